Context: an optimization exercise on an open-source flow, tuned for small area. The choices shown serve that exercise and are no tape-out recipe. Where RTL was checked, it was by simulation tests only, not by an equivalence proof against the original. Runs are listed by start time; runs that overlapped did not see each other's results, and the first one shown may already differ from the original design. Not every run is shown, and edits may drop behaviour that the tests do not exercise. No functional check of the RTL was part of runs 2, 3 and 6 to 8. Power figures rest on the tool's default switching activity, not on a simulated workload.

## design/flow/design.v

```verilog
`timescale 1ns/1ps
module FIFO_sync(clk,reset,wr_en,rd_en,din,dout,full,empty);
  input clk,reset;
  input wr_en,rd_en;
  input [7:0]din;
  output [7:0]dout;
  output full,empty;
  reg [7:0]mem[0:15]; 
  wire clk,reset;
  wire wr_en,rd_en;
  wire [7:0]din;
  reg [7:0]dout;
  wire full,empty;
  reg [4:0]addr;
  integer i;
  assign full = (addr ==5'b10000) ? 1'b1 : 1'b0;
  assign empty = (addr ==5'b00000) ? 1'b1 : 1'b0;
  always@(posedge clk)
    begin
      if(reset)
        begin
        	addr = 4'b0000;
      		for(i=0;i<=15;i=i+1) 
        		mem[i] = 8'b0;
        end
      else if(wr_en | rd_en) 
        begin
          if(wr_en && (!full))
            begin
            	mem[addr]=din;
            	addr = addr + 1;
            end
          else
            if(rd_en && (!empty))
              begin
                dout =mem[0];
                mem[0] = mem[1];
                mem[1] = mem[2];
                mem[2] = mem[3];
                mem[3] = mem[4];
                mem[4] = mem[5];
                mem[5] = mem[6];
                mem[6] = mem[7];
                mem[7] = mem[8];
                mem[8] = mem[9];
                mem[9] = mem[10];
                mem[10] = mem[11];
                mem[11] = mem[12];
                mem[12] = mem[13];
                mem[13] = mem[14];
                mem[14] = mem[15];
                mem[15] = 8'b0;
                   addr = addr - 1;         
              end
        end
    end
endmodule
```

## design/flow/config.mk

```make
export PLATFORM = sky130hd
export DESIGN_NAME = FIFO_sync
export DESIGN_NICKNAME = FIFO_sync
export VERILOG_FILES = /design/flow/design.v
export SDC_FILE = /design/flow/constraint.sdc
export NUM_CORES = 4
export LEC_CHECK = 0
export CAP_MARGIN = 20
export CORE_MARGIN = 2
export CORE_UTILIZATION = 40
export SLEW_MARGIN = 20
```

## design/flow/constraint.sdc

```tcl
create_clock -name core_clock -period 5.0 [get_ports {clk}]
set_input_delay 1.0000 -clock core_clock [delete_from_list [all_inputs] [get_ports {clk}]]
set_output_delay 1.0000 -clock core_clock [all_outputs]
set_load 0.01 [all_outputs]
```

## design/flow/run.sh

```bash
#!/bin/bash
# synth_recipe.tcl (not shown) runs the flow's synth.tcl, then flattens the netlist and writes it again
# the make line also repeats each setting of config.mk as NAME=value (left out here)
make -C /OpenROAD-flow-scripts/flow DESIGN_CONFIG=/design/flow/config.mk WORK_HOME=/design/flow/orfs CLKGATE_MAP_FILE= SYNTH_SCRIPT=/design/flow/synth_recipe.tcl finish
```

==> flow_summary.json, run 1 <==
{
  "post-cts-setup-buffer-count": 0,
  "wire_per_inst_um": 18.8,
  "fmax_ghz": 0.284,
  "layout-drive-gt1-share_pct": 14.7,
  "clkSinkCount": 141,
  "n_antenna_cell": 0,
  "tns_ns": 0,
  "path_class": "register to output pin",
  "r2r_slack_ns": 1.69,
  "p_per_area_nw_per_um2": 619,
  "ys_seq_area_share_pct": 44.0,
  "first_iter_violations": 409,
  "finalHoldViolations": 0,
  "r2r_cells": 9,
  "r2r_end": "addr[4]",
  "grt_max_degree": 90,
  "worst_setup_path_end_kind": "output pin",
  "hold_end": "dout[1]",
  "min_from": "mem[0][1]",
  "ir_drop_v": 0.000325,
  "crit_fanout": 20,
  "clk_latency_ns": 0.42,
  "dpl_worst_slack_ns": 1.24,
  "grt.overflow.total": 0,
  "layout_commonest_cell": "dfxtp_1",
  "viasPerCell": 6.15,
  "die_h_um": 132,
  "slew_headroom_pct": 28.1,
  "placed_area_um2": 6920,
  "numCtsBuffers": 17,
  "max_stage_delay_ns": 0.82,
  "dp_hpwl_um": 11100,
  "outcome": "finished clean",
  "syn_inst": 711,
  "crit_chain": "or4_1, nor2_1, clkdlybuf4s50_1",
  "layout_common_cells": "dfxtp_1, a21oi_1, nor2_1",
  "reg2reg_from": "addr[0]",
  "power_leakage_nw": 2.64,
  "grt_setup_unrepaired": "false",
  "ctsResizeCount": 0,
  "cp_slowest_cell": "or4_1",
  "synth_flop_cell": "dfxtp_1",
  "wirelength_um": 17400,
  "cp_top_family": "simple AND/OR/NAND/NOR gates",
  "first_global_vias": 5490,
  "avgSynthCellArea_um2": 9.27,
  "syn_area_um2": 6590,
  "area_delta_synth_final_pct": 14.8,
  "ant_nets": 0,
  "slew_violations": 0,
  "final_nets": 709,
  "dieArea_um2": 17500,
  "clk_pin_slew_ns": 0.06,
  "first_pass_iters": 5,
  "synth_edf_count": 8,
  "drc": 0,
  "setup.worst_path.start_class": "register",
  "portBuffers": 21,
  "io_pins": 22,
  "rows": 46,
  "syn-num-nets": 727,
  "grt_pass1_wl_um": 28700,
  "required_ns": 4.00,
  "tightestPinTransition_ns": 1.08,
  "synthArstFlopShare_pct": 0,
  "start_util_pct": 41.2,
  "total_power_mw": 4.68,
  "cts_tree": "built",
  "clk_path_buf_depth": 2,
  "setup_viol": 0,
  "antenna_found_initial": 0,
  "maxCapViolations": 0,
  "grt_usage_pct": 20.2,
  "place.gp.congestion": 0.811,
  "htreeDepth": 4,
  "die_w_um": 132,
  "ys_seq_elements": 141,
  "cts-root-buf": "clkbuf_16",
  "hold_buffers": 0,
  "final_area_um2": 7560,
  "synthDistinctLibCells": 49,
  "coreArea_um2": 16000,
  "worstSetupPathDepth": 3,
  "fin_crit_sh_pct": 70.4,
  "setup_ws_ns": 1.48,
  "via_count": 5667,
  "critPathArrivalTime_ns": 2.52,
  "yosys_warnings": 2,
  "whs_path_depth": 0,
  "clock_skew_ns": 0.00663,
  "path_buf_inv": 1,
  "period_minus_slack_ns": 3.52,
  "hold_class": "register to register"
}
==> layout make-up <==
class                   count  area (um2)
inverters                  28         106
clock buffers              23         489
flip-flops and latches    141        2900
well taps                 216         270
fillers                  1549        8440
repair buffers             37         340
multi-input cells         468        3300
clock inverters             9         158
==> where the power goes <==
part           leakage, nW  switching [mW]  internal (mW)  total, mW
clock network        0.309           0.468          0.892       1.36
logic                 1.16           0.918          0.609       1.53
registers             1.17           0.288           1.51       1.80
==> flip-flops by register name, summed over array words and instances, names as in the netlist <==
signal / flops
mem: 128
dout: 8
addr: 5
==> cells by family (layout without fill, tap and decap cells) <==
logic type,Yosys count,in the layout,synth area share (%)
AOI/OAI and AO/OA,322,322,38.1
DFF,141,141,44.0
and+or+nand+nor,140,140,10.2
buffers and inverters,102,97,6.51
adders and majority gates,4,4,0.873
xor gates and xnor gates,2,2,0.266
==> Yosys cell counts (all sizes together) (2+ instances only) <==
master | count | share of area [%]
o22ai | 2 | 0.38
a21boi | 3 | 0.34
or2 | 3 | 0.28
buf | 29 | 2.3
a21oi | 126 | 9.6
o221a | 10 | 1.7
a21o | 5 | 0.57
o221ai | 2 | 0.27
a211oi | 44 | 5.0
o41a | 2 | 0.34
or3 | 2 | 0.19
xor2 | 2 | 0.27
nand2 | 6 | 0.34
edfxtp | 8 | 3.6
o31a | 2 | 0.27
o31ai | 18 | 2.1
clkbuf | 45 | 2.6
nor3 | 25 | 2.0
or4bb | 2 | 0.34
nand3 | 2 | 0.15
a221oi | 64 | 11
o311ai | 16 | 2.1
nor2 | 73 | 4.2
and2 | 4 | 0.38
a2111oi | 8 | 1.1
o21ai | 8 | 1.5
dfxtp | 133 | 40
ha | 3 | 0.57
nand2b | 19 | 1.8
a41o | 8 | 1.2
inv | 28 | 1.6
==> stage by stage <==
step	instances	hold slack, ns	utilization [%]
6_report	922	0.436	47.3
5_1_grt	922	0.454	47.3
4_1_cts	922	0.436	47.3
3_5_place_dp	890	0.422	43.2
3_3_place_gp	890	0.431	43.2
2_1_floorplan	711	0.409	-
==> how the worst max path moves through the flow <==
stage,end,start
floorplan,addr[4],wr_en
global placement,addr[3],wr_en
detailed placement,addr[4],wr_en
CTS,full,addr[0]
global route,empty,addr[0]
finish,full,addr[0]
==> per-layer routing <==
metal / GRT usage [%] / part of all wire [%] / wire (um) / vias up
li1: - / - / - / 2709
met1: 27.4 / 47 / 8100 / 2782
met2: 32.8 / 48 / 8370 / 156
met3: 3.38 / 3.6 / 619 / 20
met4: 6.75 / 1.5 / 266 / 0
met5: 0 / 0 / 0 / -
==> run 2: changes to the inputs <==
==> design/flow/design.v (replaced) <==
`timescale 1ns/1ps
module FIFO_sync(clk,reset,wr_en,rd_en,din,dout,full,empty);
  input clk,reset;
  input wr_en,rd_en;
  input [7:0]din;
  output [7:0]dout;
  output full,empty;
  reg [7:0] dout;
  reg [4:0] count;
  reg [7:0] mem [0:15];    
  integer i;
  assign full  = count[4];
  assign empty = (count == 5'd0);
  wire wr = wr_en & ~full;
  wire rd = ~wr & rd_en & ~empty;
  wire [15:0] sel;
  fifo_dec dec (.rd(rd), .idx(count[3:0]), .sel(sel));
  wire [7:0] rdata;
  genvar b;
  generate
    for (b = 0; b < 8; b = b + 1) begin : g_bit
      fifo_rmux m (.sel(sel), .hold(~rd),
                   .d({mem[15][b], mem[14][b], mem[13][b], mem[12][b],
                       mem[11][b], mem[10][b], mem[9][b],  mem[8][b],
                       mem[7][b],  mem[6][b],  mem[5][b],  mem[4][b],
                       mem[3][b],  mem[2][b],  mem[1][b],  mem[0][b]}),
                   .q(dout[b]), .y(rdata[b]));
    end
  endgenerate
  always @(posedge clk)
    dout <= rdata;
  always @(posedge clk)
    if (wr) begin
      mem[1] <= din;
      for (i = 2; i <= 15; i = i + 1)
        mem[i] <= mem[i-1];
      mem[0] <= mem[15];
    end
  always @(posedge clk)
    if (reset)
      count <= 5'd0;
    else if (wr)
      count <= count + 5'd1;
    else if (rd)
      count <= count - 5'd1;
endmodule
module fifo_dec(rd, idx, sel);
  input rd;
  input [3:0] idx;
  output [15:0] sel;
  genvar k;
  generate
    for (k = 0; k < 16; k = k + 1) begin : g_sel
      assign sel[k] = rd & (idx == k);
    end
  endgenerate
endmodule
module fifo_rmux(sel, hold, d, q, y);
  input [15:0] sel;
  input hold;
  input [15:0] d;
  input q;
  output y;
  assign y = (|(sel & d)) | (hold & q);
endmodule
--- a/design/flow/config.mk
+++ b/design/flow/config.mk
@@ -9,3 +9,6 @@
 export CORE_MARGIN = 2
 export CORE_UTILIZATION = 40
+export CTS_BUF_LIST = sky130_fd_sc_hd__clkbuf_4
 export SLEW_MARGIN = 20
+export SYNTH_HIERARCHICAL = 1
+export SYNTH_MINIMUM_KEEP_SIZE = 0
==> flow_summary.json, run 2 <==
{
  "cp_slowest_cell": "nor2_1",
  "dpl_worst_slack_ns": 0.965,
  "ctsResizeCount": 0,
  "synthArstFlopShare_pct": 0,
  "layout_common_cells": "edfxtp_1, a22oi_1, clkbuf_4",
  "via_count": 2899,
  "syn-num-nets": 304,
  "slew_violations": 0,
  "cp_top_family": "simple AND/OR/NAND/NOR gates",
  "clock_skew_ns": 0.0167,
  "synth_adder_area_share_pct": 1.11,
  "largest_register_ffs": 128,
  "fin_crit_sh_pct": 69.7,
  "max_stage_delay_ns": 0.66,
  "synth_area_leaders": "edfxtp_1, dfxtp_1, a22oi_1, a221oi_2, a222oi_1",
  "area_delta_synth_final_pct": 14.1,
  "dp_hpwl_um": 6440,
  "yosys-top-cells-count": "edfxtp_1, a22oi_1, nand2_1, nor2_1, dfxtp_1",
  "synth.top_cell.area_share_pct": 74.2,
  "worst_setup_path_end_kind": "register",
  "ys_seq_area_share_pct": 79.3,
  "antenna_found_initial": 1,
  "syn_inst": 288,
  "power_leakage_nw": 1.96,
  "synthDistinctLibCells": 31,
  "avgSynthCellArea_um2": 18.0,
  "ir_drop_v": 0.000314,
  "synth_compound_area_share_pct": 12.8,
  "synth_flop_cell": "edfxtp_1",
  "p_per_area_nw_per_um2": 510,
  "layout_commonest_cell": "edfxtp_1",
  "grt_max_degree": 90,
  "die_h_um": 118,
  "critPathArrivalTime_ns": 3.94,
  "outcome": "finished clean",
  "synth_top_cell_by_area": "edfxtp_1",
  "slew_headroom_pct": 31.1,
  "clk_pin_slew_ns": 0.11,
  "required_ns": 5.46,
  "crit_fanout": 9,
  "fmax_ghz": 0.287,
  "grt.overflow.total": 0,
  "ant_nets": 0,
  "synth_top_family_by_area": "compound AO/OA/AOI/OAI gates",
  "period_minus_slack_ns": 3.49,
  "synth_edf_count": 128,
  "cts-root-buf": "clkbuf_4",
  "layout-drive-gt1-share_pct": 15.1,
  "tightestPinTransition_ns": 1.03,
  "synth.area.mux_share_pct": 0,
  "drc": 0,
  "total_power_mw": 3.01,
  "wirelength_um": 10700,
  "setup_ws_ns": 1.51,
  "post-cts-setup-buffer-count": 0,
  "dpl.cell_count": 490,
  "path_buf_inv": 2,
  "clk_latency_ns": 0.52,
  "tns_ns": 0,
  "clk_path_buf_depth": 2,
  "portBuffers": 21,
  "viasPerCell": 5.54,
  "first_global_vias": 2869,
  "grt_pass1_wl_um": 16500,
  "finalHoldViolations": 0,
  "synth_xor_area_share_pct": 0.338,
  "first_iter_violations": 357,
  "clkSinkCount": 141,
  "setup.worst_path.start_class": "input port",
  "grt_setup_unrepaired": "false",
  "io_pins": 22,
  "synthSimpleGateAreaFrac_pct": 6.28,
  "fillers": 1116,
  "path_class": "input port to register",
  "start_util_pct": 41.0,
  "place.gp.congestion": 0.813,
  "htreeDepth": 4,
  "ys_seq_elements": 141,
  "maxCapViolations": 0,
  "grt_usage_pct": 16.3,
  "dieArea_um2": 13900,
  "wire_per_inst_um": 20.4,
  "yosys_warnings": 8,
  "hold_class": "register to register",
  "rows": 41,
  "hold_buffers": 0,
  "coreArea_um2": 12600,
  "instances_no_fill": 523,
  "cts_tree": "built",
  "synth_most_common_cell": "edfxtp_1",
  "hold_slack_ns": 0.445,
  "setup_viol": 0,
  "syn_area_um2": 5180,
  "final_nets": 353,
  "first_pass_iters": 5,
  "die_w_um": 118,
  "numCtsBuffers": 17,
  "crit_chain": "clkdlybuf4s50_1, nand2b_1, nand2_1, inv_1, or3b_4, nor2_1, a22o_1, a221oi_2, and3_1, nand3_1"
}
==> run 2: per-stage QoR <==
step	area, um2	utilization (%)
CTS	5910	46.8
detailed placement	5690	45.1
global placement	5690	45.1
global route	5910	46.8
finish	5910	46.8
floorplan	5180	-
==> run 2: cells by family (layout without fill, tap and decap cells) <==
group / count (synthesis) / count (layout)
simple gates: 62 / 62
buf+inv: 3 / 65
compound gates: 76 / 76
fa+ha+maj: 4 / 4
xor+xnor: 2 / 2
other cells: 0 / 1
flops: 141 / 141
==> run 2: power breakdown <==
part	internal, mW	total [mW]	switching [mW]
clock network	0.215	0.588	0.373
registers	1.67	1.86	0.194
logic	0.255	0.564	0.309
total	2.14	3.01	0.876
==> run 2: path summary, 6_finish.rpt <==
| path | from | to | slack (ns) | cells after the start |
|---|---|---|---|---|
| worst max-delay path | wr_en | dout[0] | 1.51 | 10 |
| worst min-delay path | mem[12][0] | mem[13][0] | 0.44 | 0 |
| worst max register to register | count[0] | dout[0] | 1.81 | 10 |
| worst min register to register | mem[12][0] | mem[13][0] | 0.44 | 0 |
==> run 2: area by class of cell <==
cell class | count | area, um2 | area share, %
multi-input cells | 144 | 1070 | 18.1
diodes | 1 | 2.50 | 0.0423
repair buffers | 30 | 290 | 4.91
well taps | 172 | 215 | 3.64
flip-flops and latches | 141 | 4100 | 69.4
clock inverters | 10 | 51.3 | 0.868
inverters | 3 | 13.8 | 0.233
clock buffers | 22 | 165 | 2.79
==> run 2: layer usage <==
metal / GRT usage (%) / wire, um
met5: 0 / 0
met4: 6.70 / 280
met3: 5.09 / 858
met2: 23.8 / 4870
met1: 22.7 / 4680
==> run 2: modules after synthesis, one instance, submodules excluded <==
module | cells inside | cell area, um2 | flip-flops and latches | copies in the design
FIFO_sync | 177 | 4360 | 141 | 1
fifo_dec | 23 | 118 | 0 | 1
fifo_rmux | 11 | 87.6 | 0 | 8
==> run 3: changes to the inputs <==
--- a/design/flow/config.mk
+++ b/design/flow/config.mk
@@ -9,5 +9,5 @@
 export CORE_MARGIN = 2
 export CORE_UTILIZATION = 40
-export CTS_BUF_LIST = sky130_fd_sc_hd__clkbuf_4
+export CTS_BUF_LIST = sky130_fd_sc_hd__clkbuf_2 sky130_fd_sc_hd__clkbuf_4 sky130_fd_sc_hd__clkbuf_8
 export SLEW_MARGIN = 20
 export SYNTH_HIERARCHICAL = 1
==> flow_summary.json, run 3 <==
{
  "grt.overflow.total": 0,
  "period_minus_slack_ns": 3.57,
  "r2r_end": "dout[5]",
  "htreeDepth": 4,
  "first_global_vias": 2901,
  "instances_no_fill": 522,
  "syn_area_um2": 5180,
  "cp_slowest_cell": "nor2_1",
  "ir_drop_v": 0.000253,
  "yosys_warnings": 8,
  "required_ns": 5.37,
  "setup_viol": 0,
  "synth_flop_cell": "edfxtp_1",
  "hold_end": "mem[13][0]",
  "tns_ns": 0,
  "drc": 0,
  "io_pins": 22,
  "dpl.cell_count": 490,
  "syn-num-nets": 304,
  "largest_register_ffs": 128,
  "dp_hpwl_um": 6440,
  "via_count": 2905,
  "fin_crit_sh_pct": 71.5,
  "grt_usage_pct": 16.3,
  "cp_top_family": "simple AND/OR/NAND/NOR gates",
  "whs_path_depth": 0,
  "hold_class": "register to register",
  "hold_slack_ns": 0.444,
  "fillers": 1109,
  "layout_commonest_cell": "edfxtp_1",
  "clock_skew_ns": 0.00958,
  "setup.worst_path.start_class": "input port",
  "hold_buffers": 0,
  "ys_seq_area_share_pct": 79.3,
  "synth_edf_count": 128,
  "place.gp.congestion": 0.813,
  "grt_pass1_wl_um": 16500,
  "area_delta_synth_final_pct": 16.1,
  "coreArea_um2": 12600,
  "yosys-top-cells-count": "edfxtp_1, a22oi_1, nand2_1, nor2_1, dfxtp_1",
  "wirelength_um": 10700,
  "clk_latency_ns": 0.43,
  "path_buf_inv": 2,
  "crit_fanout": 9,
  "ctsResizeCount": 0,
  "avgSynthCellArea_um2": 18.0,
  "dieArea_um2": 13900,
  "clkSinkCount": 141,
  "synth.top_cell.area_share_pct": 74.2,
  "synth_area_leaders": "edfxtp_1, dfxtp_1, a22oi_1, a221oi_2, a222oi_1",
  "multi_input_area_um2": 1070,
  "layout_common_cells": "edfxtp_1, a22oi_1, clkdlybuf4s50_1",
  "synthDistinctLibCells": 31,
  "grt_setup_unrepaired": "false",
  "crit_chain": "clkdlybuf4s50_1, nand2b_1, nand2_1, inv_1, or3b_4, nor2_1, a22o_1, a221oi_2, and3_1, nand3_1",
  "max_stage_delay_ns": 0.68,
  "numCtsBuffers": 17,
  "first_iter_violations": 328,
  "slew_headroom_pct": 32.9,
  "antenna_found_initial": 0,
  "path_class": "input port to register",
  "final_nets": 353,
  "synthArstFlopShare_pct": 0,
  "outcome": "finished clean",
  "min_from": "mem[12][0]",
  "first_pass_iters": 5,
  "p_per_area_nw_per_um2": 529,
  "reg2reg_from": "count[0]",
  "r2r_slack_ns": 1.81,
  "wire_per_inst_um": 20.5,
  "cts-root-buf": "clkbuf_8",
  "layout-drive-gt1-share_pct": 15.1,
  "n_antenna_cell": 0,
  "r2r_cells": 10,
  "critPathArrivalTime_ns": 3.94,
  "synth_most_common_cell": "edfxtp_1",
  "portBuffers": 21,
  "grt_max_degree": 90,
  "die_h_um": 118,
  "power_leakage_nw": 2.00,
  "clk_pin_slew_ns": 0.07,
  "syn_inst": 288,
  "viasPerCell": 5.57,
  "finalHoldViolations": 0,
  "rows": 41,
  "ys_seq_elements": 141,
  "slew_violations": 0,
  "synth_top_cell_by_area": "edfxtp_1",
  "fmax_ghz": 0.280,
  "ant_nets": 0,
  "clk_path_buf_depth": 2,
  "cts_tree": "built",
  "post-cts-setup-buffer-count": 0,
  "start_util_pct": 41.0,
  "regArea_um2": 4100,
  "tightestPinTransition_ns": 1.00,
  "die_w_um": 118,
  "maxCapViolations": 0,
  "worst_setup_path_end_kind": "register"
}
## run 3: cell count changes in the layout (fill, tap and decap cells not counted), sizes merged
cell   delta
diode     -1
## run 3: worst max-delay path by stage
stage	start	to	slack, ns	cells after the start
floorplan	wr_en	count[0]	0.71	4
global placement	wr_en	dout[2]	1.07	10
detailed placement	wr_en	dout[0]	0.96	10
CTS	wr_en	dout[0]	1.43	10
global route	wr_en	dout[6]	1.25	10
finish	wr_en	dout[5]	1.43	10
## run 3: where the power goes
| part | total (mW) | internal (mW) | leakage [nW] | switching [mW] |
|---|---|---|---|---|
| logic | 0.563 | 0.255 | 0.484 | 0.308 |
| clock network | 0.752 | 0.359 | 0.170 | 0.393 |
| registers | 1.86 | 1.67 | 1.35 | 0.193 |
## run 3: final cells by class
class,instances,share of cell area [%]
timing repair buffer,30,4.83
sequential,141,68.2
clock buffer,22,4.52
multi-input combinational,144,17.7
inverter,3,0.229
clock inverter,10,0.853
tap,172,3.58
## run 3: per-layer routing
metal  part of all wire (%)  vias to the layer above  global-route usage, %
met3                    7.0                       23                   4.55
met5                      0                        -                      0
met4                    2.3                        0                   8.28
li1                       -                     1318                      -
met2                     46                      118                   23.8
met1                     44                     1446                   22.4
## run 3: through the flow
stage	total power, mW	util, %	cell area (um2)	worst slack [ns]
2_1_floorplan	2.20	-	5180	0.713
3_3_place_gp	2.44	45.1	5690	1.07
3_5_place_dp	2.45	45.1	5690	0.965
4_1_cts	3.21	47.7	6010	1.43
5_1_grt	3.35	47.7	6010	1.25
6_report	3.18	47.7	6010	1.43
## run 3: cell families (layout without fill, tap and decap cells)
family,after synthesis,in the layout,synth area share (%)
AO/OA/AOI/OAI,76,76,12.8
XOR/XNOR,2,2,0.338
buffers and inverters,3,65,0.217
adder cells (fa/ha/maj),4,4,1.11
AND/OR/NAND/NOR,62,62,6.28
flip-flops,141,141,79.3
## run 3: worst register-to-register path, delay by kind of cell (launching register included)
family | cells | cell delay (ns)
buffers and inverters | 1 | 0.22
DFF | 1 | 0.60
AOI/OAI and AO/OA | 3 | 0.49
and+or+nand+nor | 6 | 1.83
## run 3: per-module statistics from Yosys (local to each module, per instance)
module / copies in the design / cells inside
FIFO_sync: 1 / 177
fifo_dec: 1 / 23
fifo_rmux: 8 / 11
==> run 4: changes to the inputs <==
--- a/design/flow/design.v
+++ b/design/flow/design.v
@@ -62,4 +62,21 @@
   input q;
   output y;
-  assign y = (|(sel & d)) | (hold & q);
+  wire [5:0] n;
+  fifo_aoi222 g0 (.a0(sel[0]),  .b0(d[0]),  .a1(sel[1]),  .b1(d[1]),  .a2(sel[2]),  .b2(d[2]),  .y(n[0]));
+  fifo_aoi222 g1 (.a0(sel[3]),  .b0(d[3]),  .a1(sel[4]),  .b1(d[4]),  .a2(sel[5]),  .b2(d[5]),  .y(n[1]));
+  fifo_aoi222 g2 (.a0(sel[6]),  .b0(d[6]),  .a1(sel[7]),  .b1(d[7]),  .a2(sel[8]),  .b2(d[8]),  .y(n[2]));
+  fifo_aoi222 g3 (.a0(sel[9]),  .b0(d[9]),  .a1(sel[10]), .b1(d[10]), .a2(sel[11]), .b2(d[11]), .y(n[3]));
+  fifo_aoi222 g4 (.a0(sel[12]), .b0(d[12]), .a1(sel[13]), .b1(d[13]), .a2(sel[14]), .b2(d[14]), .y(n[4]));
+  fifo_aoi22  g5 (.a0(sel[15]), .b0(d[15]), .a1(hold),    .b1(q),     .y(n[5]));
+  assign y = ~&n;
 endmodule
+module fifo_aoi222(a0, b0, a1, b1, a2, b2, y);
+  input a0, b0, a1, b1, a2, b2;
+  output y;
+  assign y = ~((a0 & b0) | (a1 & b1) | (a2 & b2));
+endmodule
+module fifo_aoi22(a0, b0, a1, b1, y);
+  input a0, b0, a1, b1;
+  output y;
+  assign y = ~((a0 & b0) | (a1 & b1));
+endmodule
==> design/flow/flow/run.sh (new file) <==
#!/bin/bash
# Standard layout, with small port buffers and a clock tree without dummy loads.
set -euo pipefail
bash standard.sh \
  BUFFER_PORTS_ARGS="-buffer_cell sky130_fd_sc_hd__buf_1" \
  CTS_ARGS="-sink_clustering_enable -repair_clock_nets -dont_use_dummy_load -buf_list {sky130_fd_sc_hd__clkbuf_2 sky130_fd_sc_hd__clkbuf_4 sky130_fd_sc_hd__clkbuf_8} -sink_clustering_size 30" \
  finish > make.log 2>&1
==> design/flow/standard.sh (new file) <==
#!/bin/bash
# synth_recipe.tcl (not shown) runs the flow's synth.tcl, then flattens the netlist and writes it again
# the make line also repeats each setting of config.mk as NAME=value (left out here)
make -C /OpenROAD-flow-scripts/flow DESIGN_CONFIG=/design/flow/config.mk WORK_HOME=/design/flow/orfs CLKGATE_MAP_FILE= SYNTH_SCRIPT=/design/flow/synth_recipe.tcl "${@:-finish}"
--- a/design/flow/config.mk
+++ b/design/flow/config.mk
@@ -9,5 +9,4 @@
 export CORE_MARGIN = 2
 export CORE_UTILIZATION = 40
-export CTS_BUF_LIST = sky130_fd_sc_hd__clkbuf_2 sky130_fd_sc_hd__clkbuf_4 sky130_fd_sc_hd__clkbuf_8
 export SLEW_MARGIN = 20
 export SYNTH_HIERARCHICAL = 1
removed: design/flow/run.sh
==> flow_summary.json, run 4 <==
{
  "outcome": "finished clean",
  "htreeDepth": 4,
  "dp_hpwl_um": 6320,
  "grt_usage_pct": 16.1,
  "fin_crit_sh_pct": 63.2,
  "drc": 0,
  "first_pass_iters": 6,
  "place.gp.congestion": 0.768,
  "path_buf_inv": 2,
  "synthDistinctLibCells": 28,
  "clock_skew_ns": 0.0230,
  "synth_area_leaders": "edfxtp_1, a222oi_1, dfxtp_1, a22oi_2, and4_1",
  "wire_per_inst_um": 21.7,
  "synth_xor_area_share_pct": 0.344,
  "cts_tree": "built",
  "critPathArrivalTime_ns": 3.52,
  "top_layer_used": "met4",
  "dpl.cell_count": 461,
  "layout_commonest_cell": "edfxtp_1",
  "avgSynthCellArea_um2": 19.3,
  "synth_adder_area_share_pct": 1.13,
  "wl_met1_um": 4420,
  "post-cts-setup-buffer-count": 0,
  "layout_common_cells": "edfxtp_1, a222oi_1, buf_1",
  "r2r_end": "dout[3]",
  "reg2reg_from": "count[0]",
  "wirelength_um": 10400,
  "finalHoldViolations": 0,
  "die_w_um": 117,
  "synth.area.mux_share_pct": 0,
  "synth_top_family_by_area": "compound AO/OA/AOI/OAI gates",
  "largest_register_ffs": 128,
  "crit_fanout": 9,
  "via_count": 2826,
  "hold_end": "mem[15][5]",
  "yosys-top-cells-count": "edfxtp_1, a222oi_1, nor2_1, dfxtp_1, nand3_1",
  "total_power_mw": 3.02,
  "first_global_vias": 2684,
  "slew_headroom_pct": 31.4,
  "dieArea_um2": 13600,
  "period_minus_slack_ns": 3.16,
  "syn_inst": 264,
  "maxCapViolations": 0,
  "clk_pin_slew_ns": 0.08,
  "tns_ns": 0,
  "antenna_found_initial": 0,
  "area_delta_synth_final_pct": 11.3,
  "met2_length_um": 4890,
  "synth_most_common_cell": "edfxtp_1",
  "grt_setup_unrepaired": "false",
  "hold_slack_ns": 0.439,
  "whs_path_depth": 0,
  "final_nets": 324,
  "ctsResizeCount": 0,
  "die_h_um": 117,
  "io_pins": 22,
  "synth_edf_count": 128,
  "worstSetupPathDepth": 9,
  "ys_seq_elements": 141,
  "synth.top_cell.area_share_pct": 75.6,
  "clk_path_buf_depth": 2,
  "power_leakage_nw": 1.79,
  "ir_drop_v": 0.000189,
  "hold_class": "register to register",
  "n_antenna_cell": 0,
  "tightestPinTransition_ns": 1.03,
  "rows": 41,
  "start_util_pct": 40.6,
  "max_stage_delay_ns": 0.81,
  "grt_max_degree": 71,
  "yosys_warnings": 8,
  "numCtsBuffers": 17,
  "met3WireLength_um": 893,
  "crit_chain": "buf_1, nand2b_1, nand2_1, inv_1, nand3_1, nor2_1, a22oi_2, and4_1, nand3_1",
  "clk_latency_ns": 0.42,
  "hold_buffers": 0,
  "r2r_slack_ns": 1.86,
  "cts-root-buf": "clkbuf_8",
  "instances_no_fill": 478,
  "syn_area_um2": 5090,
  "cp_top_family": "simple AND/OR/NAND/NOR gates",
  "fmax_ghz": 0.317,
  "viasPerCell": 5.91,
  "first_iter_violations": 396,
  "synth_flop_cell": "edfxtp_1",
  "required_ns": 5.36,
  "grt_pass1_wl_um": 15600,
  "layout-drive-gt1-share_pct": 11.4,
  "coreArea_um2": 12500,
  "p_per_area_nw_per_um2": 534,
  "synthArstFlopShare_pct": 0,
  "setup.worst_path.start_class": "input port",
  "ant_nets": 0,
  "clkSinkCount": 141,
  "syn-num-nets": 280,
  "synth_top_cell_by_area": "edfxtp_1",
  "portBuffers": 21,
  "cpMostUsedCell": "nand3_1",
  "synth_compound_area_share_pct": 11.4,
  "min_from": "mem[14][5]",
  "ys_seq_area_share_pct": 80.7,
  "cp_slowest_cell": "nor2_1",
  "synthSimpleGateAreaFrac_pct": 6.20,
  "setup_viol": 0,
  "slew_violations": 0,
  "worst_setup_path_end_kind": "register",
  "r2r_cells": 9,
  "grt.overflow.total": 0,
  "path_class": "input port to register"
}
[run 4: changes by cell type after synthesis, sizes merged]
| cell | previous run | this run |
|---|---|---|
| a222oi | 8 | 40 |
| a22oi | 32 | 8 |
| a221oi | 16 | 0 |
| a22o | 8 | 0 |
| and3 | 8 | 0 |
| and4 | 0 | 8 |
| nand2 | 14 | 6 |
[run 4: area by class of cell]
cell class / count / area, um2
clock buffers: 17 / 234
well taps: 172 / 215
inverters: 3 / 13.8
repair buffers: 25 / 121
flip-flops and latches: 141 / 4100
fillers: 1119 / 6860
multi-input cells: 120 / 972
[run 4: worst max-delay path by stage]
stage | startpoint | to | slack (ns)
finish | wr_en | dout[5] | 1.84
floorplan | wr_en | count[0] | 0.71
CTS | count[0] | dout[3] | 1.88
global placement | wr_en | dout[7] | 1.51
global route | count[0] | dout[3] | 1.68
detailed placement | wr_en | dout[6] | 1.48
[run 4: per-module statistics from Yosys, one instance, submodules excluded]
| module | flops+latches | area (um2) | copies in the design |
|---|---|---|---|
| FIFO_sync | 141 | 4360 | 1 |
| fifo_aoi22 | 0 | 12.5 | 8 |
| fifo_aoi222 | 0 | 10.0 | 40 |
| fifo_dec | 0 | 118 | 1 |
| fifo_rmux | 0 | 13.8 | 8 |
[run 4: power by group]
part / switching, mW / internal (mW) / total [mW]
registers: 0.203 / 1.67 / 1.88
clock network: 0.350 / 0.299 / 0.649
logic: 0.305 / 0.192 / 0.497
[run 4: per-layer routing]
metal,up-vias,track usage (%)
met5,-,0
met4,0,7.29
met3,18,4.94
met2,141,23.3
met1,1425,22.6
li1,1242,-
[run 4: through the flow]
| stage | setup slack [ns] | util, % | instance area [um2] |
|---|---|---|---|
| floorplan | 0.713 | - | 5090 |
| detailed placement | 1.48 | 43.4 | 5430 |
| CTS | 1.88 | 45.2 | 5660 |
| finish | 1.84 | 45.2 | 5660 |
| global route | 1.68 | 45.2 | 5660 |
| global placement | 1.51 | 43.4 | 5430 |
[run 4: logic make-up after synthesis]
kind of cell / after synthesis
buf+inv: 3
fa+ha+maj: 4
xor+xnor: 2
simple gates: 54
flops: 141
compound gates: 60
[run 4: worst register-to-register path: cells and delay by family, from the launching register on]
kind | cells | cell delay, ns
AND/OR/NAND/NOR | 6 | 1.62
flip-flops | 1 | 0.45
AO/OA/AOI/OAI | 2 | 0.74
buffers and inverters | 1 | 0.18
==> run 5: changes to the inputs <==
==> design/flow/flow/run.sh (replaced) <==
#!/bin/bash
# Standard layout, with small port buffers and a clock tree without dummy loads.
set -euo pipefail
bash standard.sh \
  BUFFER_PORTS_ARGS="-buffer_cell sky130_fd_sc_hd__buf_1" \
  CTS_ARGS="-sink_clustering_enable -repair_clock_nets -dont_use_dummy_load -buf_list sky130_fd_sc_hd__clkbuf_4" \
  finish > make.log 2>&1
==> flow_summary.json, run 5 <==
{
  "outcome": "finished clean",
  "antenna_found_initial": 0,
  "multi_input_area_um2": 972,
  "ctsResizeCount": 0,
  "setup_ws_ns": 1.87,
  "maxCapViolations": 0,
  "die_w_um": 117,
  "final_nets": 324,
  "wire_per_inst_um": 21.6,
  "layout_common_cells": "edfxtp_1, a222oi_1, buf_1",
  "io_pins": 22,
  "clk_pin_slew_ns": 0.11,
  "dp_hpwl_um": 6320,
  "p_per_area_nw_per_um2": 513,
  "via_count": 2799,
  "tightestPinTransition_ns": 1.01,
  "portBuffers": 21,
  "avgSynthCellArea_um2": 19.3,
  "ir_drop_v": 0.000232,
  "setup.worst_path.start_class": "register",
  "synth_edf_count": 128,
  "clkSinkCount": 141,
  "clk_latency_ns": 0.51,
  "cts_tree": "built",
  "power_leakage_nw": 1.75,
  "dpl_worst_slack_ns": 1.48,
  "die_h_um": 117,
  "rows": 41,
  "first_iter_violations": 411,
  "syn_area_um2": 5090,
  "yosys_warnings": 8,
  "crit_fanout": 12,
  "coreArea_um2": 12500,
  "largest_register_ffs": 128,
  "ys_seq_elements": 141,
  "clock_skew_ns": 0.0298,
  "layout-drive-gt1-share_pct": 11.4,
  "first_pass_iters": 6,
  "start_util_pct": 40.6,
  "cts-root-buf": "clkbuf_4",
  "place.gp.congestion": 0.768,
  "post-cts-setup-buffer-count": 0,
  "fmax_ghz": 0.319,
  "grt.overflow.total": 0,
  "synth_top_cell_by_area": "edfxtp_1",
  "slew_violations": 0,
  "ys_seq_area_share_pct": 80.7,
  "synthArstFlopShare_pct": 0,
  "numCtsBuffers": 17,
  "syn_inst": 264,
  "grt_setup_unrepaired": "false",
  "setup_viol": 0,
  "area_delta_synth_final_pct": 9.22,
  "hold_buffers": 0,
  "dieArea_um2": 13600,
  "worst_setup_path_end_kind": "register",
  "synth.top_cell.area_share_pct": 75.6,
  "finalHoldViolations": 0,
  "wirelength_um": 10400,
  "hold_class": "register to register",
  "drc": 0,
  "period_minus_slack_ns": 3.13,
  "viasPerCell": 5.84,
  "clk_path_buf_depth": 2,
  "synth_area_leaders": "edfxtp_1, a222oi_1, dfxtp_1, a22oi_2, and4_1",
  "regArea_um2": 4100,
  "yosys-top-cells-count": "edfxtp_1, a222oi_1, nor2_1, dfxtp_1, nand3_1",
  "ant_nets": 0,
  "fillers": 1145,
  "layout_commonest_cell": "edfxtp_1",
  "slew_headroom_pct": 32.3,
  "synth_most_common_cell": "edfxtp_1",
  "path_class": "register to register",
  "tns_ns": 0,
  "first_global_vias": 2655,
  "required_ns": 5.39,
  "synthDistinctLibCells": 28,
  "critPathArrivalTime_ns": 3.52,
  "grt_pass1_wl_um": 15400,
  "syn-num-nets": 280,
  "synth_flop_cell": "edfxtp_1",
  "grt_max_degree": 71,
  "grt_usage_pct": 15.9,
  "fin_crit_sh_pct": 62.7,
  "htreeDepth": 4
}
run 5: cell counts after synthesis:
Identical to the previous run, type by type.
run 5: per-stage QoR:
stage / utilization [%] / cell area (um2) / hold WS [ns] / power (mW) / cells
global route: 44.4 / 5550 / 0.458 / 3.00 / 478
global placement: 43.4 / 5430 / 0.428 / 2.37 / 461
detailed placement: 43.4 / 5430 / 0.433 / 2.39 / 461
CTS: 44.4 / 5550 / 0.439 / 2.87 / 478
finish: 44.4 / 5560 / 0.441 / 2.85 / 479
floorplan: - / 5090 / 0.425 / 2.19 / 264
run 5: modules after synthesis, one instance, submodules excluded:
| module | cells inside | flops+latches |
|---|---|---|
| FIFO_sync | 177 | 141 |
| fifo_aoi22 | 1 | 0 |
| fifo_aoi222 | 1 | 0 |
| fifo_dec | 23 | 0 |
| fifo_rmux | 2 | 0 |
run 5: area by class of cell:
cell class | count | share of cell area (%)
Multi-Input combinational cell | 120 | 17.5
Sequential cell | 141 | 73.9
Antenna cell | 1 | 0.0450
Tap cell | 172 | 3.87
Inverter | 3 | 0.248
Clock buffer | 17 | 2.30
Timing Repair Buffer | 25 | 2.18
run 5: power breakdown:
part,internal [mW],total [mW],switching (mW)
clock network,0.155,0.481,0.325
logic,0.192,0.495,0.304
registers,1.67,1.87,0.204
total,2.02,2.85,0.833
run 5: final timing paths:
check,from,endpoint,slack (ns),cells after the start
worst min register to register,mem[14][5],mem[15][5],0.44,0
worst max-delay path,count[0],dout[6],1.87,10
worst min-delay path,mem[14][5],mem[15][5],0.44,0
worst max register to register,count[0],dout[6],1.87,10
run 5: kinds of logic after synthesis:
| group | Yosys count | synth area share (%) |
|---|---|---|
| xor+xnor | 2 | 0.344 |
| fa+ha+maj | 4 | 1.13 |
| buf+inv | 3 | 0.221 |
| simple gates | 54 | 6.20 |
| compound gates | 60 | 11.4 |
| flops | 141 | 80.7 |
run 5: critical path: stages (launching register included):
cell	delay (ns)
dfxtp_1	0.46
or3_4	0.43
o31a_4	0.32
nand2_1	0.44
inv_1	0.17
nand3b_1	0.20
nor3_1	0.12
buf_4	0.22
a222oi_1	0.31
and4_1	0.27
nand3_1	0.08
run 5: routing by layer:
layer | up-vias | part of all wire, % | GRT usage, %
li1 | 1246 | - | -
met1 | 1415 | 43 | 22.5
met2 | 126 | 47 | 23.0
met3 | 12 | 8.5 | 5.10
met4 | 0 | 1.2 | 6.51
met5 | - | 0 | 0
==> run 6: changes to the inputs <==
==> design/flow/design.v (replaced) <==
`timescale 1ns/1ps
module FIFO_sync(clk,reset,wr_en,rd_en,din,dout,full,empty);
  input clk,reset;
  input wr_en,rd_en;
  input [7:0]din;
  output [7:0]dout;
  output full,empty;
  reg [7:0] dout;
  reg [4:0] count;
  reg [7:0] mem [0:15];    
  integer i;
  wire wr, rd, rd_n;
  wire [4:0] count_nxt;
  wire [15:0] sel;
  assign full = count[4];
  fifo_ctl ctl (.reset(reset), .wr_en(wr_en), .rd_en(rd_en), .c(count),
                .wr(wr), .rd(rd), .rd_n(rd_n), .empty(empty), .cn(count_nxt));
  fifo_dec dec (.rd(rd), .c(count[3:0]), .sel(sel));
  wire [7:0] rdata;
  genvar b;
  generate
    for (b = 0; b < 8; b = b + 1) begin : g_bit
      fifo_rmux m (.sel(sel), .hold(rd_n),
                   .d({mem[15][b], mem[14][b], mem[13][b], mem[12][b],
                       mem[11][b], mem[10][b], mem[9][b],  mem[8][b],
                       mem[7][b],  mem[6][b],  mem[5][b],  mem[4][b],
                       mem[3][b],  mem[2][b],  mem[1][b],  mem[0][b]}),
                   .q(dout[b]), .y(rdata[b]));
    end
  endgenerate
  always @(posedge clk)
    dout <= rdata;
  always @(posedge clk)
    count <= count_nxt;
  always @(posedge clk)
    if (wr) begin
      mem[1] <= din;
      for (i = 2; i <= 15; i = i + 1)
        mem[i] <= mem[i-1];
      mem[0] <= mem[15];
    end
endmodule
module fifo_ctl(reset, wr_en, rd_en, c, wr, rd, rd_n, empty, cn);
  input reset, wr_en, rd_en;
  input [4:0] c;
  output wr, rd, rd_n, empty;
  output [4:0] cn;
  wire z4, nwz, nt0, nt1, nt2, nt3, a2, z2, a3, z3, x4;
  wire [3:0] s;
  fifo_nor4  u_z4  (.a(c[0]), .b(c[1]), .c(c[2]), .d(c[3]), .y(z4));
  fifo_nor2b u_emp (.a(c[4]), .bn(z4), .y(empty));
  fifo_nor2b u_wr  (.a(c[4]), .bn(wr_en), .y(wr));
  fifo_nor2  u_nwz (.a(wr_en), .b(z4), .y(nwz));
  fifo_o21ai u_rdn (.a1(c[4]), .a2(nwz), .b1(rd_en), .y(rd_n));
  fifo_inv   u_rd  (.a(rd_n), .y(rd));
  fifo_nor2  u_t0  (.a(wr), .b(rd), .y(nt0));
  fifo_mux2i u_t1  (.s(c[0]), .a0(rd), .a1(wr), .y(nt1));
  fifo_and2  u_a2  (.a(c[0]), .b(c[1]), .y(a2));
  fifo_nor2  u_z2  (.a(c[0]), .b(c[1]), .y(z2));
  fifo_a22oi u_t2  (.a1(wr), .a2(a2), .b1(rd), .b2(z2), .y(nt2));
  fifo_and3  u_a3  (.a(c[0]), .b(c[1]), .c(c[2]), .y(a3));
  fifo_nor3  u_z3  (.a(c[0]), .b(c[1]), .c(c[2]), .y(z3));
  fifo_a22oi u_t3  (.a1(wr), .a2(a3), .b1(rd), .b2(z3), .y(nt3));
  fifo_xor2  u_s0  (.a(c[0]), .b(nt0), .y(s[0]));
  fifo_xor2  u_s1  (.a(c[1]), .b(nt1), .y(s[1]));
  fifo_xor2  u_s2  (.a(c[2]), .b(nt2), .y(s[2]));
  fifo_xor2  u_s3  (.a(c[3]), .b(nt3), .y(s[3]));
  fifo_nor2  u_n0  (.a(reset), .b(s[0]), .y(cn[0]));
  fifo_nor2  u_n1  (.a(reset), .b(s[1]), .y(cn[1]));
  fifo_nor2  u_n2  (.a(reset), .b(s[2]), .y(cn[2]));
  fifo_nor2  u_n3  (.a(reset), .b(s[3]), .y(cn[3]));
  fifo_a32oi u_x4  (.a1(wr), .a2(c[3]), .a3(a3), .b1(c[4]), .b2(rd_n), .y(x4));
  fifo_nor2  u_n4  (.a(reset), .b(x4), .y(cn[4]));
endmodule
module fifo_dec(rd, c, sel);
  input rd;
  input [3:0] c;
  output [15:0] sel;
  wire [3:0] nlo, nhi;
  wire z2, a2;
  fifo_nor2   u_z2 (.a(c[0]), .b(c[1]), .y(z2));
  fifo_and2   u_a2 (.a(c[0]), .b(c[1]), .y(a2));
  fifo_nand2  u_l0 (.a(rd), .b(z2), .y(nlo[0]));
  fifo_nand3b u_l1 (.an(c[1]), .b(c[0]), .c(rd), .y(nlo[1]));
  fifo_nand3b u_l2 (.an(c[0]), .b(c[1]), .c(rd), .y(nlo[2]));
  fifo_nand2  u_l3 (.a(rd), .b(a2), .y(nlo[3]));
  fifo_or2    u_h0 (.a(c[2]), .b(c[3]), .y(nhi[0]));
  fifo_nand2b u_h1 (.an(c[3]), .b(c[2]), .y(nhi[1]));
  fifo_nand2b u_h2 (.an(c[2]), .b(c[3]), .y(nhi[2]));
  fifo_nand2  u_h3 (.a(c[2]), .b(c[3]), .y(nhi[3]));
  genvar j, k;
  generate
    for (j = 0; j < 4; j = j + 1) begin : g_hi
      for (k = 0; k < 4; k = k + 1) begin : g_lo
        fifo_nor2 u_s (.a(nhi[j]), .b(nlo[k]), .y(sel[4*j+k]));
      end
    end
  endgenerate
endmodule
module fifo_rmux(sel, hold, d, q, y);
  input [15:0] sel;
  input hold;
  input [15:0] d;
  input q;
  output y;
  wire [5:0] n;
  wire m;
  fifo_a222oi g0 (.a1(sel[0]),  .a2(d[0]),  .b1(sel[1]),  .b2(d[1]),  .c1(sel[2]),  .c2(d[2]),  .y(n[0]));
  fifo_a222oi g1 (.a1(sel[3]),  .a2(d[3]),  .b1(sel[4]),  .b2(d[4]),  .c1(sel[5]),  .c2(d[5]),  .y(n[1]));
  fifo_a222oi g2 (.a1(sel[6]),  .a2(d[6]),  .b1(sel[7]),  .b2(d[7]),  .c1(sel[8]),  .c2(d[8]),  .y(n[2]));
  fifo_a222oi g3 (.a1(sel[9]),  .a2(d[9]),  .b1(sel[10]), .b2(d[10]), .c1(sel[11]), .c2(d[11]), .y(n[3]));
  fifo_a222oi g4 (.a1(sel[12]), .a2(d[12]), .b1(sel[13]), .b2(d[13]), .c1(sel[14]), .c2(d[14]), .y(n[4]));
  fifo_a22oi  g5 (.a1(sel[15]), .a2(d[15]), .b1(hold),    .b2(q),     .y(n[5]));
  fifo_and4   g6 (.a(n[0]), .b(n[1]), .c(n[2]), .d(n[3]), .y(m));
  fifo_nand3  g7 (.a(m), .b(n[4]), .c(n[5]), .y(y));
endmodule
module fifo_inv(a, y);          input a; output y; assign y = ~a; endmodule
module fifo_and2(a, b, y);      input a, b; output y; assign y = a & b; endmodule
module fifo_and3(a, b, c, y);   input a, b, c; output y; assign y = a & b & c; endmodule
module fifo_and4(a, b, c, d, y); input a, b, c, d; output y; assign y = a & b & c & d; endmodule
module fifo_or2(a, b, y);       input a, b; output y; assign y = a | b; endmodule
module fifo_nand2(a, b, y);     input a, b; output y; assign y = ~(a & b); endmodule
module fifo_nand2b(an, b, y);   input an, b; output y; assign y = ~(~an & b); endmodule
module fifo_nand3(a, b, c, y);  input a, b, c; output y; assign y = ~(a & b & c); endmodule
module fifo_nand3b(an, b, c, y); input an, b, c; output y; assign y = ~(~an & b & c); endmodule
module fifo_nor2(a, b, y);      input a, b; output y; assign y = ~(a | b); endmodule
module fifo_nor2b(a, bn, y);    input a, bn; output y; assign y = ~(a | ~bn); endmodule
module fifo_nor3(a, b, c, y);   input a, b, c; output y; assign y = ~(a | b | c); endmodule
module fifo_nor4(a, b, c, d, y); input a, b, c, d; output y; assign y = ~(a | b | c | d); endmodule
module fifo_xor2(a, b, y);      input a, b; output y; assign y = a ^ b; endmodule
module fifo_mux2i(s, a0, a1, y); input s, a0, a1; output y; assign y = ~(s ? a1 : a0); endmodule
module fifo_o21ai(a1, a2, b1, y); input a1, a2, b1; output y; assign y = ~((a1 | a2) & b1); endmodule
module fifo_a22oi(a1, a2, b1, b2, y); input a1, a2, b1, b2; output y; assign y = ~((a1 & a2) | (b1 & b2)); endmodule
module fifo_a32oi(a1, a2, a3, b1, b2, y); input a1, a2, a3, b1, b2; output y; assign y = ~((a1 & a2 & a3) | (b1 & b2)); endmodule
module fifo_a222oi(a1, a2, b1, b2, c1, c2, y); input a1, a2, b1, b2, c1, c2; output y; assign y = ~((a1 & a2) | (b1 & b2) | (c1 & c2)); endmodule
==> design/flow/flow/run.sh (replaced) <==
#!/bin/bash
# Standard layout with three changes that only affect cell sizes:
#  - port buffers are buf_1 cells;
#  - after floorplan every combinational cell is set to its smallest size
#    (repair_design later upsizes where slew or load needs it);
#  - the clock tree uses clkbuf_4 and no dummy loads.
set -euo pipefail
here=$(pwd)
bash standard.sh \
  BUFFER_PORTS_ARGS="-buffer_cell sky130_fd_sc_hd__buf_1" \
  POST_FLOORPLAN_TCL="$here/flow/downsize.tcl" \
  CTS_ARGS="-sink_clustering_enable -repair_clock_nets -dont_use_dummy_load -buf_list sky130_fd_sc_hd__clkbuf_4" \
  finish > make.log 2>&1
==> design/flow/flow/downsize.tcl (new file) <==
# Resize every combinational cell to the smallest drive of its own
# function; repair_design then upsizes only where slew or load demand it.
proc fifo_downsize {} {
  set n 0
  foreach inst [get_cells *] {
    set master [get_property $inst ref_name]
    if {![regexp {^(sky130_fd_sc_hd__[a-z0-9]+)_([0-9]+)$} $master -> base drive]} { continue }
    if {[regexp {^sky130_fd_sc_hd__(df|edf|sdf|tap|fill|decap|conb|clk|dly|buf|inv)} $base]} { continue }
    set best ""
    set best_area 1e9
    foreach cand [get_lib_cells */${base}_*] {
      set cn [get_property $cand name]
      if {[lsearch -exact $::env(DONT_USE_CELLS) $cn] >= 0} { continue }
      set a [get_property $cand area]
      if {$a < $best_area} { set best_area $a; set best $cand }
    }
    set cur [get_property [get_lib_cells */$master] area]
    if {$best ne "" && $best_area < $cur} {
      if {[replace_cell $inst $best]} { incr n }
    }
  }
  puts "fifo_downsize: resized $n cells"
}
fifo_downsize
==> flow_summary.json, run 6 <==
{
  "synth_flop_cell": "edfxtp_1",
  "hold_slack_ns": 0.413,
  "synthDistinctLibCells": 21,
  "dieArea_um2": 13400,
  "cp_top_family": "simple AND/OR/NAND/NOR gates",
  "slew_headroom_pct": 26.7,
  "ys_seq_elements": 141,
  "clk_path_buf_depth": 2,
  "p_per_area_nw_per_um2": 392,
  "crit_fanout": 11,
  "coreArea_um2": 12100,
  "largest_register_ffs": 128,
  "wirelength_um": 10200,
  "fmax_ghz": 0.346,
  "setup_viol": 0,
  "first_global_vias": 2558,
  "portBuffers": 21,
  "viasPerCell": 5.93,
  "max_stage_delay_ns": 0.86,
  "period_minus_slack_ns": 2.89,
  "die_h_um": 116,
  "wire_per_inst_um": 21.8,
  "slew_violations": 0,
  "worst_setup_path_end_kind": "register",
  "n_antenna_cell": 0,
  "cts_tree": "built",
  "finalHoldViolations": 0,
  "layout_common_cells": "edfxtp_1, a222oi_1, nor2_1",
  "final_nets": 312,
  "cp-startpoint": "count[0]",
  "antenna_found_initial": 0,
  "synth.top_cell.area_share_pct": 76.7,
  "ant_nets": 0,
  "post-cts-setup-buffer-count": 0,
  "cts-root-buf": "clkbuf_4",
  "layout-drive-gt1-share_pct": 7.72,
  "synth_top_cell_by_area": "edfxtp_1",
  "first_pass_iters": 6,
  "crit_chain": "nor4_1, nor2_1, o21ai_1, buf_4, inv_1, nand2_1, nor2_1, a222oi_1, and4_1, nand3_1",
  "path_class": "register to register",
  "clk_latency_ns": 0.51,
  "power_leakage_nw": 1.70,
  "placed_area_um2": 5270,
  "first_iter_violations": 460,
  "grt_pass1_wl_um": 15100,
  "dp_hpwl_um": 6000,
  "cpMostUsedCell": "nor2_1",
  "tns_ns": 0,
  "layout_commonest_cell": "edfxtp_1",
  "die_w_um": 116,
  "start_util_pct": 41.4,
  "outcome": "finished clean",
  "reg2reg_from": "count[0]",
  "setup.worst_path.start_class": "register",
  "fillers": 1063,
  "ctsResizeCount": 0,
  "hold_class": "register to register",
  "grt_usage_pct": 15.9,
  "clk_pin_slew_ns": 0.12,
  "critPathArrivalTime_ns": 3.32,
  "via_count": 2764,
  "grt.overflow.total": 0,
  "synth_edf_count": 128,
  "maxCapViolations": 0,
  "numCtsBuffers": 17,
  "ys_seq_area_share_pct": 81.9,
  "min_from": "mem[5][0]",
  "area_delta_synth_final_pct": 7.69,
  "required_ns": 5.43,
  "tightestPinTransition_ns": 1.09,
  "syn_inst": 255,
  "grt_max_degree": 38,
  "clock_skew_ns": 0.0365,
  "hold_buffers": 0,
  "final_area_um2": 5400,
  "cp_slowest_cell": "nor2_1",
  "synth_area_leaders": "edfxtp_1, a222oi_1, dfxtp_1, a22oi_2, nor2_1",
  "yosys_warnings": 8,
  "synthArstFlopShare_pct": 0,
  "rows": 40,
  "synth_most_common_cell": "edfxtp_1",
  "place.gp.congestion": 0.759,
  "yosys-top-cells-count": "edfxtp_1, a222oi_1, nor2_1, dfxtp_1, a22oi_2",
  "clkSinkCount": 141,
  "avgSynthCellArea_um2": 19.6,
  "io_pins": 22,
  "drc": 0,
  "syn_area_um2": 5010,
  "path_buf_inv": 2,
  "fin_crit_sh_pct": 57.8,
  "ir_drop_v": 0.000176,
  "htreeDepth": 4,
  "grt_setup_unrepaired": "false",
  "fin_util_pct": 44.5,
  "syn-num-nets": 267
}
## run 6: area by class of cell
type | count | area, um2 | share of cell area, %
tap | 168 | 210 | 3.90
clock buffer | 17 | 128 | 2.37
multi-input combinational | 113 | 833 | 15.4
inverter | 1 | 3.75 | 0.0696
timing repair buffer | 26 | 116 | 2.16
sequential | 141 | 4100 | 76.1
## run 6: stage by stage
stage               power [mW]  setup slack [ns]  std cells
floorplan                 1.60              1.33        255
global placement          1.66              1.84        449
detailed placement        1.66              1.71        449
CTS                       2.14              2.15        466
global route              2.21              1.99        466
finish                    2.11              2.11        466
## run 6: logic make-up after synthesis
group                  count (synthesis)  synth area share (%)
buffers and inverters                  1                0.0749
flip-flops                           141                  81.9
XOR/XNOR                               4                 0.699
multiplexers                           1                 0.200
AND/OR/NAND/NOR                       56                  6.34
AO/OA/AOI/OAI                         52                  10.8
## run 6: modules after synthesis, one instance, submodules excluded, a selection
module	cells	flip-flops and latches	cell area (um2)
fifo_nand3b	1	0	7.51
fifo_and4	1	0	8.76
fifo_nand3	1	0	5.00
fifo_nand2b	1	0	6.26
fifo_o21ai	1	0	5.00
fifo_and3	1	0	6.26
## run 6: worst paths after layout
check | end | slack (ns) | depth (start not counted)
hold / removal | mem[6][0] | 0.41 | 0
setup / recovery | dout[7] | 2.11 | 10
setup reg to reg | dout[7] | 2.11 | 10
hold reg to reg | mem[6][0] | 0.41 | 0
## run 6: layer usage
layer | GRT usage, % | part of all wire [%] | vias to the layer above
li1 | - | - | 1204
met1 | 23.8 | 45 | 1377
met2 | 21.6 | 43 | 156
met3 | 4.45 | 9.2 | 27
met4 | 7.54 | 3.4 | 0
met5 | 0 | 0 | -
## run 6: where the power goes
part	internal [mW]	switching, mW	total (mW)
sequential	1.39	0.0647	1.46
combinational	0.0701	0.104	0.174
clock	0.156	0.325	0.480
==> run 7: changes to the inputs <==
--- a/design/flow/config.mk
+++ b/design/flow/config.mk
@@ -8,5 +8,6 @@
 export CAP_MARGIN = 20
 export CORE_MARGIN = 2
-export CORE_UTILIZATION = 40
+export CORE_UTILIZATION = 70
+export PLACE_DENSITY = 0.85
 export SLEW_MARGIN = 20
 export SYNTH_HIERARCHICAL = 1
==> flow_summary.json, run 7 <==
{
  "outcome": "finished clean",
  "period_minus_slack_ns": 3.22,
  "synth_area_leaders": "edfxtp_1, a222oi_1, dfxtp_1, a22oi_2, nor2_1",
  "path_class": "register to register",
  "crit_fanout": 11,
  "clk_pin_slew_ns": 0.10,
  "viasPerCell": 7.02,
  "avgSynthCellArea_um2": 19.6,
  "synth_flop_cell": "edfxtp_1",
  "fin_crit_sh_pct": 64.4,
  "hold_slack_ns": 0.443,
  "hold_class": "register to register",
  "drc": 0,
  "die_h_um": 88.6,
  "n_antenna_cell": 0,
  "ant_nets": 0,
  "final_area_um2": 5280,
  "first_global_vias": 2525,
  "numCtsBuffers": 17,
  "syn_inst": 255,
  "grt_setup_unrepaired": "false",
  "coreArea_um2": 6870,
  "clk_path_buf_depth": 2,
  "final_nets": 309,
  "layout_commonest_cell": "edfxtp_1",
  "clkSinkCount": 141,
  "required_ns": 5.37,
  "synthArstFlopShare_pct": 0,
  "dieArea_um2": 7850,
  "clock_skew_ns": 0.0330,
  "tns_ns": 0,
  "r2r_end": "dout[0]",
  "synth_edf_count": 128,
  "via_count": 2745,
  "portBuffers": 21,
  "tightestPinTransition_ns": 0.977,
  "finalHoldViolations": 0,
  "grt_pass1_wl_um": 13600,
  "synth.top_cell.area_share_pct": 76.7,
  "r2r_slack_ns": 1.78,
  "first_pass_iters": 6,
  "slew_violations": 0,
  "syn-num-nets": 267,
  "grt_usage_pct": 24.7,
  "wire_per_inst_um": 22.6,
  "fillers": 370,
  "synth_most_common_cell": "edfxtp_1",
  "die_w_um": 88.6,
  "power_leakage_nw": 1.69,
  "r2r_cells": 9,
  "rows": 30,
  "area_delta_synth_final_pct": 5.44,
  "critPathArrivalTime_ns": 3.59,
  "maxCapViolations": 0,
  "worst_setup_path_end_kind": "register",
  "place.gp.congestion": 0.841,
  "wirelength_um": 8850,
  "post-cts-setup-buffer-count": 0,
  "antenna_found_initial": 0,
  "layout-drive-gt1-share_pct": 6.78,
  "ir_drop_v": 0.000269,
  "ys_seq_elements": 141,
  "setup.worst_path.start_class": "register",
  "clk_latency_ns": 0.50,
  "fmax_ghz": 0.311,
  "reg2reg_from": "count[0]",
  "grt.overflow.total": 0,
  "ys_seq_area_share_pct": 81.9,
  "slew_headroom_pct": 34.8,
  "setup_viol": 0,
  "layout_common_cells": "edfxtp_1, a222oi_1, nor2_1",
  "hold_buffers": 0,
  "p_per_area_nw_per_um2": 399,
  "yosys_warnings": 8,
  "synthDistinctLibCells": 21,
  "cts_tree": "built",
  "fin_util_pct": 76.9,
  "cts-root-buf": "clkbuf_4",
  "whs_path_depth": 0,
  "largest_register_ffs": 128,
  "htreeDepth": 4,
  "io_pins": 22,
  "min_from": "mem[12][3]",
  "hold_end": "mem[13][3]",
  "yosys-top-cells-count": "edfxtp_1, a222oi_1, nor2_1, dfxtp_1, a22oi_2",
  "grt_max_degree": 52,
  "ctsResizeCount": 0,
  "start_util_pct": 72.9,
  "total_power_mw": 2.11,
  "syn_area_um2": 5010,
  "synth_top_cell_by_area": "edfxtp_1",
  "placed_area_um2": 5150,
  "first_iter_violations": 480,
  "dp_hpwl_um": 5960
}
-- run 7: kinds of logic (layout without fill, tap and decap cells) --
kind of cell	Yosys count	in the layout	share of synthesized area (%)
flops	141	141	81.9
simple gates	56	56	6.34
compound gates	52	52	10.8
xor+xnor	4	4	0.699
mux	1	1	0.200
buf+inv	1	41	0.0749
-- run 7: power breakdown --
group	leakage (nW)	internal [mW]	switching (mW)
logic	0.248	0.0679	0.105
clock network	0.0782	0.156	0.317
registers	1.36	1.39	0.0681
-- run 7: worst max path at each step --
stage,startpoint,to,slack (ns),cells after the start
final,count[0],dout[0],1.78,9
after detailed placement,wr_en,dout[4],1.62,9
after floorplan,wr_en,count[1],1.33,4
after CTS,count[0],dout[0],1.87,9
after global routing,count[0],dout[4],1.63,9
after global placement,wr_en,dout[4],1.80,9
-- run 7: final cells by class --
class / count / area, um2 / share of cell area, %
Sequential cell: 141 / 4100 / 77.7
Clock buffer: 17 / 128 / 2.42
Timing Repair Buffer: 23 / 93.8 / 1.78
Inverter: 1 / 3.75 / 0.0711
Tap cell: 96 / 120 / 2.27
Multi-Input combinational cell: 113 / 833 / 15.8
-- run 7: worst max-delay path: stages (launching register included) --
cell      delay, ns
dfxtp_1        0.43
nor4_1         0.39
nor2_1         0.09
o21ai_1        0.58
inv_1          0.31
nand3b_1       0.27
nor2_1         0.20
a222oi_1       0.46
and4_1         0.29
nand3_1        0.09
-- run 7: per-layer routing --
layer | GRT usage (%) | part of all wire [%] | routed length, um | vias up
met3 | 8.86 | 11 | 972 | 19
met2 | 35.7 | 46 | 4030 | 195
met4 | 7.71 | 1.6 | 139 | 0
met1 | 36.3 | 42 | 3700 | 1334
met5 | 0 | 0 | 0 | -
li1 | - | - | - | 1197
-- run 7: stage by stage --
stage | setup WS (ns) | instances
CTS | 1.87 | 391
floorplan | 1.33 | 255
global route | 1.63 | 391
global placement | 1.80 | 374
detailed placement | 1.62 | 374
finish | 1.78 | 391
-- run 7: modules after synthesis (local to each module, per instance), excerpt --
| module | area (um2) | flops+latches | cells inside |
|---|---|---|---|
| fifo_and2 | 6.26 | 0 | 1 |
| FIFO_sync | 4100 | 141 | 141 |
| fifo_nand3 | 5.00 | 0 | 1 |
| fifo_nand3b | 7.51 | 0 | 1 |
| fifo_nor2b | 13.8 | 0 | 1 |
| fifo_xor2 | 8.76 | 0 | 1 |
| fifo_a222oi | 10.0 | 0 | 1 |
| fifo_a32oi | 8.76 | 0 | 1 |
| fifo_and4 | 8.76 | 0 | 1 |
| fifo_and3 | 6.26 | 0 | 1 |
| fifo_or2 | 6.26 | 0 | 1 |
| fifo_nor2 | 3.75 | 0 | 1 |
| fifo_nor3 | 10.0 | 0 | 1 |
| fifo_mux2i | 10.0 | 0 | 1 |
==> run 8: changes to the inputs <==
--- a/design/flow/config.mk
+++ b/design/flow/config.mk
@@ -6,9 +6,9 @@
 export NUM_CORES = 4
 export LEC_CHECK = 0
-export CAP_MARGIN = 20
+export CAP_MARGIN = 0
 export CORE_MARGIN = 2
 export CORE_UTILIZATION = 70
 export PLACE_DENSITY = 0.85
-export SLEW_MARGIN = 20
+export SLEW_MARGIN = 0
 export SYNTH_HIERARCHICAL = 1
 export SYNTH_MINIMUM_KEEP_SIZE = 0
==> flow_summary.json, run 8 <==
{
  "worst_setup_path_end_kind": "register",
  "setup_ws_ns": 1.78,
  "first_iter_violations": 480,
  "first_pass_iters": 6,
  "antenna_found_initial": 0,
  "final_area_um2": 5280,
  "p_int_mw": 1.62,
  "synth_most_common_cell": "edfxtp_1",
  "p_sw_share_pct": 23.2,
  "syn-num-nets": 267,
  "required_ns": 5.37,
  "hold_class": "register to register",
  "dpl_worst_slack_ns": 1.62,
  "path_class": "register to register",
  "finalHoldViolations": 0,
  "first_global_vias": 2525,
  "setup_viol": 0,
  "ant_nets": 0,
  "drc": 0,
  "wire_per_inst_um": 22.6,
  "largest_register_ffs": 128,
  "fmax_ghz": 0.311,
  "rows": 30,
  "clk_path_buf_depth": 2,
  "ctsResizeCount": 0,
  "portBuffers": 21,
  "cts-root-buf": "clkbuf_4",
  "clk_latency_ns": 0.50,
  "clkPwrFrac_pct": 22.4,
  "yosys_warnings": 8,
  "synthArstFlopShare_pct": 0,
  "final_nets": 309,
  "layout_common_cells": "edfxtp_1, a222oi_1, nor2_1",
  "viasPerCell": 7.02,
  "hold_buffers": 0,
  "outcome": "finished clean",
  "setup.worst_path.start_class": "register",
  "die_w_um": 88.6,
  "slew_violations": 0,
  "wirelength_um": 8850,
  "grt_usage_pct": 24.7,
  "power_leakage_nw": 1.69,
  "cts_tree": "built",
  "start_util_pct": 72.9,
  "numCtsBuffers": 17,
  "clkSinkCount": 141,
  "via_count": 2745,
  "synth_area_leaders": "edfxtp_1, a222oi_1, dfxtp_1, a22oi_2, nor2_1",
  "area_delta_synth_final_pct": 5.44,
  "coreArea_um2": 6870,
  "grt.overflow.total": 0,
  "dp_hpwl_um": 5960,
  "synth_edf_count": 128,
  "power_frac_comb_pct": 8.2,
  "synth_top_cell_by_area": "edfxtp_1",
  "syn_area_um2": 5010,
  "grt_pass1_wl_um": 13600,
  "synth_flop_cell": "edfxtp_1",
  "seq_power_share_pct": 69.4,
  "critPathArrivalTime_ns": 3.59,
  "placed_area_um2": 5150,
  "post-cts-setup-buffer-count": 0,
  "tightestPinTransition_ns": 0.977,
  "layout_commonest_cell": "edfxtp_1",
  "avgSynthCellArea_um2": 19.6,
  "synthDistinctLibCells": 21,
  "synth.top_cell.area_share_pct": 76.7,
  "p_per_area_nw_per_um2": 399,
  "grt_setup_unrepaired": "false",
  "period_minus_slack_ns": 3.22,
  "n_antenna_cell": 0,
  "syn_inst": 255,
  "place.gp.congestion": 0.841,
  "clk_pin_slew_ns": 0.10,
  "ir_drop_v": 0.000269,
  "tns_ns": 0,
  "die_h_um": 88.6,
  "io_pins": 22,
  "layout-drive-gt1-share_pct": 6.78,
  "maxCapViolations": 0,
  "switching_power_mw": 0.490,
  "dieArea_um2": 7850,
  "ys_seq_area_share_pct": 81.9,
  "htreeDepth": 4,
  "crit_fanout": 11,
  "grt_max_degree": 52,
  "fin_crit_sh_pct": 64.4,
  "yosys-top-cells-count": "edfxtp_1, a222oi_1, nor2_1, dfxtp_1, a22oi_2",
  "clock_skew_ns": 0.0330,
  "ys_seq_elements": 141,
  "slew_headroom_pct": 34.8
}
## run 8: cell counts after synthesis
No cell type changed its count.
## run 8: logic make-up after synthesis
logic type	after synthesis	share of synthesized area (%)
buffers and inverters	1	0.0749
flip-flops	141	81.9
XOR/XNOR	4	0.699
multiplexers	1	0.200
AO/OA/AOI/OAI	52	10.8
AND/OR/NAND/NOR	56	6.34
## run 8: power groups by stage
stage / combinational (mW) / sequential, mW / clock [mW]
final: 0.173 / 1.46 / 0.472
after global routing: 0.187 / 1.47 / 0.529
after CTS: 0.172 / 1.46 / 0.480
after detailed placement: 0.172 / 1.49 / 0
after global placement: 0.165 / 1.48 / 0
after floorplan: 0.117 / 1.48 / 0
## run 8: stage by stage
stage	util [%]	hold WS, ns	power [mW]	cells
after global routing	76.9	0.456	2.19	391
after detailed placement	75.0	0.435	1.66	374
final	76.9	0.443	2.11	391
after CTS	76.9	0.449	2.11	391
after floorplan	-	0.425	1.60	255
after global placement	75.0	0.428	1.64	374
## run 8: layer usage
metal / vias to the layer above / global-route usage [%] / routed length [um]
met5: - / 0 / 0
met4: 0 / 7.71 / 139
met3: 19 / 8.86 / 972
met2: 195 / 35.7 / 4030
met1: 1334 / 36.3 / 3700
li1: 1197 / - / -
## run 8: worst max-delay path, cell delays in order, from the launching register on
cell and delay (ns):
dfxtp_1 0.43, nor4_1 0.39, nor2_1 0.09, o21ai_1 0.58, inv_1 0.31, nand3b_1 0.27
nor2_1 0.20, a222oi_1 0.46, and4_1 0.29, nand3_1 0.09
## run 8: per-module statistics from Yosys, one instance, submodules excluded, excerpt
module | flip-flops and latches | cell area [um2]
fifo_nand3b | 0 | 7.51
fifo_o21ai | 0 | 5.00
FIFO_sync | 141 | 4100
fifo_a22oi | 0 | 12.5
fifo_and3 | 0 | 6.26
fifo_xor2 | 0 | 8.76
fifo_nor2 | 0 | 3.75
fifo_or2 | 0 | 6.26
fifo_nor4 | 0 | 12.5
fifo_and4 | 0 | 8.76
fifo_mux2i | 0 | 10.0
fifo_and2 | 0 | 6.26
fifo_nor2b | 0 | 13.8
## run 8: path summary, 6_finish.rpt
check                           slack (ns)       start  depth (start not counted)          to
worst min-delay path                  0.44  mem[12][3]                          0  mem[13][3]
worst max register to register        1.78    count[0]                          9     dout[0]
worst max-delay path                  1.78    count[0]                          9     dout[0]
worst min register to register        0.44  mem[12][3]                          0  mem[13][3]
## run 8: cell type report
| class | count | area, um2 |
|---|---|---|
| flip-flops and latches | 141 | 4100 |
| inverters | 1 | 3.75 |
| well taps | 96 | 120 |
| repair buffers | 23 | 93.8 |
| clock buffers | 17 | 128 |
| multi-input cells | 113 | 833 |
| fillers | 370 | 1590 |

static timing again, ports no longer ideal:
In the flow no input, the clock included, has a driving cell. The finished layouts below were timed again as built, in two steps. Step 1: set_driving_cell puts a clkbuf_16 on clk and a buf_2 on each other input, an assumption about the parent block. Step 2 moves the port delays by t, midway between the first and last clock arrival at a register: inputs arrive t later, outputs are due t later. That takes back most of the time a late clock gives input paths. a / b / c = ideal / step 1 / step 2; a / b = the first two.
run	t (ns)	setup WS [ns]	worst setup path at the end	clock arrival spread, ns
run 1	0.460	1.482 / 1.440 / 1.195	input to register	0.008 / 0.009
run 2	0.546	1.514 / 1.524 / 0.978	input to register	0.019 / 0.018
run 3	0.463	1.426 / 1.437 / 0.975	input to register	0.010 / 0.011
run 4	0.450	1.842 / 1.851 / 1.402	input to register	0.032 / 0.033
run 5	0.537	1.865 / 1.865 / 1.445	input to register	0.046 / 0.046
run 6	0.526	2.110 / 2.110 / 1.674	input to register	0.043 / 0.043
run 7	0.519	1.782 / 1.782 / 1.521	input to register	0.040 / 0.040
run 8	0.519	1.782 / 1.782 / 1.521	input to register	0.040 / 0.040
After both steps setup and hold are still met in every run listed. The setup slack of run 2, which loses most, moves by +0.010 ns with the drivers and by -0.536 ns with both steps.
